This is an optimization exercise on Yosys and OpenROAD, whose aim is small area and a short achievable clock period, not a production implementation.
Only simulation tests tie the RTL to the original design; equivalence was not proved.
Order is by start time. A run may have started before the one above it ended, and the first run may already hold edits.
Not every run is shown, and edits may drop behaviour that the tests do not exercise.
Power is estimated from default activity; no workload was simulated.

==> flow/design.v <==
`timescale 1ns / 1ps
module Decoder(
    output[5:0]  opcode,
    output[4:0]  rs,
	 output[4:0]  rt,
	 output[4:0]  rd,
	 output[4:0]  shamt,
	 output[5:0]  funct,
	 output[15:0] constant,
	 output[25:0] jumpConst,
    input [31:0] Instruction
    );
    reg[5:0]   tempOpcode;
    reg[4:0]   tempRs;
    reg[4:0]   tempRt;
    reg[4:0]   tempRd;
	 reg[4:0]   tempShamt;
    reg[5:0]   tempFunct;
    reg[15:0]  tempConstant;
    reg[25:0]  tempJumpConst;
	 always@(*)
	 begin
	       tempOpcode    = Instruction[31:26];
			 tempRs        = Instruction[25:21];
			 tempRt        = Instruction[20:16];
			 tempRd        = Instruction[15:11];
			 tempShamt     = Instruction[10:6];
			 tempFunct     = Instruction[5:0];
			 tempConstant  = Instruction[15:0];
			 tempJumpConst = Instruction[25:0];
	 end
	  assign   opcode     =     tempOpcode   ;
	  assign   rs         =     tempRs       ;
	  assign   rt         =     tempRt       ;
	  assign   rd         =     tempRd       ;
	  assign   shamt      =     tempShamt    ;
	  assign   funct      =     tempFunct    ;
	  assign   constant   =     tempConstant ;
	  assign   jumpConst  =     tempJumpConst;
endmodule
`timescale 1ns / 1ps
module ControlUnit(
output RegDst,
output ALUSrc,
output MemtoReg,
output RegWrite,
output MemRead,
output MemWrite,
output Branch,
output Jump,
output SignZero,
output [1:0 ]ALUOp,
input [5:0]Opcode
);
reg tempRegDst,tempALUSrc,tempMemtoReg,tempRegWrite,tempMemRead,tempMemWrite,tempBranch,tempJump,tempSignZero;
reg [1:0] tempALUOp;
always @(*)
begin
casex (Opcode)
 6'b000000 : begin  
    tempRegDst = 1'b1;
    tempALUSrc = 1'b0;
    tempMemtoReg= 1'b0;
    tempRegWrite= 1'b1;
    tempMemRead = 1'b0;
    tempMemWrite= 1'b0;
    tempBranch = 1'b0;
    tempALUOp = 2'b10;
    tempJump = 1'b0;
    tempSignZero= 1'b0;
    end
	 6'b000001 : begin  
    tempRegDst = 1'b1;
    tempALUSrc = 1'b0;
    tempMemtoReg= 1'b0;
    tempRegWrite= 1'b1;
    tempMemRead = 1'b0;
    tempMemWrite= 1'b0;
    tempBranch = 1'b0;
    tempALUOp = 2'b01;
    tempJump = 1'b0;
    tempSignZero= 1'b0;
    end
	 6'b000010 : begin  
    tempRegDst = 1'b1;
    tempALUSrc = 1'b0;
    tempMemtoReg= 1'b0;
    tempRegWrite= 1'b1;
    tempMemRead = 1'b0;
    tempMemWrite= 1'b0;
    tempBranch = 1'b0;
    tempALUOp = 2'b00;
    tempJump = 1'b0;
    tempSignZero= 1'b0;
    end
	 6'b000011 : begin  
    tempRegDst = 1'b1;
    tempALUSrc = 1'b0;
    tempMemtoReg= 1'b0;
    tempRegWrite= 1'b1;
    tempMemRead = 1'b0;
    tempMemWrite= 1'b0;
    tempBranch = 1'b0;
    tempALUOp = 2'b11;
    tempJump = 1'b0;
    tempSignZero= 1'b0;
    end
 6'b100011 : begin  
     tempRegDst = 1'b0;
     tempALUSrc = 1'b1;
     tempMemtoReg= 1'b1;
     tempRegWrite= 1'b1;
     tempMemRead = 1'b1;
     tempMemWrite= 1'b0;
     tempBranch = 1'b0;
     tempALUOp = 2'b00;
     tempJump = 1'b0;
     tempSignZero= 1'b0;  
    end
 6'b101011 : begin  
     tempRegDst = 1'b0;
     tempALUSrc = 1'b1;
     tempMemtoReg= 1'b0;
     tempRegWrite= 1'b0;
     tempMemRead = 1'b0;
     tempMemWrite= 1'b1;
     tempBranch = 1'b0;
     tempALUOp = 2'b00;
     tempJump = 1'b0;
     tempSignZero= 1'b0;
    end
 6'b000100 : begin  
     tempRegDst = 1'b0;
     tempALUSrc = 1'b0;
     tempMemtoReg= 1'b0;
     tempRegWrite= 1'b0;
     tempMemRead = 1'b0;
     tempMemWrite= 1'b0;
     tempBranch = 1'b1;
     tempALUOp = 2'b01;
     tempJump = 1'b0;
     tempSignZero= 1'b0;  
    end
 6'b001111 : begin  
     tempRegDst = 1'b0;
     tempALUSrc = 1'b1;
     tempMemtoReg= 1'b0;
     tempRegWrite= 1'b1;
     tempMemRead = 1'b0;
     tempMemWrite= 1'b0;
     tempBranch = 1'b0;
     tempALUOp = 2'b11;
     tempJump = 1'b0;
     tempSignZero= 1'b1;  
    end
 6'b100000 : begin  
     tempRegDst = 1'b0;
     tempALUSrc = 1'b0;
     tempMemtoReg= 1'b0;
     tempRegWrite= 1'b0;
     tempMemRead = 1'b0;
     tempMemWrite= 1'b0;
     tempBranch = 1'b0;
     tempALUOp = 2'b00;
     tempJump = 1'b1;
     tempSignZero= 1'b0;
    end
 default : begin 
     tempRegDst = 1'b0;
     tempALUSrc = 1'b0;
     tempMemtoReg= 1'b0;
     tempRegWrite= 1'b0;
     tempMemRead = 1'b0;
     tempMemWrite= 1'b0;
     tempBranch = 1'b0;
     tempALUOp = 2'b10;
     tempJump = 1'b0;
     tempSignZero= 1'b0;
    end
endcase
end
assign  RegDst       =    tempRegDst;
assign  ALUSrc       =    tempALUSrc;
assign  MemtoReg     =    tempMemtoReg;
assign  RegWrite     =    tempRegWrite;
assign  MemRead      =    tempMemRead ;
assign  MemWrite     =    tempMemWrite;
assign  Branch       =    tempBranch; 
assign  ALUOp        =    tempALUOp; 
assign  Jump         =    tempJump;
assign  SignZero     =    tempSignZero;
endmodule 
`timescale 1ns / 1ps
module SignExtensionMod(
    output [31:0] SignExtConst,
    input [15:0] Constant,
    input SignZero
    );
	  reg[31:0] tempextendedImmediate;
     always@(*)
     begin
            tempextendedImmediate[15:0] = Constant[15:0];
             if(Constant[15] == 1'b0 || SignZero == 1'b1)
                begin
                  tempextendedImmediate[31:16] = 16'd0;
                end
             else
                begin
                  tempextendedImmediate[31:16] = 16'b1111111111111111;
                end
     end
	  assign SignExtConst = tempextendedImmediate;
endmodule
`timescale 1ns / 1ps
module BranchCalculator(
    output [31:0] BranchAddress,
    input [31:0] SignExtConst,
	 input [31:0] Instruction,
	 input [31:0] pcWire
    );
	 reg[31:0] tempBranchAddr;
	 always@(*)
	 begin
		  tempBranchAddr = (SignExtConst << 2);
        tempBranchAddr = tempBranchAddr + pcWire;
	 end
	 assign BranchAddress = tempBranchAddr;
endmodule
`timescale 1ns / 1ps
module jumpcalc(
input [31:0] pc,
input [25:0]jumpinstr,
output[31:0] jumper
);
reg[31:0] tempjumper;
always@(*)
begin 
tempjumper= (jumpinstr<<2);
tempjumper[31:28]= pc[31:28];
end
assign jumper=tempjumper;
endmodule
`timescale 1ns / 1ps
module PCmodule(
    output [31:0] muxout,
    input [31:0] plus1,
    input [31:0] branchAddr,
	 input [31:0] jumpaddress,
	 input jump,
	 input pcSrc
    );
	 reg[31:0] tempmuxout;
	 always@(*)
	 begin
	       if(pcSrc == 1)
			   begin
			      tempmuxout  = branchAddr;
			   end
				else if(jump==1)
				begin
				tempmuxout=jumpaddress;
				end
	         else
			   begin
			      tempmuxout  =  plus1;
			   end
	 end
	 assign muxout = tempmuxout;
endmodule
`timescale 1ns / 1ps
module PCregister(
    output [31:0] PCwire,
    input [31:0] PCin,
	 input clk
    );
	 reg[31:0] PCreg;
	 always@(*)
	 begin 
	     PCreg = PCin;
	 end
	 assign PCwire = PCreg; 
endmodule
`timescale 1ns / 1ps
module FetchModule(
    output [31:0] InstrOut,
    output [31:0] PCAdderOut,
    input [31:0] PCin,
    input [31:0] InstrMemData,
	 input clk,
	 input rst,
	 input PCWrite
    );
  reg [31:0] tempInstrOut;
  reg [31:0 ]tempPCAdderOut;
	  always@(posedge clk)
	  begin
	      if(rst)
	      begin
			tempInstrOut <= 32'd0;
			tempPCAdderOut <= 32'd0;
	      end
	      else
	      begin
			tempInstrOut <= InstrMemData;
			if(PCWrite==1'b1)
			begin
				tempPCAdderOut <= PCin + 1;
			end
	      end
	  end
	  assign InstrOut   = tempInstrOut;
	  assign PCAdderOut = tempPCAdderOut;
endmodule
`timescale 1ns / 1ps
module InstrRegMux(
    output IFIDWriteMux,
    input IFIDWrite,
    input[31:0] PCWire
    );
	 reg tempOut;
	 always@(*)
	 begin
	     if(PCWire==32'd0)
		  begin
		      tempOut = 1'b1;
		  end
		  else
		  begin
		      tempOut = IFIDWrite;
		  end
	 end
	 assign IFIDWriteMux = tempOut;
endmodule
`timescale 1ns / 1ps
module InstructionRegister(
    output [31:0] InstructionOut,
    input [31:0] InstructionIn,
	 input clk,
	 input rst,
	 input IFIDWrite, 
	 input IFFLush
    );
   reg[31:0] InstructionReg;
   always@(posedge clk)
   begin
		if(rst == 1'b1 || IFFLush == 1'b1)
		begin
		InstructionReg <= 32'b0;
		end
		else if(IFIDWrite == 1'b1)
			begin
            InstructionReg <= InstructionIn;
			end 
	end
	assign InstructionOut = InstructionReg;
endmodule
`timescale 1ns / 1ps
module RegisterModule(
    output [31:0] RsData,
    output [31:0] RtData,
    input clk,
    input rst,
    input [4:0] rs,
    input [4:0] rt,
    input [31:0] WriteData,
    input RegWrite,
	 input [4:0]WriteAddress
    );
   reg [31:0] registerFile[31:1];
   integer i;
   always@(posedge clk)
   begin
       if(rst)
       begin
           for(i = 1; i < 32; i = i + 1)
               registerFile[i] <= i * 10;
       end
       else if(RegWrite==1 && WriteAddress != 5'd0)
       begin
           registerFile[WriteAddress] <= WriteData;
       end
   end
	reg [31:0] tempRsData;
	reg [31:0] tempRtData;
   always@(*)
	begin
	    if(rs == 5'd0)
	        tempRsData = 32'd0;
	    else if(RegWrite==1 && WriteAddress == rs)
	        tempRsData = WriteData;
	    else
	        tempRsData = registerFile[rs];
	    if(rt == 5'd0)
	        tempRtData = 32'd0;
	    else if(RegWrite==1 && WriteAddress == rt)
	        tempRtData = WriteData;
	    else
	        tempRtData = registerFile[rt];
	end
	assign RsData = tempRsData;
	assign RtData = tempRtData;
endmodule
`timescale 1ns / 1ps
module BranchChecker(
    output branchFlag,    
	 output BranchTaken,
    input [31:0] RsData,
    input [31:0] RtData,
    input branch_control
    );
  reg tempbranchflag;
  reg TempBranchTaken;
  always@(*)
  begin
      if(RsData == RtData)
		  begin
			 TempBranchTaken = 1'b1;
			 tempbranchflag = branch_control;
	     end
		else
		  begin
		    tempbranchflag = 1'b0;
			 TempBranchTaken = 1'b0;
		  end
  end
  assign branchFlag  = tempbranchflag;
  assign BranchTaken = TempBranchTaken;
endmodule
`timescale 1ns / 1ps
module Stalling(
   output IFIDFlush,
   output IFIDWrite,
	output PCWrite,
	output hazard,
	input[4:0]rsfetch,
	input [4:0]rtfetch,
	input [4:0]rtexecute,
	input [4:0] rdexecute,
	input IDEXmemread,
	input branch,
	input branchtaken,
	input regwriteIDEX,
	input StallControl
	);
	reg ifidflush;
	reg ifidwritereg;
	reg pcwritereg;
	reg hazardreg;
	always@(*)
	begin
	ifidwritereg=1'b1;
	pcwritereg=1'b1;
	hazardreg=1'b0;
	ifidflush=1'b0;
 if(StallControl==1)
 begin
	if(IDEXmemread && (rtfetch==rtexecute || rsfetch==rtexecute))   
		begin
			ifidwritereg=0;
			pcwritereg=0;
			hazardreg=1;
		end
	if (branch && branchtaken && !((rdexecute == rsfetch) || (rdexecute == rtfetch))) 
		begin
            ifidwritereg= 0;
            ifidflush = 1;
           hazardreg = 0;
		end
	if (branch && regwriteIDEX && ((rdexecute == rsfetch) || (rdexecute == rtfetch)))
		begin
            pcwritereg = 0;
            ifidwritereg = 0;
            hazardreg = 0;
		end
	if (branch && IDEXmemread && ((rtexecute == rsfetch) || (rtexecute == rtfetch))) 
		begin
            pcwritereg = 0;
            ifidwritereg = 0;
            hazardreg = 0;
		end
	if (branch && branchtaken && IDEXmemread && !((rtexecute == rsfetch) || (rtexecute==rtfetch))) 
		begin
            ifidwritereg = 0;
            ifidflush = 1;
            hazardreg = 0;
		end
	end
end
	assign IFIDWrite = ifidwritereg;
	assign PCWrite = pcwritereg;
	assign hazard =hazardreg;
	assign IFIDFlush=ifidflush;
endmodule
`timescale 1ns / 1ps
module HazardMux(
	 output pcSrcOut,
	 output RegDstOut,
    output ALUSrcOut,
    output MemtoRegOut,
    output RegWriteOut,
    output MemReadOut,
    output MemWriteOut,
    output BranchOut,
    output JumpOut,
    output SignZeroOut,
    output [1:0 ]ALUOpOut,
	 input pcSrcin,
	 input RegDstin,
    input ALUSrcin,
    input MemtoRegin,
    input RegWritein,
    input MemReadin,
    input MemWritein,
    input Branchin,
    input Jumpin,
    input SignZeroin,
    input [1:0]ALUOpin,
	 input Hazard
    );
	 reg              pcSrctemp ;
    reg              RegDsttemp;
    reg              ALUSrctemp;
    reg            MemtoRegtemp;
    reg            RegWritetemp;
    reg             MemReadtemp;
    reg            MemWritetemp;
    reg              Branchtemp;
    reg                Jumptemp;
    reg            SignZerotemp;
    reg [1:0]         ALUOptemp;
	 always@(*)
	 begin
		  if (Hazard==1)
		  begin
	      pcSrctemp        =     1'b0;
			RegDsttemp		  =     1'b0;
			ALUSrctemp		  =     1'b0;
			MemtoRegtemp	  =     1'b0;
			RegWritetemp	  =     1'b0;
			MemReadtemp		  =     1'b0;
			MemWritetemp	  =     1'b0;
			Branchtemp		  =     1'b0;
			Jumptemp		     =     1'b0;
			SignZerotemp	  =     1'b0;
			ALUOptemp		  =     2'b00;
		  end
		  else
		  begin
		   pcSrctemp        =     pcSrcin;
			RegDsttemp		  =     RegDstin;
			ALUSrctemp		  =     ALUSrcin;
			MemtoRegtemp	  =     MemtoRegin;
			RegWritetemp	  =     RegWritein;
			MemReadtemp		  =     MemReadin;
			MemWritetemp	  =     MemWritein;
			Branchtemp		  =     Branchin;
			Jumptemp		     =     Jumpin;
			SignZerotemp	  =     SignZeroin;
			ALUOptemp		  =     ALUOpin;
		  end
	 end
assign      pcSrcOut           =    pcSrctemp         ;
assign      RegDstOut          =    RegDsttemp		   ;
assign      ALUSrcOut          =    ALUSrctemp		   ;
assign      MemtoRegOut        =    MemtoRegtemp	   ;
assign      RegWriteOut        =    RegWritetemp	   ;
assign      MemReadOut         =    MemReadtemp	      ;
assign      MemWriteOut        =    MemWritetemp	   ;
assign      BranchOut          =    Branchtemp		   ;
assign      JumpOut            =    Jumptemp		      ;
assign      SignZeroOut        =    SignZerotemp	   ;
assign      ALUOpOut           =    ALUOptemp		   ;
endmodule
`timescale 1ns / 1ps
module ID_EX_REGISTER(
    output [31:0] InstrOut,
    output [31:0] RsData,
    output [31:0] RtData,
    output [31:0] SignExtConst,
	 output [31:0] BranchAddress,
	 output [31:0] jumpaddress2,
	 output [4:0] rs,
    output [4:0] rt,
    output [4:0] rd,
	 output [5:0] opcode,
	 output pcSrc,
	 output RegDst,
    output ALUSrc,
    output MemtoReg,
    output RegWrite,
    output MemRead,
    output MemWrite,
    output Branch,
    output Jump,
    output SignZero,
    output [1:0 ]ALUOp,
	 input clk,
	 input         rst,
    input [31:0] Instrin,
    input [31:0] RsDatain,
    input [31:0] RtDatain,
    input [31:0] SignExtConstin,
	 input [31:0] BranchAddressin,
	 input [4:0] rsin,
    input [4:0] rtin,
    input [4:0] rdin,
	 input [5:0] opcodein,
	 input pcSrcin,
	 input RegDstin,
    input ALUSrcin,
    input MemtoRegin,
    input RegWritein,
    input MemReadin,
    input MemWritein,
    input Branchin,
    input Jumpin,
    input SignZeroin,
    input [1:0]ALUOpin,
	 input [31:0] jumpaddress
    );
	 reg [31:0]     InstrOuttemp;
    reg [31:0]       RsDatatemp;
    reg [31:0]       RtDatatemp;
    reg [31:0] SignExtConsttemp;
	 reg [31:0] BranchAddresstemp;
	 reg [31:0] jumpaddressreg;
	 reg [4:0]            rstemp;
    reg [4:0]            rttemp;
    reg [4:0]            rdtemp;
	 reg [5:0]        opcodetemp;
	 reg              pcSrctemp ;
    reg              RegDsttemp;
    reg              ALUSrctemp;
    reg            MemtoRegtemp;
    reg            RegWritetemp;
    reg             MemReadtemp;
    reg            MemWritetemp;
    reg              Branchtemp;
    reg                Jumptemp;
    reg            SignZerotemp;
    reg [1:0]         ALUOptemp;
	 always@(posedge clk)
	 begin
	   if(rst)
	   begin
		InstrOuttemp <= 0;
		RsDatatemp <= 0;
		RtDatatemp <= 0;
		SignExtConsttemp <= 0;
		BranchAddresstemp <= 0;
		rstemp <= 0;
		rttemp <= 0;
		rdtemp <= 0;
		opcodetemp <= 0;
		pcSrctemp <= 0;
		RegDsttemp <= 0;
		ALUSrctemp <= 0;
		MemtoRegtemp <= 0;
		RegWritetemp <= 0;
		MemReadtemp <= 0;
		MemWritetemp <= 0;
		Branchtemp <= 0;
		Jumptemp <= 0;
		SignZerotemp <= 0;
		ALUOptemp <= 0;
		jumpaddressreg <= 0;
	   end
	   else
	   begin
	     InstrOuttemp      <=     Instrin;
			RsDatatemp		  <=     RsDatain;
			RtDatatemp		  <=     RtDatain;
			SignExtConsttemp <=     SignExtConstin;
			BranchAddresstemp<=     BranchAddressin;
			rstemp           <=     rsin;
			rttemp			  <=     rtin;
			rdtemp			  <=     rdin;
			opcodetemp       <=     opcodein;
			pcSrctemp        <=     pcSrcin;
			RegDsttemp		  <=     RegDstin;
			ALUSrctemp		  <=     ALUSrcin;
			MemtoRegtemp	  <=     MemtoRegin;
			RegWritetemp	  <=     RegWritein;
			MemReadtemp		  <=     MemReadin;
			MemWritetemp	  <=     MemWritein;
			Branchtemp		  <=     Branchin;
			Jumptemp		     <=     Jumpin;
			SignZerotemp	  <=     SignZeroin;
			ALUOptemp		  <=     ALUOpin;
			jumpaddressreg   <=     jumpaddress;
	   end
	 end
assign     InstrOut         =    InstrOuttemp      ;
assign     RsData           =    RsDatatemp		   ;
assign     RtData           =    RtDatatemp		   ;
assign     SignExtConst     =    SignExtConsttemp  ;
assign     BranchAddress    =    BranchAddresstemp ;
assign      rs              =    rstemp            ;
assign      rt              =    rttemp			   ;
assign      rd              =    rdtemp			   ;
assign     opcode           =    opcodetemp        ;
assign      pcSrc           =    pcSrctemp;
assign      RegDst          =    RegDsttemp		   ;
assign      ALUSrc          =    ALUSrctemp		   ;
assign      MemtoReg        =    MemtoRegtemp	   ;
assign      RegWrite        =    RegWritetemp	   ;
assign      MemRead         =    MemReadtemp	   ;
assign      MemWrite        =    MemWritetemp	   ;
assign      Branch          =    Branchtemp		   ;
assign      Jump            =    Jumptemp		   ;
assign      SignZero        =    SignZerotemp	   ;
assign    ALUOp             =    ALUOptemp		   ;
assign    jumpaddress2      =    jumpaddressreg;
endmodule
`timescale 1ns / 1ps
module Forwarding_Unit	(			 
    output [1:0] forward_a_mux,		 
    output [1:0] forward_b_mux,			 
    input RegWrite_ex,				 
    input RegWrite_mem,				 
    input [4:0] id_rs,				 
	 input [4:0] id_rt,				 
	 input [4:0] ex_rd,				 
    input [4:0] mem_rd,				 
	 input ForwardControl
);
    reg [1:0] a;					
    reg [1:0] b;
    always @(*) begin
     a = 2'b00;
     b = 2'b00;
     if(ForwardControl)
	  begin
        if (RegWrite_ex && (ex_rd != 5'b0) && (ex_rd == id_rs)) begin
            a = 2'b01; 
        end else if (RegWrite_mem && (mem_rd != 5'b0) && (mem_rd == id_rs)) begin
            a = 2'b10; 
        end else begin
            a = 2'b00;
        end
        if (RegWrite_ex && (ex_rd != 5'b0) && (ex_rd == id_rt)) begin
            b = 2'b01;
        end else if (RegWrite_mem && (mem_rd != 5'b0) && (mem_rd == id_rt)) begin
            b = 2'b10; 
        end else begin
            b = 2'b00; 
        end
	 end
    end
    assign forward_a_mux = a;		
    assign forward_b_mux = b;
endmodule
`timescale 1ns / 1ps
module AluMUX1(
    output [31:0] Mux1Output,
    input [31:0] RsData1,
	 input [31:0] AluOut_exmem,
	 input [31:0] MuxOut_memwb,
	 input [1:0] selectLine1
    );
	 reg[31:0] tempOut;
	 always@(*)
	 begin
			 if(selectLine1 == 2'b01)
			 begin
			      tempOut = AluOut_exmem;
			 end
			 else if(selectLine1 == 2'b10)
			 begin
			      tempOut = MuxOut_memwb;
			 end
			 else 
			 begin
			      tempOut = RsData1;
			 end
	 end
	 assign Mux1Output = tempOut;
endmodule
`timescale 1ns / 1ps
module BackAluMux(
    output [31:0] BackAluMux_Out,
    input [31:0] RtData1,
    input [31:0] SignExtConst1,
	 input ALUSrc1
    );
    reg[31:0] tempOut;
	 always@(*)
	 begin
		  if(ALUSrc1==0)
		  begin
		      tempOut = RtData1;
		  end
		  else
		  begin
		      tempOut = SignExtConst1;
		  end
	 end
   assign BackAluMux_Out = tempOut;
endmodule
`timescale 1ns / 1ps
module AluMux2(
    output[31:0] AluMux2Out,
    input [31:0] BackAluMux_in,
	 input [31:0] AluOut_exmem,
	 input [31:0] MuxOut_memwb,
	 input [1:0] selectLine2
    );
    reg[31:0] tempOut;
	 always@(*)
	 begin
			 if(selectLine2 == 2'b01)
			 begin
			      tempOut = AluOut_exmem;
			 end
			 else if(selectLine2 == 2'b10)
			 begin
			      tempOut = MuxOut_memwb;
			 end
			 else 
			 begin
			      tempOut = BackAluMux_in;
			 end
	 end
	 assign AluMux2Out = tempOut;
endmodule
`timescale 1ns / 1ps
module ALU_Control(
    output [3:0] ALUControl,
    input [5:0] opcode,
    input [1:0] ALUOp
    );
	 reg[3:0] tempALUControl;
	 always@(*)
	 begin
	     tempALUControl = 4'b0000;     
	     if(opcode == 6'b000000 && ALUOp ==2'b10)    
          begin
			   tempALUControl = 4'b0000;     
          end
        else if(opcode == 6'b000001 && ALUOp ==2'b01)   
          begin
			   tempALUControl = 4'b0110;     
          end			   
		  else if(opcode == 6'b000010 && ALUOp ==2'b00)    
          begin
			   tempALUControl = 4'b0001;     
          end
		  else if(opcode == 6'b000011 && ALUOp ==2'b11)    
          begin
			   tempALUControl = 4'b0010;     
          end
		  else if(opcode == 6'b100011)     
		    begin
			   tempALUControl = 4'b0000;  
			 end
		  else if(opcode == 6'b101011)     
		    begin
			   tempALUControl = 4'b0000;  
			 end
		  else if(opcode == 6'b000101)     
		    begin
			   tempALUControl = 4'b0110;  
			 end
		  else if(opcode == 6'b001111)     
		    begin
			   tempALUControl = 4'b1100;  
			 end
		  else if(opcode == 6'b100000)     
		    begin
			   tempALUControl = 4'b0000;  
			 end	
	 end
assign ALUControl = tempALUControl;
endmodule
`timescale 1ns / 1ps
module ALU(
    output [31:0] ALUResult,
	 input[31:0] Mux1Out,
	 input[31:0] Mux2Out,
    input [3:0] ALUControl
    );
	 reg[31:0] tempALUResult;
	 always@(*)
	 begin
	      if(ALUControl == 4'b0110)
			  begin
			      tempALUResult = Mux1Out - Mux2Out;
			  end
			else if(ALUControl == 4'b0001)
			  begin
			      tempALUResult = Mux1Out | Mux2Out;
			  end
			else if(ALUControl == 4'b0010)
			  begin
			      tempALUResult = Mux1Out & Mux2Out;
			  end
			else if(ALUControl == 4'b1100)
			  begin
			      tempALUResult = Mux1Out ^ Mux2Out;
			  end
			else
			  begin
			      tempALUResult = Mux1Out + Mux2Out;
			  end
	 end
	 assign ALUResult = tempALUResult;
endmodule
`timescale 1ns / 1ps
module RegWriteAddressSelector(
    output [4:0] WriteAddress,
    input [4:0] rt,
    input [4:0] rd,
    input RegDst
    );
	 reg [4:0]tempWriteAddress;
	 always@(*)
	begin
		 if(RegDst == 0)
		 begin
		   tempWriteAddress = rt;
		 end
		 else
		 begin
		   tempWriteAddress = rd;
		 end
	end
  assign WriteAddress = tempWriteAddress;
endmodule
`timescale 1ns / 1ps
module ExMemReg(
    output [31:0] ALUResult,
	 output [31:0] RtData,
	 output [4:0]  rs,
    output [4:0]  rt,
	 output [4:0]  regwriteAddress,
	 output [31:0] BranchAddress,
	 output        pcSrc,
	 output        ZeroFlag,
    output MemtoReg,   
    output RegWrite,   
    output MemRead,    
    output MemWrite,   
	 output Branch,     
	 input         clk,
	 input         rst,
	 input [31:0]  ALUResultin,
	 input [31:0]  RtDatain,
	 input [4:0]   rsin,
	 input [4:0]   rtin,
	 input [4:0]   regwriteAddressin,
	 input  [31:0] BranchAddressin,
	 input         pcSrcin,
	 input         ZeroFlagin,
	 input         MemtoRegin,
	 input         RegWritein,
    input         MemReadin,   
    input         MemWritein,  
	 input      	Branchin
    );
	 reg [31:0] tempALUResult;
	 reg [31:0] tempRtData;
	 reg [4:0]  temprs;
	 reg [4:0]  temprt;
	 reg [4:0]  tempregwriteAddress;
	 reg [31:0] tempBranchAddress;
	 reg        temppcSrc;
	 reg        tempZeroFlag;
	 reg        tempMemtoReg;  
	 reg        tempRegWrite;   
	 reg        tempMemRead;  
	 reg        tempMemWrite;  
	 reg        tempBranch;  
	 always@(posedge clk)
	 begin
	   if(rst)
	   begin
		tempALUResult <= 0;
		tempRtData <= 0;
		temprs <= 0;
		temprt <= 0;
		tempregwriteAddress <= 0;
		tempBranchAddress <= 0;
		temppcSrc <= 0;
		tempZeroFlag <= 0;
		tempMemtoReg <= 0;
		tempRegWrite <= 0;
		tempMemRead <= 0;
		tempMemWrite <= 0;
		tempBranch <= 0;
	   end
	   else
	   begin
            tempALUResult         <=  ALUResultin         ;
				tempRtData            <=  RtDatain            ;
				temprs                <=  rsin                ;
            temprt                <=  rtin                ;
            tempregwriteAddress   <=  regwriteAddressin   ;
				tempBranchAddress     <= BranchAddressin      ;
				temppcSrc             <= pcSrcin              ;
            tempZeroFlag          <=  ZeroFlagin          ;
            tempMemtoReg          <=  MemtoRegin          ;
            tempRegWrite          <=  RegWritein          ;
            tempMemRead           <=  MemReadin           ;
            tempMemWrite          <=  MemWritein          ;
            tempBranch            <=  Branchin            ;	 
	   end
	 end
      assign          ALUResult         =  tempALUResult       ;
      assign          RtData            =  tempRtData          ;
      assign		    rs                =  temprs              ;
      assign          rt                =  temprt              ;
      assign          regwriteAddress   =  tempregwriteAddress ;
		assign          BranchAddress     =  tempBranchAddress   ;
		assign          pcSrc             =  temppcSrc           ;
      assign          ZeroFlag          =  tempZeroFlag        ;
      assign          MemtoReg          =  tempMemtoReg        ;
      assign          RegWrite          =  tempRegWrite        ;
      assign          MemRead           =  tempMemRead         ;
      assign          MemWrite          =  tempMemWrite        ;
      assign          Branch            =  tempBranch          ;
endmodule
`timescale 1ns / 1ps
module MEMWB_Reg(
    output [31:0] DataMemOut,
    output [31:0] ALUOutput,
    output [4:0] RegWriteAddress,
	 output [31:0] BranchAddress,
	 output pcSrc,
    output MemToReg,
    output RegWrite,
    input clk,
	 input         rst,
    input [31:0] DataMemOutin,
    input [31:0] ALUOutputin,
    input [4:0] RegWriteAddressin,
	 input [31:0] BranchAddressin,
	 input pcSrcin,
    input MemToRegin,
    input RegWritein
    );
	 reg [31:0]  tempDataMemOut;
	 reg [31:0]  tempALUOutput;
	 reg [4:0]   tempRegWriteAddress;
	 reg [31:0]  tempBranchAddress;
	 reg         temppcSrc;
	 reg         tempMemToReg;
	 reg         tempRegWrite;
	 always@(posedge clk)
	 begin
	   if(rst)
	   begin
		tempDataMemOut <= 0;
		tempALUOutput <= 0;
		tempRegWriteAddress <= 0;
		tempBranchAddress <= 0;
		temppcSrc <= 0;
		tempMemToReg <= 0;
		tempRegWrite <= 0;
	   end
	   else
	   begin
	     tempDataMemOut      <= DataMemOutin;
		  tempALUOutput       <= ALUOutputin;
		  tempRegWriteAddress <= RegWriteAddressin;
		  tempBranchAddress   <= BranchAddressin;
		  temppcSrc           <= pcSrcin;
		  tempMemToReg        <= MemToRegin;
		  tempRegWrite        <= RegWritein;
	   end
	 end
	 assign DataMemOut      = tempDataMemOut;
	 assign ALUOutput       = tempALUOutput;
	 assign RegWriteAddress = tempRegWriteAddress;
	 assign BranchAddress   = tempBranchAddress;
	 assign pcSrc           = temppcSrc;
	 assign MemToReg        = tempMemToReg;
	 assign RegWrite        = tempRegWrite;
endmodule
`timescale 1ns / 1ps
module OutputSelectorMUX(
    output [31:0] regWriteData,
    input [31:0] DataMemOut,
    input [31:0] ALUResult,
    input MemToReg
    );
	 reg[31:0] tempregWriteData;
	 always@(*)
	   begin
		    if(MemToReg == 0)
			  begin
			    tempregWriteData = ALUResult;
			  end
			  else
			   begin
				    tempregWriteData = DataMemOut;
				end
		end
		assign regWriteData = tempregWriteData;
endmodule
`timescale 1ns / 1ps
module TopModule(
    input clk,
    input rst,
	 input stallingControl,
	 input forwardControl,
    output [31:0] imem_addr,
    input  [31:0] imem_rdata,
    output [31:0] dmem_addr,
    output [31:0] dmem_wdata,
    output dmem_we,
    output dmem_re,
    input  [31:0] dmem_rdata,
    output wb_we,
    output [4:0] wb_addr,
    output [31:0] wb_data
    );
   wire [31:0] jumpaddr;
	wire[31:0] PCmuxout;
	wire[31:0] plus1;
	wire[31:0] BranchAddress;
	wire pcSrc;
	wire[31:0]  BranchAddress1;
	wire   pcSrc1;
	wire[31:0]  BranchAddress2;
	wire   pcSrc2;
	wire[31:0]  BranchAddress3;
	wire   pcSrc3;
	wire   Jump1;
	PCmodule uut_pcmod(PCmuxout,plus1,BranchAddress1,jumpaddr,Jump1,pcSrc1);
	wire[31:0] PCwire;
	PCregister uut_pcreg(PCwire,PCmuxout,clk);      
	assign imem_addr = PCwire;
	wire PCWrite;
	wire[31:0] FetchOut;
	FetchModule uut_fetch(FetchOut,plus1,PCwire,imem_rdata,clk,rst,PCWrite);     
	wire[31:0] InstrRegOut;
	wire Write_IFID;
	wire Flush_IFID; 
	wire TestIFIDWrite;
	InstrRegMux uut_instrRegMux(TestIFIDWrite,Write_IFID,PCwire);
	InstructionRegister uut_InstructionReg(InstrRegOut,FetchOut,clk,rst,TestIFIDWrite,Flush_IFID);     
	 wire[5:0]  opcode;
    wire[4:0]  rs;
	 wire[4:0]  rt;
	 wire[4:0]  rd;
	 wire[4:0]  shamt;
	 wire[5:0]  funct;
	 wire[15:0] constant;
	 wire[25:0] jumpConst;
	Decoder uut_decoder(opcode,rs,rt,rd,shamt,funct,constant,jumpConst,InstrRegOut);
	wire   RegDst;
	wire   ALUSrc;
	wire   MemtoReg;
	wire   RegWrite;
	wire   MemRead;
	wire   MemWrite;
	wire   Branch;
	wire   Jump;
   wire   SignZero;
	wire   [1:0]ALUOp;
	ControlUnit uut_ControlUnit(RegDst,ALUSrc,MemtoReg,RegWrite,MemRead,MemWrite,Branch,Jump,SignZero,ALUOp,opcode);
	wire[31:0] SignExtConst;
	SignExtensionMod uut_signExt(SignExtConst,constant,SignZero);
	wire[31:0] jumpaddress;
	BranchCalculator uut_branchCalc(BranchAddress,SignExtConst,InstrRegOut,PCwire);
	jumpcalc uut_jumper(PCwire,jumpConst,jumpaddress);
	wire[31:0] RsData;
	wire[31:0] RtData;
	wire[31:0] regWriteData;
	wire[4:0] RegWriteAddress;
   wire [4:0] RegWriteAddress3;
   wire RegWrite3;		 
	RegisterModule uut_RegistersMod(RsData,RtData,clk,rst,rs,rt,regWriteData,RegWrite3,RegWriteAddress3);
	wire BranchTaken;
	BranchChecker uut_BranchChecker(pcSrc,BranchTaken,RsData,RtData,Branch);   
   wire[31:0]      InstrOut1;
   wire[31:0]        RsData1;
   wire[31:0]        RtData1;
   wire[31:0]  SignExtConst1;
	wire[4:0]             rs1;
   wire[4:0]             rt1;
   wire[4:0]             rd1;
	wire[5:0]         opcode1;
   wire              RegDst1;
   wire              ALUSrc1;
   wire            MemtoReg1;
   wire            RegWrite1;
   wire             MemRead1;
   wire            MemWrite1;
   wire              Branch1;
   wire            SignZero1;
   wire[1:0]          ALUOp1;	
	wire Hazard;
	Stalling uut_stall(Flush_IFID,Write_IFID,PCWrite,Hazard,rs,rt,rt1,rd1,MemRead1,Branch,BranchTaken,
	                   RegWrite1,stallingControl);
	 wire pcSrcMux;
	 wire RegDstMux;
    wire ALUSrcMux;
    wire MemtoRegMux;
    wire RegWriteMux;
    wire MemReadMux;
    wire MemWriteMux;
    wire BranchMux;
    wire JumpMux;
    wire SignZeroMux;
    wire [1:0 ]ALUOpMux;
	HazardMux uut_MuxHazard(pcSrcMux,RegDstMux,ALUSrcMux,MemtoRegMux,RegWriteMux,MemReadMux,MemWriteMux,
	                        BranchMux,JumpMux,SignZeroMux,ALUOpMux,pcSrc,RegDst,ALUSrc,MemtoReg,
										RegWrite,MemRead,MemWrite,Branch,Jump,SignZero,ALUOp, Hazard );
	ID_EX_REGISTER uut_IdExReg(InstrOut1,RsData1,RtData1,SignExtConst1,BranchAddress1,jumpaddr,rs1,rt1,rd1,opcode1,pcSrc1,
	                           RegDst1,ALUSrc1,MemtoReg1,RegWrite1,MemRead1,MemWrite1,Branch1,Jump1,SignZero1,ALUOp1,
										clk,rst,InstrRegOut,RsData,RtData,SignExtConst,BranchAddress,rs,rt,rd,opcode,pcSrcMux,RegDstMux,ALUSrcMux,
										MemtoRegMux,RegWriteMux,MemReadMux,MemWriteMux,BranchMux,JumpMux,SignZeroMux,ALUOpMux,jumpaddress);
	wire [1:0] ForwardingOutput1;
	wire [1:0] ForwardingOutput2;
	wire RegWrite2;
	wire [4:0] RegWriteAddress2;
	Forwarding_Unit uut_Forwarding(ForwardingOutput1,ForwardingOutput2,RegWrite2,RegWrite3,rs1,rt1,RegWriteAddress2,RegWriteAddress3,forwardControl);
	wire [31:0] ALUResult2;
	wire [31:0] AluMuxOneOut;
	AluMUX1   uut_AluMux1(AluMuxOneOut,RsData1,ALUResult2,regWriteData,ForwardingOutput1);
	wire [31:0] BackAluMuxOut;
	BackAluMux  uut_BackAluMux(BackAluMuxOut,RtData1,SignExtConst1,ALUSrc1);
	wire [31:0] AluMuxTwoOut;	
	AluMux2 uut_AluMux2(AluMuxTwoOut,BackAluMuxOut,ALUResult2,regWriteData,ForwardingOutput2);
	wire[3:0] ALUControl;
	ALU_Control uut_ALUControl(ALUControl,opcode1,ALUOp1);
	wire[31:0] ALUResult;
	ALU uut_ALU(ALUResult,AluMuxOneOut,AluMuxTwoOut,ALUControl);
	RegWriteAddressSelector uut_regWrtAddressSelector(RegWriteAddress,rt1,rd1,RegDst1);
	wire [31:0] RtData2;
	wire [4:0] rs2;
	wire [4:0] rt2;
	wire zeroFlag2;
	wire MemtoReg2;
   wire MemRead2;
   wire MemWrite2;  
	wire Branch2;
	ExMemReg uut_ExMemReg(ALUResult2,RtData2,rs2,rt2,RegWriteAddress2,BranchAddress2,pcSrc2,zeroFlag2,MemtoReg2,RegWrite2,MemRead2,
	                      MemWrite2,Branch2,clk,rst,ALUResult,RtData1,rs1,rt1,RegWriteAddress,BranchAddress1,
								 pcSrc1,1'b0,MemtoReg1,RegWrite1,MemRead1,MemWrite1,Branch1);
	assign dmem_addr  = ALUResult2;
	assign dmem_wdata = RtData2;
	assign dmem_we    = MemWrite2;
	assign dmem_re    = MemRead2;
    wire [31:0] DataMemOutput3;
    wire [31:0] ALUResult3;
    wire MemtoReg3;
	 MEMWB_Reg uut_MemWbReg(DataMemOutput3,ALUResult3,RegWriteAddress3,BranchAddress3,pcSrc3,MemtoReg3,RegWrite3,clk,rst,dmem_rdata,
	           ALUResult2,RegWriteAddress2,BranchAddress2,pcSrc2,MemtoReg2,RegWrite2);
	OutputSelectorMUX uut_outputSelectorMux(regWriteData,DataMemOutput3,ALUResult3,MemtoReg3);
	assign wb_we   = RegWrite3;
	assign wb_addr = RegWriteAddress3;
	assign wb_data = regWriteData;
endmodule
==> flow/run.sh <==
#!/bin/bash
# synth_recipe.tcl (not shown) runs the flow's synth.tcl, then flattens the netlist and writes it again
# the make line also repeats each setting of config.mk as NAME=value (left out here)
make -C /OpenROAD-flow-scripts/flow DESIGN_CONFIG=/design/flow/config.mk WORK_HOME=/design/flow/orfs CLKGATE_MAP_FILE= SYNTH_SCRIPT=/design/flow/synth_recipe.tcl finish
==> flow/config.mk <==
export PLATFORM = sky130hd
export DESIGN_NAME = TopModule
export DESIGN_NICKNAME = TopModule
export VERILOG_FILES = /design/flow/design.v
export SDC_FILE = /design/flow/constraint.sdc
export NUM_CORES = 4
export LEC_CHECK = 0
export CAP_MARGIN = 20
export CORE_MARGIN = 2
export CORE_UTILIZATION = 40
export SLEW_MARGIN = 20
==> flow/constraint.sdc <==
create_clock -name core_clock -period 7.0 [get_ports {clk}]
set_input_delay 1.4000 -clock core_clock [delete_from_list [all_inputs] [get_ports {clk}]]
set_output_delay 1.4000 -clock core_clock [all_outputs]
set_load 0.01 [all_outputs]
==> impl_metrics.json, run 1 <==
{
  "power_density_mw_per_mm2": 242.0,
  "cp.required_ps": 7680,
  "finalWirelength_um": 298900,
  "wl_per_cell_um": 32.86,
  "cts_tree": "built",
  "max_freq_mhz": 156.7,
  "cp-end-kind": "flip-flop",
  "grt_remaining_overflow": 0,
  "crit_family": "compound AO/OA/AOI/OAI gates",
  "async_flop_share": 0,
  "synth.distinct_cells": 92,
  "crit_cells": 15,
  "crit_path_top_delay_cell": "dfxtp_4",
  "antenna_found_initial": 20,
  "largest_reg_flops": 1024,
  "avgSynthCellArea_sq_um": 11.74,
  "grt_pass1_vias": 56150,
  "die_y_um": 436.3,
  "fin_cells": 9096,
  "ant_nets": 0,
  "dieArea_sq_mm": 0.1903,
  "regMostFlops": "uut_RegistersMod.registerFile",
  "ys_ff_latch": 1415,
  "slew_headroom": 0.1143,
  "ys_warn_count": 25,
  "fill_cells": 16660,
  "drt-pass1-iter-count": 6,
  "holdCritPathClass": "reg2reg",
  "intPower_uw": 15080,
  "gp_congestion": 0.9653,
  "grt_usage": 0.3070,
  "fin_skew_ps": 50.61,
  "p_leak_uw": 0.02902,
  "finalSetupViolations": 0,
  "viasPerCell": 6.303,
  "p_total_uw": 20720,
  "final_util": 0.4611,
  "drv_cap": 0,
  "hold_buffers": 0,
  "synthFlopType": "edfxtp_1",
  "reg2reg_to": "uut_InstructionReg.InstructionReg[25]",
  "die_w_um": 436.3,
  "pwr-share-seq": 0.461,
  "cp_num_buf_inv": 4,
  "r2r_cells": 15,
  "worst_setup_path_start_kind": "flip-flop",
  "vias": 57340,
  "ctsResizeCount": 0,
  "synth_edf_count": 1024,
  "cts_num_sinks": 1415,
  "path_class": "reg2reg",
  "cpMostUsedCell": "buf_4",
  "swShare": 0.2720,
  "cts-root-buf": "clkbuf_16",
  "cts-buffers-inserted": 155,
  "worst_pin_slew_ps": 1321,
  "reg2reg_slack_ps": 620,
  "outcome": "finished clean",
  "fin_crit_sh": 0.9115,
  "p_sw_uw": 5635,
  "grt_pass1_wl_um": 418500,
  "area_growth_pct": 14.52,
  "post_cts_buffers": 0,
  "start_util": 0.4027,
  "rsz0062_at_grt": "no",
  "arrival_ps": 7060,
  "maxSlewViolCount": 0,
  "clk_pin_slew_ps": 60,
  "layout-drive-gt1-share": 0.1815,
  "synth_seq_area_share": 0.5161,
  "clk_path_buf_depth": 3,
  "drt_iter0_markers": 8659,
  "dp.cells": 8811,
  "hold_viol_final": 0,
  "endpoint": "uut_InstructionReg.InstructionReg[25]",
  "final.min_clock_period_ps": 6380,
  "core_sq_mm": 0.1856,
  "placementRows": 158,
  "ir_worst_vdd_uv": 280.3,
  "h-tree-depth": 4,
  "dp_hpwl_um": 201900,
  "pwr-share-clk": 0.406,
  "nets": 6688,
  "pin_count": 204,
  "grt_start_max_net_pins": 80,
  "final.setup.tns_ps": 0,
  "portBuffers": 203,
  "cp_slowest_stage_delay_ps": 950,
  "synthesis.area_sq_mm": 0.07475,
  "drc": 0,
  "crit_chain": "buf_4, buf_4, nor2b_1, a22oi_1, nand3_1, a41oi_1, nand2_1, a22oi_1, o2111ai_1, a311oi_1, o2111ai_1, buf_4, o21ai_4, buf_12, nor2_2",
  "syn_inst": 6368,
  "cp_max_fo": 32,
  "clkLatencyLatePin_ps": 820,
  "comb_power_share": 0.133
}
cells by family (layout without fill, tap and decap cells):
group | Yosys count | after routing | share of synthesized area
mux | 803 | 803 | 0.1903
buf+inv | 742 | 953 | 0.04272
flops | 1415 | 1415 | 0.5161
simple gates | 2237 | 2237 | 0.1307
fa+ha+maj | 132 | 132 | 0.02240
xor+xnor | 148 | 148 | 0.01734
other cells | 1 | 38 | 0.00005017
compound gates | 890 | 890 | 0.08030
area by class of cell:
| type | count | area (sq um) | share of cell area |
|---|---|---|---|
| tap | 2480 | 3103 | 0.03625 |
| inverter | 198 | 743.2 | 0.008682 |
| antenna | 6 | 15.01 | 0.0001754 |
| sequential | 1415 | 38610 | 0.4511 |
| clock inverter | 79 | 910.9 | 0.01064 |
| clock buffer | 200 | 4254 | 0.04970 |
| timing repair buffer | 476 | 4262 | 0.04979 |
| multi-input combinational | 4242 | 33700 | 0.3937 |
worst reg2reg max path, delay by kind of cell, from the launching register on:
kind | cells | cell delay [ps]
AO/OA/AOI/OAI | 7 | 3230
buffers and inverters | 4 | 1290
flip-flops | 1 | 950
AND/OR/NAND/NOR | 4 | 780
power by group through the flow:
stage	Combinational (uW)	Sequential (uW)	Clock [uW]
4_1_cts	2670	9530	8450
3_3_place_gp	2660	9690	0
6_report	2760	9540	8410
3_5_place_dp	2660	9710	0
2_1_floorplan	1610	9560	0
5_1_grt	2860	9560	8760
stage by stage:
stage               worst slack (ps)  area, sq um  hold WS, ps
finish                         619.8        85600        446.4
global route                   397.9        85590        471.9
CTS                            953.1        85560        448.7
detailed placement             157.7        80390        434.3
global placement               227.0        80390        434.0
floorplan                      910.7        74860        404.6
worst min path at each step:
stage | start | to | cells after the start
final | uut_IdExReg.MemWritetemp | uut_ExMemReg.tempMemWrite | 1
after global routing | uut_IdExReg.MemWritetemp | uut_ExMemReg.tempMemWrite | 1
after CTS | uut_IdExReg.MemWritetemp | uut_ExMemReg.tempMemWrite | 1
after detailed placement | uut_IdExReg.MemWritetemp | uut_ExMemReg.tempMemWrite | 1
after global placement | uut_IdExReg.MemWritetemp | uut_ExMemReg.tempMemWrite | 1
after floorplan | uut_IdExReg.RtDatatemp[31] | uut_ExMemReg.tempRtData[31] | 2
cells in the final DEF, fill, tap and decap left out, types with 129 or more instances in the layout:
master and instances:
nor2_1 1268, edfxtp_1 1024, mux4_2 491, dfxtp_1 378
nand2_1 350, buf_4 259, mux2i_1 243, clkdlybuf4s50_1 202
inv_1 193, a21oi_1 191, nor2b_1 188, clkbuf_16 160
o21ai_0 150, ha_1 129
cells in the mapped netlist (all sizes together), types with 29 or more instances:
| cell | n | area (sq um) |
|---|---|---|
| edfxtp | 1024 | 30750 |
| nor3 | 68 | 340.3 |
| nand2 | 381 | 1430 |
| o21ai | 163 | 830.8 |
| ha | 129 | 1614 |
| inv | 194 | 728.2 |
| xor2 | 34 | 297.8 |
| and2 | 44 | 275.3 |
| a21oi | 192 | 960.9 |
| buf | 153 | 979.7 |
| a221oi | 55 | 481.7 |
| nand3 | 86 | 430.4 |
| nor2b | 190 | 1189 |
| clkbuf | 391 | 1470 |
| nor2 | 1300 | 4955 |
| a22oi | 83 | 623.1 |
| dfxtp | 391 | 7828 |
| mux4 | 491 | 11060 |
| a21o | 42 | 315.3 |
| o211ai | 34 | 255.2 |
| a211oi | 86 | 650.6 |
| mux2i | 275 | 2753 |
| xnor2 | 114 | 998.5 |
| a31oi | 29 | 181.4 |
| mux2 | 37 | 416.7 |
metal layers:
metal  wire, um  vias up  GRT usage
li1           -    23570          -
met1     107900    28730     0.3855
met2     135100     4167     0.4763
met3      38630      857    0.09718
met4      17160       18     0.1558
met5        117        -          0
==> inputs of run 2 (changes only) <==
==> flow/design.v (replaced) <==
`timescale 1ns / 1ps
module TopModule(
    input clk,
    input rst,
    input stallingControl,
    input forwardControl,
    output [31:0] imem_addr,
    input  [31:0] imem_rdata,
    output [31:0] dmem_addr,
    output [31:0] dmem_wdata,
    output dmem_we,
    output dmem_re,
    input  [31:0] dmem_rdata,
    output wb_we,
    output [4:0] wb_addr,
    output [31:0] wb_data
    );
   reg  [31:0] fq;             
   reg  [31:0] pcn;            
   reg  [31:0] ir;             
   reg  [31:0] rsv, rtv;       
   reg         e_redir;        
   reg  [31:0] e_tgt;
   reg         e_rw, e_mr, e_mw, e_regdst, e_alusrc;
   reg  [2:0]  e_op;           
   reg  [4:0]  e_rt, e_rd;
   reg  [31:0] e_a, e_b;
   reg  [15:0] e_imm;
   reg         e_ext;
   reg         e_fa1, e_fa2, e_fb1, e_fb2;
   reg  [31:0] m_alu, m_st;    
   reg  [4:0]  m_wa;
   reg         m_rw, m_mr, m_mw;
   reg  [31:0] w_d;            
   reg  [4:0]  w_wa;
   reg         w_rw;
   wire [5:0] op = ir[31:26];
   wire [4:0] rs = ir[25:21];
   wire [4:0] rt = ir[20:16];
   wire [4:0] rd = ir[15:11];
   wire d_isR  = (op[5:2] == 4'b0000);
   wire d_lw   = (op == 6'b100011);
   wire d_sw   = (op == 6'b101011);
   wire d_beq  = (op == 6'b000100);
   wire d_xori = (op == 6'b001111);
   wire d_j    = (op == 6'b100000);
   wire d_rw   = d_isR | d_lw | d_xori;
   wire taken = (rsv == rtv);
   wire [31:0] pc = e_redir ? e_tgt : pcn;
   assign imem_addr = pc;
   wire x_rd    = (e_rd == rs) | (e_rd == rt);
   wire x_rt    = (e_rt == rs) | (e_rt == rt);
   wire lu      = e_mr & x_rt;
   wire stallb  = d_beq & ((e_rw & x_rd) | (e_mr & x_rt));
   wire flushc  = d_beq & taken & (~x_rd | (e_mr & ~x_rt));
   wire sc      = stallingControl;
   wire hazard  = sc & lu & ~d_beq;
   wire flush   = sc & flushc;
   wire pcwrite = ~(sc & (lu | stallb));
   wire irload  = (pc == 32'd0) | (pcwrite & ~flush);
   wire [4:0] e_wa = e_regdst ? e_rd : e_rt;
   reg  [31:0] rf [1:31];
   wire [31:0] rfa [0:31];
   assign rfa[0] = 32'd0;
   wire [31:0] wd1 = w_d | {32{rst}};
   wire [31:0] wd0 = w_d & ~{32{rst}};
   genvar gi;
   generate
      for (gi = 1; gi < 32; gi = gi + 1) begin : g_rf
         localparam [31:0] RV = gi * 10;
         always @(posedge clk)
            if (rst | (w_rw & (w_wa == gi)))
               rf[gi] <= (RV & wd1) | (~RV & wd0);
         assign rfa[gi] = rf[gi];
      end
   endgenerate
   wire [4:0]  frs = fq[25:21];
   wire [4:0]  frt = fq[20:16];
   wire [31:0] wdn = m_mr ? dmem_rdata : m_alu;
   wire [31:0] lrs = (frs == 5'd0) ? 32'd0 :
                     (m_rw & (m_wa == frs)) ? wdn :
                     (w_rw & (w_wa == frs)) ? w_d : rfa[frs];
   wire [31:0] lrt = (frt == 5'd0) ? 32'd0 :
                     (m_rw & (m_wa == frt)) ? wdn :
                     (w_rw & (w_wa == frt)) ? w_d : rfa[frt];
   wire [31:0] hrs = (m_rw & (m_wa == rs) & (rs != 5'd0)) ? wdn : rsv;
   wire [31:0] hrt = (m_rw & (m_wa == rt) & (rt != 5'd0)) ? wdn : rtv;
   always @(posedge clk) begin
      if (rst) fq <= 32'd0;
      else     fq <= imem_rdata;
      if (rst)          pcn <= 32'd0;
      else if (pcwrite) pcn <= pc + 32'd1;
      if (rst | flush) begin
         ir  <= 32'd0;
         rsv <= 32'd0;
         rtv <= 32'd0;
      end else if (irload) begin
         ir  <= fq;
         rsv <= lrs;
         rtv <= lrt;
      end else begin
         rsv <= hrs;
         rtv <= hrt;
      end
   end
   always @(posedge clk) begin
      if (rst) begin
         e_redir <= 1'b0;
         e_rw    <= 1'b0;
         e_mr    <= 1'b0;
         e_mw    <= 1'b0;
      end else begin
         e_redir <= ~hazard & ((d_beq & taken) | d_j);
         e_rw    <= ~hazard & d_rw;
         e_mr    <= ~hazard & d_lw;
         e_mw    <= ~hazard & d_sw;
      end
      e_tgt    <= d_beq ? pc + {{14{ir[15]}}, ir[15:0], 2'b00}
                        : {pc[31:28], ir[25:0], 2'b00};
      e_regdst <= d_isR;
      e_alusrc <= d_lw | d_sw | d_xori;
      e_op     <= {~op[5] & op[3], (op[5] | op[3]) ? 2'b00 : op[1:0]};
      e_rt     <= rt;
      e_rd     <= rd;
      e_a      <= rsv;
      e_b      <= rtv;
      e_imm    <= ir[15:0];
      e_ext    <= ir[15] & ~d_xori;
      e_fa1    <= e_rw & (e_wa != 5'd0) & (e_wa == rs);
      e_fa2    <= m_rw & (m_wa != 5'd0) & (m_wa == rs);
      e_fb1    <= e_rw & (e_wa != 5'd0) & (e_wa == rt);
      e_fb2    <= m_rw & (m_wa != 5'd0) & (m_wa == rt);
   end
   wire        fc  = forwardControl;
   wire [31:0] bb  = e_alusrc ? {{16{e_ext}}, e_imm} : e_b;
   wire [31:0] opa = (fc & e_fa1) ? m_alu : (fc & e_fa2) ? w_d : e_a;
   wire [31:0] opb = (fc & e_fb1) ? m_alu : (fc & e_fb2) ? w_d : bb;
   wire        sub = ~e_op[2] & (e_op[1:0] == 2'b01);
   wire [31:0] sum = opa + (sub ? ~opb : opb) + {31'd0, sub};
   reg  [31:0] res;
   always @(*) begin
      if (e_op[2])                 res = opa ^ opb;
      else if (e_op[1:0] == 2'b10) res = opa | opb;
      else if (e_op[1:0] == 2'b11) res = opa & opb;
      else                         res = sum;
   end
   always @(posedge clk) begin
      if (rst) begin
         m_rw <= 1'b0;
         m_mr <= 1'b0;
         m_mw <= 1'b0;
         w_rw <= 1'b0;
      end else begin
         m_rw <= e_rw;
         m_mr <= e_mr;
         m_mw <= e_mw;
         w_rw <= m_rw;
      end
      m_alu <= res;
      m_st  <= e_b;
      m_wa  <= e_wa;
      w_d   <= wdn;
      w_wa  <= m_wa;
   end
   assign dmem_addr  = m_alu;
   assign dmem_wdata = m_st;
   assign dmem_we    = m_mw;
   assign dmem_re    = m_mr;
   assign wb_we   = w_rw;
   assign wb_addr = w_wa;
   assign wb_data = w_d;
endmodule
==> run 2 against run 1 <==
Against the previous run:
- clock skew rose by 17 ps
- critical path type is now in2reg
- largest power group unchanged
- critical path depth rose by 4
- routed wire length fell by 4.0%
- sequential power rose by 21%
- synthesized area fell by 16%
- non-clock buffer count fell by 102
- final area fell by 15%
- setup slack improved by 870 ps
- first-iteration DRC count rose by 32%
- cell count fell by 18%
==> impl_metrics.json, run 2 <==
{
  "start_util": 0.4016,
  "core_sq_mm": 0.1558,
  "yosysMostFrequentCell": "edfxtp_1",
  "p_total_uw": 22810,
  "wl_per_cell_um": 38.48,
  "final.setup.tns_ps": 0,
  "die_y_um": 399.5,
  "max_freq_mhz": 181.5,
  "final.min_clock_period_ps": 5509,
  "ant_nets": 0,
  "use_met3": 0.1497,
  "fin_crit_sh": 0.7871,
  "crit_path_top_delay_cell": "clkdlybuf4s50_1",
  "dpl-instance-area_sq_mm": 0.06781,
  "gp_congestion": 0.9780,
  "p_sw_uw": 6882,
  "viasPerCell": 7.080,
  "crit_chain": "clkdlybuf4s50_1, nand2_2, buf_4, nor2_1, a211oi_1, a21oi_1, xnor2_1, ha_1, or2_2, o22ai_1, o211ai_1, a211oi_1, nor3_1, o32ai_2, buf_4, o21ai_1, a221oi_2, xnor2_1, o21ai_1",
  "async_flop_share": 0,
  "layout-drive-gt1-share": 0.1060,
  "met2_usage": 0.5009,
  "multi_input_area_sq_mm": 0.02350,
  "pin_count": 204,
  "finalWirelength_um": 286900,
  "rsz0062_at_grt": "no",
  "holdCritPathClass": "reg2reg",
  "portBuffers": 203,
  "cp_num_buf_inv": 3,
  "regMostFlops": "rf",
  "h-tree-depth": 4,
  "cts-buffers-inserted": 143,
  "fill_cells": 13810,
  "arrival_ps": 6210,
  "post_cts_buffers": 0,
  "cts_tree": "built",
  "pwr-share-clk": 0.352,
  "dieArea_sq_mm": 0.1596,
  "cts_num_sinks": 1393,
  "synthesis.area_sq_mm": 0.06258,
  "drt-pass1-iter-count": 12,
  "synth_edf_count": 992,
  "final_cell_mix": "edfxtp_1 (992), a221oi_1 (413), dfxtp_1 (398)",
  "drc": 0,
  "cp_max_fo": 49,
  "intPower_uw": 15930,
  "synth_top_cell_by_area": "edfxtp_1",
  "final_util": 0.4672,
  "vias": 52790,
  "synth_top_area_frac": 0.4760,
  "drt_iter0_markers": 11450,
  "ir_worst_vdd_uv": 188.1,
  "fin_hold_ws_ps": 353.4,
  "grt_remaining_overflow": 0,
  "grt_start_max_net_pins": 66,
  "pwr-share-seq": 0.506,
  "path_class": "in2reg",
  "cp.required_ps": 7700,
  "synth_commonest_cells": "edfxtp_1 (992), a221oi_1 (413), dfxtp_1 (401), o21ai_0 (325), nand2_1 (324)",
  "outcome": "finished clean",
  "clkLatencyLatePin_ps": 840,
  "swShare": 0.3017,
  "synthFlopType": "edfxtp_1",
  "finalSetupViolations": 0,
  "ys_warn_count": 2,
  "maxSlewViolCount": 0,
  "ys_ff_latch": 1393,
  "clk_path_buf_depth": 3,
  "synthTopCellsByArea": "edfxtp_1 (48%), dfxtp_1 (13%), a221oi_1 (5.8%)",
  "power_density_mw_per_mm2": 313.3,
  "hold_viol_final": 0,
  "hold_buffers": 0,
  "synth.distinct_cells": 77,
  "grt_pass1_vias": 49300,
  "comb_power_share": 0.142,
  "avgSynthCellArea_sq_um": 12.19,
  "p_leak_uw": 0.02668,
  "synth_seq_area_share": 0.6043,
  "die_w_um": 399.5,
  "syn_inst": 5135,
  "antenna_found_initial": 13,
  "crit_family": "compound AO/OA/AOI/OAI gates",
  "cp-end-kind": "flip-flop",
  "slew_headroom": 0.1320,
  "cp_slowest_stage_delay_ps": 670,
  "fin_area_sq_mm": 0.07281,
  "largest_reg_flops": 992,
  "worst_pin_slew_ps": 1299,
  "dp_hpwl_um": 166400,
  "busiest_layer": "met2",
  "area_growth_pct": 16.34,
  "seq_area_sq_mm": 0.03782,
  "grt_usage": 0.3471,
  "drv_cap": 0,
  "placementRows": 145,
  "cts-root-buf": "clkbuf_16",
  "worst_setup_path_start_kind": "primary input",
  "mostFrequentLayoutCell": "edfxtp_1",
  "grt_pass1_wl_um": 388000,
  "use_met1": 0.4259,
  "nets": 5469,
  "clk_pin_slew_ps": 60,
  "fin_skew_ps": 67.28,
  "ctsResizeCount": 0
}
## run 2: power groups by stage
stage,clock [uW],sequential (uW),combinational (uW)
floorplan,0,11100,1540
global placement,0,11600,3040
detailed placement,0,11600,3080
CTS,8030,11400,3080
global route,8340,11600,3370
finish,8030,11500,3250
## run 2: worst register-to-register path: stages, from the launching register on
cell	delay [ps]
dfxtp_1	890
nand2_1	770
nor2_4	1080
buf_4	640
a22oi_1	200
nand4_1	150
or4_1	130
o21ai_0	410
o21ai_0	330
o21ai_0	130
a221oi_1	270
## run 2: cell families (layout without fill, tap and decap cells)
| family | Yosys count | count (layout) | synth area share |
|---|---|---|---|
| other | 0 | 2 | 0 |
| adder cells (fa/ha/maj) | 125 | 125 | 0.02519 |
| AND/OR/NAND/NOR | 1000 | 1000 | 0.07753 |
| multiplexers | 194 | 194 | 0.03123 |
| XOR/XNOR | 199 | 199 | 0.02785 |
| AO/OA/AOI/OAI | 1680 | 1680 | 0.2005 |
| buffers and inverters | 544 | 805 | 0.03343 |
| flip-flops | 1393 | 1393 | 0.6043 |
## run 2: final cells by class
class / instances / area share
Antenna cell: 2 / 0.00006874
Clock buffer: 173 / 0.05286
Clock inverter: 91 / 0.01457
Inverter: 167 / 0.008609
Multi-Input combinational cell: 3198 / 0.3227
Sequential cell: 1393 / 0.5194
Tap cell: 2058 / 0.03537
Timing Repair Buffer: 374 / 0.04640
## run 2: worst paths after layout
path | to | slack (ps) | startpoint | depth (start not counted)
setup / recovery | m_alu[30] | 1490 | forwardControl | 19
hold / removal | m_st[15] | 350 | e_b[15] | 0
setup reg to reg | rsv[20] | 1910 | fq[22] | 10
hold reg to reg | m_st[15] | 350 | e_b[15] | 0
## run 2: routing by layer
metal / vias to the layer above / wire, um
met3: 1570 / 46020
li1: 20620 / -
met4: 24 / 23080
met2: 5358 / 117700
met1: 25210 / 99790
met5: - / 345
## run 2: metrics by stage
stage               worst slack, ps  instances
floorplan                      1445       5135
finish                         1491       7456
global route                   1137       7455
CTS                            1571       7451
detailed placement            733.7       7187
global placement              736.7       7185
==> inputs of run 3 (changes only) <==
==> flow/design.v (replaced) <==
`timescale 1ns / 1ps
module TopModule(
    input clk,
    input rst,
    input stallingControl,
    input forwardControl,
    output [31:0] imem_addr,
    input  [31:0] imem_rdata,
    output [31:0] dmem_addr,
    output [31:0] dmem_wdata,
    output dmem_we,
    output dmem_re,
    input  [31:0] dmem_rdata,
    output wb_we,
    output [4:0] wb_addr,
    output [31:0] wb_data
    );
   reg  [31:0] fq;             
   reg  [31:0] pc;             
   reg  [31:0] pcn;            
   reg  [31:0] ir;             
   reg  [31:0] rsv, rtv;       
   reg         e_rw, e_mr, e_mw, e_regdst;              
   reg         e_sub, e_or, e_and, e_xor;               
   reg  [4:0]  e_rt, e_rd;
   reg  [31:0] e_a, e_b;
   reg  [31:0] e_bx;           
   reg         e_fa1, e_fb1;   
   reg  [31:0] e_af, e_bf;     
   reg  [31:0] m_alu, m_st;    
   reg  [4:0]  m_wa;
   reg         m_rw, m_mr, m_mw;
   reg  [31:0] w_d;            
   reg  [4:0]  w_wa;
   reg         w_rw;
   wire [5:0] op = ir[31:26];
   wire [4:0] rs = ir[25:21];
   wire [4:0] rt = ir[20:16];
   wire [4:0] rd = ir[15:11];
   wire d_isR  = (op[5:2] == 4'b0000);
   wire d_lw   = (op == 6'b100011);
   wire d_sw   = (op == 6'b101011);
   wire d_beq  = (op == 6'b000100);
   wire d_xori = (op == 6'b001111);
   wire d_j    = (op == 6'b100000);
   wire d_rw   = d_isR | d_lw | d_xori;
   wire d_sub  = ~op[5] & ~op[3] & (op[1:0] == 2'b01);
   wire taken = (rsv == rtv);
   assign imem_addr = pc;
   wire x_rd    = (e_rd == rs) | (e_rd == rt);
   wire x_rt    = (e_rt == rs) | (e_rt == rt);
   wire lu      = e_mr & x_rt;
   wire stallb  = d_beq & ((e_rw & x_rd) | (e_mr & x_rt));
   wire flushc  = d_beq & taken & (~x_rd | (e_mr & ~x_rt));
   wire sc      = stallingControl;
   wire hazard  = sc & lu & ~d_beq;
   wire flush   = sc & flushc;
   wire pcwrite = ~(sc & (lu | stallb));
   wire irload  = (pc == 32'd0) | (pcwrite & ~flush);
   wire [4:0] e_wa = e_regdst ? e_rd : e_rt;
   wire        redir = ~hazard & ((d_beq & taken) | d_j);
   wire [31:0] tgt   = d_beq ? pc + {{14{ir[15]}}, ir[15:0], 2'b00}
                             : {pc[31:28], ir[25:0], 2'b00};
   reg  [31:0] rf [1:31];
   wire [31:0] rfa [0:31];
   assign rfa[0] = 32'd0;
   wire [31:0] wdn = m_mr ? dmem_rdata : m_alu;     
   wire [31:0] wd1 = wdn | {32{rst}};
   wire [31:0] wd0 = wdn & ~{32{rst}};
   genvar gi;
   generate
      for (gi = 1; gi < 32; gi = gi + 1) begin : g_rf
         localparam [31:0] RV = gi * 10;
         always @(posedge clk)
            if (rst | (m_rw & (m_wa == gi)))
               rf[gi] <= (RV & wd1) | (~RV & wd0);
         assign rfa[gi] = rf[gi];
      end
   endgenerate
   wire [4:0]  frs = fq[25:21];
   wire [4:0]  frt = fq[20:16];
   wire [31:0] lrs = (frs == 5'd0) ? 32'd0 :
                     (m_rw & (m_wa == frs)) ? wdn : rfa[frs];
   wire [31:0] lrt = (frt == 5'd0) ? 32'd0 :
                     (m_rw & (m_wa == frt)) ? wdn : rfa[frt];
   wire [31:0] hrs = (m_rw & (m_wa == rs) & (rs != 5'd0)) ? wdn : rsv;
   wire [31:0] hrt = (m_rw & (m_wa == rt) & (rt != 5'd0)) ? wdn : rtv;
   always @(posedge clk) begin
      if (rst) fq <= 32'd0;
      else     fq <= imem_rdata;
      if (rst)          pcn <= 32'd0;
      else if (pcwrite) pcn <= pc + 32'd1;
      if (rst)          pc <= 32'd0;
      else if (redir)   pc <= tgt;
      else if (pcwrite) pc <= pc + 32'd1;
      else              pc <= pcn;
      if (rst | flush) begin
         ir  <= 32'd0;
         rsv <= 32'd0;
         rtv <= 32'd0;
      end else if (irload) begin
         ir  <= fq;
         rsv <= lrs;
         rtv <= lrt;
      end else begin
         rsv <= hrs;
         rtv <= hrt;
      end
   end
   wire [31:0] d_bx  = ((d_lw | d_sw | d_xori) ? {{16{ir[15] & ~d_xori}}, ir[15:0]} : rtv)
                       ^ {32{d_sub}};
   wire        d_fa1 = e_rw & (e_wa != 5'd0) & (e_wa == rs);
   wire        d_fa2 = m_rw & (m_wa != 5'd0) & (m_wa == rs);
   wire        d_fb1 = e_rw & (e_wa != 5'd0) & (e_wa == rt);
   wire        d_fb2 = m_rw & (m_wa != 5'd0) & (m_wa == rt);
   always @(posedge clk) begin
      if (rst) begin
         e_rw    <= 1'b0;
         e_mr    <= 1'b0;
         e_mw    <= 1'b0;
      end else begin
         e_rw    <= ~hazard & d_rw;
         e_mr    <= ~hazard & d_lw;
         e_mw    <= ~hazard & d_sw;
      end
      e_regdst <= d_isR;
      e_sub    <= d_sub;
      e_or     <= (op[5] | op[3]) ? 1'b0 : (op[1:0] == 2'b10);
      e_and    <= (op[5] | op[3]) ? 1'b0 : (op[1:0] == 2'b11);
      e_xor    <= ~op[5] & op[3];
      e_rt     <= rt;
      e_rd     <= rd;
      e_a      <= rsv;
      e_b      <= rtv;
      e_bx     <= d_bx;
      e_fa1    <= d_fa1;
      e_fb1    <= d_fb1;
      e_af     <= d_fa1 ? 32'd0 : d_fa2 ? wdn : rsv;
      e_bf     <= d_fb1 ? 32'd0 : d_fb2 ? (wdn ^ {32{d_sub}}) : d_bx;
   end
   wire [31:0] opa = ({32{e_fa1}} & m_alu) | e_af;
   wire [31:0] opb = ({32{e_fb1}} & (m_alu ^ {32{e_sub}})) | e_bf;
   wire        e_log = e_xor | e_or | e_and;
   wire [32:0] sumf = {opa, 1'b1} + {opb, e_sub};
   wire [32:0] sum0 = {e_a, 1'b1} + {e_bx, e_sub};
   wire [31:0] logf = e_xor ? (opa ^ opb) : e_or ? (opa | opb) : (opa & opb);
   wire [31:0] log0 = e_xor ? (e_a ^ e_bx) : e_or ? (e_a | e_bx) : (e_a & e_bx);
   wire [31:0] resf = e_log ? logf : sumf[32:1];
   wire [31:0] res0 = e_log ? log0 : sum0[32:1];
   wire [31:0] res  = forwardControl ? resf : res0;
   always @(posedge clk) begin
      if (rst) begin
         m_rw <= 1'b0;
         m_mr <= 1'b0;
         m_mw <= 1'b0;
         w_rw <= 1'b0;
      end else begin
         m_rw <= e_rw;
         m_mr <= e_mr;
         m_mw <= e_mw;
         w_rw <= m_rw;
      end
      m_alu <= res;
      m_st  <= e_b;
      m_wa  <= e_wa;
      w_d   <= wdn;
      w_wa  <= m_wa;
   end
   assign dmem_addr  = m_alu;
   assign dmem_wdata = m_st;
   assign dmem_we    = m_mw;
   assign dmem_re    = m_mr;
   assign wb_we   = w_rw;
   assign wb_addr = w_wa;
   assign wb_data = w_d;
endmodule
==> flow/flow/run.sh (new file) <==
#!/bin/bash
# The standard layout (standard.sh, unchanged synthesis and steps), except that the
# input and output port buffers are sky130_fd_sc_hd__buf_2 cells instead of the delay
# cells buffer_ports picks by default. The make output goes to flow_make.log; each ORFS
# step writes its own log under orfs/logs/.
set -euo pipefail
cd "$(dirname "$0")/.."
bash standard.sh 'BUFFER_PORTS_ARGS=-buffer_cell sky130_fd_sc_hd__buf_2' finish > flow_make.log 2>&1
==> flow/standard.sh (new file) <==
#!/bin/bash
# synth_recipe.tcl (not shown) runs the flow's synth.tcl, then flattens the netlist and writes it again
# the make line also repeats each setting of config.mk as NAME=value (left out here)
make -C /OpenROAD-flow-scripts/flow DESIGN_CONFIG=/design/flow/config.mk WORK_HOME=/design/flow/orfs CLKGATE_MAP_FILE= SYNTH_SCRIPT=/design/flow/synth_recipe.tcl "${@:-finish}"
--- a/flow/config.mk
+++ b/flow/config.mk
@@ -7,5 +7,9 @@
 export LEC_CHECK = 0
 export CAP_MARGIN = 20
 export CORE_MARGIN = 2
-export CORE_UTILIZATION = 40
+export CORE_UTILIZATION = 55
+export CTS_CLUSTER_DIAMETER = 80
+export CTS_CLUSTER_SIZE = 24
+export PLACE_DENSITY = 0.65
+export SETUP_SLACK_MARGIN = 4.0
 export SLEW_MARGIN = 20
removed: flow/run.sh
==> run 3 against run 2 <==
Against the previous run:
- clock skew shrank 27 ps
- critical path type is now reg2reg
- synthesized cell count increased by 18%
- combinational power up 26%
- count of clock-buffer cells in the layout is 81 lower
- still clean on timing, DRC and antenna
- die area decreased by 21%
==> impl_metrics.json, run 3 <==
{
  "crit_chain": "buf_6, inv_4, fa_2, and2b_1, o211ai_2, a311o_1, o31a_1, or3_4, a21o_1, o21a_1, a21o_1, a221oi_2, nor2_1",
  "clkLatencyLatePin_ps": 730,
  "grt_remaining_overflow": 0,
  "dp_hpwl_um": 174300,
  "largest_reg_flops": 992,
  "vias": 60160,
  "placementRows": 128,
  "p_total_uw": 20980,
  "finalWirelength_um": 302900,
  "cts-buffers-inserted": 78,
  "cp-end-kind": "flip-flop",
  "met2_length_um": 122000,
  "slew_headroom": 0.1909,
  "h-tree-depth": 3,
  "holdCritPathClass": "reg2reg",
  "cp_max_fo": 8,
  "ys_warn_count": 2,
  "max_freq_mhz": 296.0,
  "synthTopCellsByArea": "edfxtp_1 (44%), dfxtp_1 (14%), a22oi_1 (9.2%)",
  "synth_commonest_cells": "edfxtp_1 (992), a22oi_1 (830), dfxtp_1 (482), nor2_1 (456), nand2_1 (442)",
  "hold_viol_final": 0,
  "viasPerCell": 7.523,
  "worst_setup_path_start_kind": "flip-flop",
  "multi_input_area_sq_mm": 0.02788,
  "wl_per_cell_um": 37.88,
  "swShare": 0.3176,
  "final_util": 0.6387,
  "hold_buffers": 0,
  "fin_skew_ps": 39.90,
  "cp.required_ps": 7590,
  "pwr-share-seq": 0.555,
  "gp_congestion": 0.9846,
  "p_sw_uw": 6663,
  "grt_usage": 0.4608,
  "area_growth_pct": 15.15,
  "drv_cap": 0,
  "intPower_uw": 14310,
  "portBuffers": 203,
  "final.setup.tns_ps": 0,
  "grt_start_max_net_pins": 84,
  "arrival_ps": 3970,
  "die_w_um": 354.3,
  "synth.distinct_cells": 78,
  "crit_path_top_delay_cell": "dfxtp_4",
  "p_leak_uw": 0.02884,
  "worst_pin_slew_ps": 1214,
  "layout-drive-gt1-share": 0.1774,
  "maxSlewViolCount": 0,
  "comb_power_share": 0.195,
  "final.min_clock_period_ps": 3378,
  "start_util": 0.5546,
  "seq_area_sq_mm": 0.03956,
  "ir_worst_vdd_uv": 249.5,
  "die_y_um": 354.3,
  "antenna_found_initial": 19,
  "mostFrequentLayoutCell": "edfxtp_1",
  "async_flop_share": 0,
  "routed-wl-met3_um": 51540,
  "drc": 0,
  "cts-root-buf": "clkbuf_16",
  "nets": 6545,
  "path_class": "reg2reg",
  "rsz0062_at_grt": "yes",
  "fin_crit_sh": 0.4826,
  "synth_edf_count": 992,
  "reg2reg_slack_ps": 3620,
  "synthesis.area_sq_mm": 0.06751,
  "synth_top_cell_by_area": "edfxtp_1",
  "cts_num_sinks": 1474,
  "synth_top_area_frac": 0.4413,
  "drt_iter0_markers": 14460,
  "outcome": "finished clean",
  "top_layer_used": "met5",
  "cpMostUsedCell": "a21o_1",
  "fill_cells": 9454,
  "avgSynthCellArea_sq_um": 11.18,
  "ant_nets": 0,
  "fin_hold_ws_ps": 316.6,
  "wl_met1_um": 99010,
  "power_density_mw_per_mm2": 269.9,
  "finalSetupViolations": 0,
  "synthFlopType": "edfxtp_1",
  "syn_inst": 6038,
  "cp_slowest_stage_delay_ps": 470,
  "yosysMostFrequentCell": "edfxtp_1",
  "final_cell_mix": "edfxtp_1 (992), a22oi_1 (829), dfxtp_1 (419)",
  "grt_pass1_wl_um": 411200,
  "clk_pin_slew_ps": 100,
  "synth_seq_area_share": 0.5842,
  "grt_pass1_vias": 54960,
  "core_sq_mm": 0.1217,
  "pin_count": 204,
  "dieArea_sq_mm": 0.1256,
  "drt-pass1-iter-count": 14,
  "ys_ff_latch": 1474,
  "regMostFlops": "rf",
  "cts_tree": "built",
  "pwr-share-clk": 0.250,
  "clk_path_buf_depth": 3
}
[run 3: worst paths after layout]
check        startpoint        end  cells past startpoint
max               e_sub  m_alu[23]                     13
max reg2reg       e_sub  m_alu[23]                     13
min reg2reg     e_b[19]   m_st[19]                      0
min             e_b[19]   m_st[19]                      0
[run 3: repair_timing]
action,CTS,global route
pin swaps,89,76
setup endpoints to repair,1040,678
resized for setup,249,200
buffers inserted,128,76
cloned,8,7
[run 3: worst max-delay path, delay by kind of cell (launching register included)]
| family | cells | cell delay, ps |
|---|---|---|
| and+or+nand+nor | 3 | 700 |
| DFF | 1 | 470 |
| AOI/OAI and AO/OA | 7 | 1590 |
| buffers and inverters | 2 | 160 |
| adders and majority gates | 1 | 330 |
[run 3: kinds of logic (layout without fill, tap and decap cells)]
kind of cell	after synthesis	count (layout)	share of synthesized area
fa+ha+maj	162	162	0.03036
compound gates	1955	1959	0.2004
mux	118	118	0.01774
flops	1474	1474	0.5842
buf+inv	629	935	0.03579
simple gates	1460	1464	0.1004
other cells	0	19	0
xor+xnor	240	240	0.03114
[run 3: cell type report]
type                    instances  share of cell area
diodes                         19           0.0006116
clock buffers                  92             0.02688
clock inverters                25            0.003831
inverters                     207             0.01012
multi-input cells            3943              0.3587
flip-flops and latches       1474              0.5089
well taps                    1625             0.02616
repair buffers                611             0.06478
[run 3: power by group through the flow]
stage,Combinational [uW],Sequential [uW],Clock (uW)
after floorplan,2040,11400,0
after global placement,3510,11700,0
after detailed placement,3560,11700,0
after CTS,3760,11600,5200
after global routing,4240,11700,5480
final,4090,11600,5250
[run 3: routing by layer]
layer / track usage / vias up
li1: - / 23640
met3: 0.1979 / 1970
met1: 0.5648 / 28230
met4: 0.3278 / 12
met5: 0.01623 / -
met2: 0.6498 / 6314
[run 3: stage by stage]
stage / std cells / setup WS (ps) / instance area, sq um
6_report: 7996 / 3622 / 77740
5_1_grt: 7982 / 3579 / 77700
4_1_cts: 7893 / 3689 / 76130
3_5_place_dp: 7640 / 2714 / 71370
3_3_place_gp: 7638 / 2729 / 71310
2_1_floorplan: 6038 / 3655 / 67710
==> inputs of run 4 (changes only) <==
==> flow/run.sh (new file) <==
#!/bin/bash
# synth_recipe.tcl (not shown) runs the flow's synth.tcl, then flattens the netlist and writes it again
# the make line also repeats each setting of config.mk as NAME=value (left out here)
make -C /OpenROAD-flow-scripts/flow DESIGN_CONFIG=/design/flow/config.mk WORK_HOME=/design/flow/orfs CLKGATE_MAP_FILE= SYNTH_SCRIPT=/design/flow/synth_recipe.tcl finish
removed: flow/flow/run.sh
removed: flow/standard.sh
==> run 4 against run 3 <==
Against the previous run:
- total power rose by 0.95%
- global-route usage increased by 0.62 points
- die area stayed put
- combinational power up 4%
- first-iteration DRC count down 7.7%
- largest power group unchanged
- sequential power hardly changed
- worst hold slack improved by 15 ps
- clock skew up 6.4 ps
- critical path depth shrank 7
- still clean
- via count grew 0.25%
- critical path type unchanged
- clock power grew 0.8%
- cell count grew 0.33%
==> impl_metrics.json, run 4 <==
{
  "outcome": "finished clean",
  "antenna_found_initial": 21,
  "gp_congestion": 1.002,
  "synth.distinct_cells": 78,
  "synth_edf_count": 992,
  "fin_crit_sh": 0.4895,
  "cp_slowest_stage_delay_ps": 620,
  "ys_ff_latch": 1474,
  "fin_hold_ws_ps": 331.8,
  "finalSetupViolations": 0,
  "h-tree-depth": 3,
  "regMostFlops": "rf",
  "synth_seq_area_share": 0.5842,
  "drt_iter0_markers": 13340,
  "grt_pass1_wl_um": 415500,
  "cpMostUsedCell": "nand2_1",
  "synth_top_cell_by_area": "edfxtp_1",
  "area_growth_pct": 16.70,
  "synthesis.area_sq_mm": 0.06751,
  "p_leak_uw": 0.02936,
  "clk_path_buf_depth": 3,
  "grt_pass1_vias": 54650,
  "ys_warn_count": 2,
  "seq_area_sq_mm": 0.03969,
  "pin_count": 204,
  "start_util": 0.5546,
  "multi_input_area_sq_mm": 0.02796,
  "hold_viol_final": 0,
  "synthFlopType": "edfxtp_1",
  "largest_reg_flops": 992,
  "grt_remaining_overflow": 0,
  "portBuffers": 203,
  "max_freq_mhz": 291.8,
  "die_y_um": 354.3,
  "cp-end-kind": "flip-flop",
  "worst_setup_path_start_kind": "flip-flop",
  "crit_chain": "inv_1, nand2_1, nor2_1, nand2_1, nand2_2, buf_4",
  "path_class": "reg2reg",
  "ant_nets": 0,
  "ir_worst_vdd_uv": 255.6,
  "mostFrequentLayoutCell": "edfxtp_1",
  "viasPerCell": 7.518,
  "synth_commonest_cells": "edfxtp_1 (992), a22oi_1 (830), dfxtp_1 (482), nor2_1 (456), nand2_1 (442)",
  "cts_num_sinks": 1474,
  "rsz0062_at_grt": "yes",
  "dieArea_sq_mm": 0.1256,
  "die_w_um": 354.3,
  "grt_usage": 0.4670,
  "drt-pass1-iter-count": 15,
  "synthTopCellsByArea": "edfxtp_1 (44%), dfxtp_1 (14%), a22oi_1 (9.2%)",
  "cts-root-buf": "clkbuf_16",
  "core_sq_mm": 0.1217,
  "drv_cap": 0,
  "grt_start_max_net_pins": 85,
  "final.setup.tns_ps": 0,
  "arrival_ps": 3800,
  "nets": 6570,
  "final_cell_mix": "edfxtp_1 (992), a22oi_1 (827), nand2_1 (414)",
  "clkLatencyLatePin_ps": 750,
  "cts_tree": "built",
  "dp_hpwl_um": 177700,
  "maxSlewViolCount": 0,
  "cp.required_ps": 7370,
  "layout-drive-gt1-share": 0.1587,
  "cts-buffers-inserted": 79,
  "holdCritPathClass": "reg2reg",
  "placementRows": 128,
  "fin_skew_ps": 46.31,
  "syn_inst": 6038,
  "reg2reg_slack_ps": 3570,
  "power_density_mw_per_mm2": 268.8,
  "yosysMostFrequentCell": "edfxtp_1",
  "fill_cells": 9430,
  "slew_headroom": 0.1646,
  "finalWirelength_um": 307300,
  "drc": 0,
  "synth_top_area_frac": 0.4413,
  "vias": 60310,
  "final.min_clock_period_ps": 3426,
  "cp_max_fo": 17,
  "worst_pin_slew_ps": 1253,
  "avgSynthCellArea_sq_um": 11.18,
  "crit_path_top_delay_cell": "nand2_2",
  "clk_pin_slew_ps": 90,
  "async_flop_share": 0,
  "final_util": 0.6472,
  "wl_per_cell_um": 38.31
}
## run 4: cell counts after synthesis
No cell type changed its count.
## run 4: where the power goes
part	internal, uW	switching, uW
clock	2250	3040
combinational	1450	2790
sequential	10800	895
total	14400	6730
## run 4: logic make-up after synthesis
logic type / share of synthesized area
AO/OA/AOI/OAI: 0.2004
flip-flops: 0.5842
AND/OR/NAND/NOR: 0.1004
multiplexers: 0.01774
adder cells (fa/ha/maj): 0.03036
buffers and inverters: 0.03579
XOR/XNOR: 0.03114
## run 4: cell type report
class | instances | area share
diodes | 19 | 0.0006035
clock buffers | 89 | 0.02597
clock inverters | 30 | 0.004765
inverters | 207 | 0.009990
multi-input cells | 3947 | 0.3550
flip-flops and latches | 1474 | 0.5038
well taps | 1625 | 0.02581
repair buffers | 631 | 0.07406
## run 4: worst paths after layout
| kind | start | end | cells after the start |
|---|---|---|---|
| min | e_b[5] | m_st[5] | 0 |
| min reg2reg | e_b[5] | m_st[5] | 0 |
| max | m_wa[0] | rf[6][14] | 6 |
| max reg2reg | m_wa[0] | rf[6][14] | 6 |
## run 4: critical path: cells and delay by family, from the launching register on
family                 cells  cell delay (ps)
DFF                        1              410
and+or+nand+nor            4             1560
buffers and inverters      2             1050
## run 4: repair_timing
action	4_1_cts	5_1_grt
endpoints found under the hold margin	0	0
buffers inserted	153	72
cloned	8	6
pin swaps	90	92
resized for setup	378	247
hold buffers	0	0
setup endpoints to repair	666	303
## run 4: layer usage
metal	up-vias	share of wire	GRT usage
met1	28480	0.33	0.5734
li1	23730	-	-
met4	20	0.096	0.3203
met3	1908	0.17	0.2048
met5	-	0.0018	0.02113
met2	6177	0.40	0.6592
## run 4: stage by stage
stage / setup WS (ps) / total power (uW) / std cells / instance area (sq um)
global placement: 2579 / 15440 / 7643 / 72410
finish: 3574 / 21180 / 8022 / 78780
floorplan: 3655 / 13460 / 6038 / 67710
detailed placement: 2479 / 15500 / 7644 / 72460
CTS: 3569 / 20680 / 7924 / 77130
global route: 3519 / 21620 / 8006 / 78740
==> inputs of run 5 (changes only) <==
--- a/flow/config.mk
+++ b/flow/config.mk
@@ -11,5 +11,5 @@
 export CTS_CLUSTER_DIAMETER = 80
 export CTS_CLUSTER_SIZE = 24
 export PLACE_DENSITY = 0.65
-export SETUP_SLACK_MARGIN = 4.0
+export SETUP_SLACK_MARGIN = 3.7
 export SLEW_MARGIN = 20
==> run 5 against run 4 <==
Against the previous run:
- register-to-register slack worse by 40 ps
- cell count is 1.5% lower
- synthesized area is the same
- critical path depth increased by 8
- first-iteration DRC count down 0.70%
- via count fell by 1.8%
- count of clock-buffer cells in the layout up 1
- core utilization decreased by 1.4 points
- non-clock buffer count is 102 lower
- largest power group unchanged
==> impl_metrics.json, run 5 <==
{
  "mostFrequentLayoutCell": "edfxtp_1",
  "synthesis.area_sq_mm": 0.06751,
  "start_util": 0.5546,
  "placementRows": 128,
  "dp_hpwl_um": 175400,
  "ys_ff_latch": 1474,
  "h-tree-depth": 3,
  "synth_commonest_cells": "edfxtp_1 (992), a22oi_1 (830), dfxtp_1 (482), nor2_1 (456), nand2_1 (442)",
  "cp_slowest_stage_delay_ps": 460,
  "maxSlewViolCount": 0,
  "grt_pass1_vias": 54340,
  "grt_start_max_net_pins": 70,
  "syn_inst": 6038,
  "final.min_clock_period_ps": 3463,
  "fin_crit_sh": 0.4948,
  "fin_area_sq_mm": 0.07709,
  "regMostFlops": "rf",
  "area_growth_pct": 14.20,
  "holdCritPathClass": "reg2reg",
  "drv_cap": 0,
  "seq_area_sq_mm": 0.03949,
  "synth.distinct_cells": 78,
  "final.setup.tns_ps": 0,
  "portBuffers": 203,
  "die_y_um": 354.3,
  "viasPerCell": 7.488,
  "finalSetupViolations": 0,
  "ir_worst_vdd_uv": 336.2,
  "vias": 59200,
  "largest_reg_flops": 992,
  "synth_edf_count": 992,
  "ant_nets": 0,
  "synthTopCellsByArea": "edfxtp_1 (44%), dfxtp_1 (14%), a22oi_1 (9.2%)",
  "ys_warn_count": 2,
  "cts_num_sinks": 1474,
  "synthFlopType": "edfxtp_1",
  "fill_cells": 9483,
  "outcome": "finished clean",
  "path_class": "reg2reg",
  "cts-buffers-inserted": 79,
  "clkLatencyLatePin_ps": 750,
  "slew_headroom": 0.2181,
  "drt_iter0_markers": 13250,
  "nets": 6463,
  "grt_usage": 0.4609,
  "dpl-instance-area_sq_mm": 0.07225,
  "cp_max_fo": 6,
  "grt_pass1_wl_um": 411600,
  "fin_skew_ps": 51.53,
  "pin_count": 204,
  "cp.required_ps": 7640,
  "clk_path_buf_depth": 3,
  "crit_path_top_delay_cell": "dfxtp_4",
  "gp_congestion": 1.023,
  "arrival_ps": 4100,
  "yosysMostFrequentCell": "edfxtp_1",
  "dieArea_sq_mm": 0.1256,
  "synth_top_area_frac": 0.4413,
  "cts_tree": "built",
  "rsz0062_at_grt": "yes",
  "multi_input_area_sq_mm": 0.02733,
  "antenna_found_initial": 16,
  "crit_chain": "xor2_2, a21o_1, ha_4, a21oi_2, nand4b_1, nand3_2, a31o_4, a311o_1, a221oi_4, buf_4, o22ai_1, mux2i_1, o22ai_2, a21oi_1",
  "grt_remaining_overflow": 0,
  "cp-end-kind": "flip-flop",
  "final_cell_mix": "edfxtp_1 (992), a22oi_1 (830), dfxtp_1 (448)",
  "finalWirelength_um": 299700,
  "worst_pin_slew_ps": 1172,
  "die_w_um": 354.3,
  "clk_pin_slew_ps": 90,
  "async_flop_share": 0,
  "core_sq_mm": 0.1217,
  "p_total_uw": 21170,
  "dp_slack_ps": 2502,
  "finalWorstSetupSlack_ps": 3537,
  "drc": 0,
  "layout-drive-gt1-share": 0.1175,
  "power_density_mw_per_mm2": 274.6,
  "synth_top_cell_by_area": "edfxtp_1",
  "worst_setup_path_start_kind": "flip-flop",
  "hold_viol_final": 0,
  "hold_buffers": 0,
  "max_freq_mhz": 288.7,
  "cts-root-buf": "clkbuf_16",
  "wl_per_cell_um": 37.92,
  "p_leak_uw": 0.02809,
  "final_util": 0.6334,
  "avgSynthCellArea_sq_um": 11.18,
  "synth_seq_area_share": 0.5842,
  "drt-pass1-iter-count": 12
}
[run 5: cell counts after synthesis]
Identical to the previous run, type by type.
[run 5: cell type report]
class / count / share of cell area
antenna: 10 / 0.0003246
multi-input combinational: 3942 / 0.3545
clock buffer: 90 / 0.02727
tap: 1625 / 0.02637
timing repair buffer: 529 / 0.06429
clock inverter: 28 / 0.004885
inverter: 207 / 0.01014
sequential: 1474 / 0.5123
[run 5: cells by family after synthesis]
| kind of cell | after synthesis | synth area share |
|---|---|---|
| compound gates | 1955 | 0.2004 |
| fa+ha+maj | 162 | 0.03036 |
| flops | 1474 | 0.5842 |
| buf+inv | 629 | 0.03579 |
| xor+xnor | 240 | 0.03114 |
| mux | 118 | 0.01774 |
| simple gates | 1460 | 0.1004 |
[run 5: where the power goes]
group	internal [uW]	total, uW	switching [uW]	leakage, uW
combinational	1440	4170	2730	0.0128
sequential	10700	11600	864	0.0140
clock	2350	5400	3050	0.00121
[run 5: path summary, 6_finish.rpt]
path	to	cells after the start	start	slack (ps)
hold reg to reg	m_st[31]	0	e_b[31]	330
setup / recovery	m_alu[20]	14	e_sub	3540
setup reg to reg	m_alu[20]	14	e_sub	3540
hold / removal	m_st[31]	0	e_b[31]	330
[run 5: what timing repair did]
item                                   in CTS  in global routing
gates resized for setup                   145                118
pin swaps                                  76                 49
buffers inserted                           87                 36
setup endpoints to repair                 186                131
cloned                                      7                  2
endpoints found under the hold margin       0                  0
[run 5: through the flow]
step | hold slack [ps] | cells
detailed placement | 312.1 | 7644
floorplan | 309.6 | 6038
global route | 337.2 | 7896
global placement | 310.1 | 7638
CTS | 332.6 | 7856
finish | 334.3 | 7905
[run 5: worst max-delay path, delay by kind of cell, from the launching register on]
family | cells | cell delay (ps)
muxes | 1 | 200
xor gates and xnor gates | 1 | 190
adders and majority gates | 1 | 240
DFF | 1 | 460
AOI/OAI and AO/OA | 8 | 1760
and+or+nand+nor | 2 | 370
buffers and inverters | 1 | 170
[run 5: per-layer routing]
layer  share of wire  vias up  track usage
li1                -    23430            -
met1            0.34    27970       0.5713
met2            0.41     5988       0.6580
met3            0.16     1784       0.1991
met4           0.088       26       0.2934
met5          0.0015        -      0.01396

==> static timing again, ports no longer ideal <==
The results above use ideal ports. As a check the final layouts listed here were re-extracted and re-timed, cells and wires unchanged. Step 1: set_driving_cell puts a clkbuf_16 on clk and a buf_2 on each other input, an assumption about the parent block. Step 2 adds t to the input delays and takes it off the output delays; t is the mean of the earliest and latest rising clock arrival at the registers after step 1. Input paths then give back, and output paths get back, about the clock's delay inside the block. Three values: no drivers, after step 1, after step 2; two values: the first two.
run | t, ns | setup slack, ns | latest minus earliest clock arrival (ns) | slew at the worst register clock pin (ns)
run 1 | 0.886 | 0.620 / 0.620 / 0.062 | 0.068 / 0.068 | 0.07 / 0.07
run 2 | 0.882 | 1.491 / 1.538 / 0.656 | 0.073 / 0.072 | 0.07 / 0.07
run 3 | 0.784 | 3.622 / 3.622 / 3.279 | 0.045 / 0.045 | 0.11 / 0.11
run 4 | 0.801 | 3.574 / 3.574 / 3.079 | 0.047 / 0.048 | 0.10 / 0.10
run 5 | 0.793 | 3.537 / 3.537 / 2.897 | 0.062 / 0.061 | 0.11 / 0.11
After both steps every run listed still meets setup and hold. The setup slack of run 2, which loses most, moves by +0.047 ns with the drivers and by -0.835 ns with both steps.
